From an optimization exercise on the open Yosys and OpenROAD flow, aimed at small area; shortcuts taken in it are not production practice.
RTL that was checked went through simulation tests only; none was proved equivalent to the original.
The runs stand in the order in which they began. Some may have run side by side, so a run need not build on the results above it, and the first need not be the original design.
The series may have gaps, and a smaller design here may also do less where the tests do not look.
For run 3, only the layout was checked, not whether the RTL still works.
Power is estimated from default activity; no workload was simulated.

`flow/run.sh`:
```
#!/bin/bash
# synth_recipe.tcl (not shown) runs the flow's synth.tcl, then flattens the netlist and writes it again
# the make line also repeats each setting of config.mk as NAME=value (left out here)
make -C /OpenROAD-flow-scripts/flow DESIGN_CONFIG=/design/flow/config.mk WORK_HOME=/design/flow/orfs CLKGATE_MAP_FILE= SYNTH_SCRIPT=/design/flow/synth_recipe.tcl finish
```
`flow/config.mk`:
```
export PLATFORM = sky130hd
export DESIGN_NAME = morseMain
export DESIGN_NICKNAME = morseMain
export VERILOG_FILES = /design/flow/design.v
export SDC_FILE = /design/flow/constraint.sdc
export NUM_CORES = 4
export LEC_CHECK = 0
export CAP_MARGIN = 20
export CORE_MARGIN = 2
export CORE_UTILIZATION = 40
export SLEW_MARGIN = 20
```
`flow/constraint.sdc`:
```
create_clock -name core_clock -period 10.0 [get_ports {clk}]
set_input_delay 2.0000 -clock core_clock [delete_from_list [all_inputs] [get_ports {clk}]]
set_output_delay 2.0000 -clock core_clock [all_outputs]
set_load 0.01 [all_outputs]
```
`flow/design.v`:
```
module morseio(
    input morsein,
    input clk,
    input rst,
    output reg valid,
    output reg [3:0] morse_length,
    output reg [7:0] morse_input
);
reg [31:0] cnt1;
reg [31:0] cnt0;
        reg state;
always @(posedge clk)
begin
    if (rst || valid)
    begin
        cnt1 <= 0;
        cnt0 <= 0;
        morse_length <= 0;
        morse_input <= 0;
        valid <= 0;
                if (rst) state <= 0;
    end
    else
    begin
        if (morsein)
        begin
            cnt1 <= cnt1 + 1;
            cnt0 <= 0;
        end
        else 
        begin 
            cnt0 <= cnt0 + 1;
            if (cnt0 + 1 >= 10  * 20 /2)
            begin
                    if (cnt1 >= 10  * 20 /2)
                        if (cnt1 < 300  * 20 /2)
                        begin
                            morse_input <= {morse_input, 1'b0};
                            morse_length <= morse_length + 1;
                        end
                        else if (cnt1 < 600  * 20 /2)
                        begin
                            morse_input <= {morse_input, 1'b1};
                            morse_length <= morse_length + 1;
                        end 
                        if (state)
                        begin
                            if (cnt1 >= 2000 * 20 /2)
                            begin
                                state <= 0;
                            end 
                            else if (cnt1 + 1 >= 600  * 20 /2)
                            begin
                                valid <= 1;
                            end
                            cnt0 <= 0;
                        end
                        else
                        begin 
                            if (cnt1 >= 600  * 20 /2)
                            begin
                                state <= 1;
                                cnt0 <= 0;
                            end 
                            else if (cnt0 + 1 >= 600  * 20 /2)
                            begin
                                valid <= 1;
                                cnt0 <= 0;
                            end
                        end
                cnt1 <= 0;
            end
        end
    end
end
endmodule
module morseTR(
    input [3:0] morse_length,
    input [7:0] morse_input,
    input clk,
    output reg valid_reg,
    output reg [16:0] sixteen_disp
);
reg [6:0] morse_index;
reg valid;
wire [16:0] sixteen_disp_arr [0:60];
assign sixteen_disp_arr[0] = 'h00000;  
assign sixteen_disp_arr[1] = 'h1000C;  
assign sixteen_disp_arr[6] = 'h09371;  
assign sixteen_disp_arr[7] = 'h00200;  
assign sixteen_disp_arr[8] = 'h01400;  
assign sixteen_disp_arr[9] = 'h04100;  
assign sixteen_disp_arr[11] = 'h0AA00;  
assign sixteen_disp_arr[12] = 'h04000;  
assign sixteen_disp_arr[13] = 'h08800;  
assign sixteen_disp_arr[14] = 'h10000;  
assign sixteen_disp_arr[15] = 'h04400;  
assign sixteen_disp_arr[16] = 'h044FF;  
assign sixteen_disp_arr[17] = 'h0040C;  
assign sixteen_disp_arr[18] = 'h08877;  
assign sixteen_disp_arr[19] = 'h0083F;  
assign sixteen_disp_arr[20] = 'h0888C;  
assign sixteen_disp_arr[21] = 'h090B3;  
assign sixteen_disp_arr[22] = 'h088FB;  
assign sixteen_disp_arr[23] = 'h0000F;  
assign sixteen_disp_arr[24] = 'h088FF;  
assign sixteen_disp_arr[25] = 'h088BF;  
assign sixteen_disp_arr[26] = 'h02200;  
assign sixteen_disp_arr[27] = 'h04200;  
assign sixteen_disp_arr[29] = 'h08830;  
assign sixteen_disp_arr[31] = 'h12807;  
assign sixteen_disp_arr[32] = 'h00AF7;  
assign sixteen_disp_arr[33] = 'h088CF;  
assign sixteen_disp_arr[34] = 'h02A3F;  
assign sixteen_disp_arr[35] = 'h000F3;  
assign sixteen_disp_arr[36] = 'h0223F;  
assign sixteen_disp_arr[37] = 'h080F3;  
assign sixteen_disp_arr[38] = 'h080C3;  
assign sixteen_disp_arr[39] = 'h008FB;  
assign sixteen_disp_arr[40] = 'h088CC;  
assign sixteen_disp_arr[41] = 'h02233;  
assign sixteen_disp_arr[42] = 'h0007C;  
assign sixteen_disp_arr[43] = 'h094C0;  
assign sixteen_disp_arr[44] = 'h000F0;  
assign sixteen_disp_arr[45] = 'h005CC;  
assign sixteen_disp_arr[46] = 'h011CC;  
assign sixteen_disp_arr[47] = 'h000FF;  
assign sixteen_disp_arr[48] = 'h088C7;  
assign sixteen_disp_arr[49] = 'h010FF;  
assign sixteen_disp_arr[50] = 'h098C7;  
assign sixteen_disp_arr[51] = 'h088BB;  
assign sixteen_disp_arr[52] = 'h02203;  
assign sixteen_disp_arr[53] = 'h000FC;  
assign sixteen_disp_arr[54] = 'h044C0;  
assign sixteen_disp_arr[55] = 'h050CC;  
assign sixteen_disp_arr[56] = 'h05500;  
assign sixteen_disp_arr[57] = 'h088BC;  
assign sixteen_disp_arr[58] = 'h04433;  
assign sixteen_disp_arr[59] = 'h00030;  
assign sixteen_disp_arr[2] = 'h00000;
assign sixteen_disp_arr[3] = 'h00000;
assign sixteen_disp_arr[4] = 'h00000;
assign sixteen_disp_arr[5] = 'h00000;
assign sixteen_disp_arr[10] = 'h00000;
assign sixteen_disp_arr[28] = 'h00000;
assign sixteen_disp_arr[30] = 'h00000;
assign sixteen_disp_arr[60] = 'h00000;
always @(*)
begin
    morse_index = 0;
    valid = 1'b0;
    case (morse_length)
        0: begin  
            morse_index = 0;  
            valid = 1'b0;
        end
        1: begin  
            if (morse_input[0] == 1'b0) begin morse_index = 37; valid = 1'b1; end  
            else if (morse_input[0] == 1'b1) begin morse_index = 52; valid = 1'b1; end  
        end
        2: begin  
            if (morse_input[1:0] == 2'b00) begin morse_index = 41; valid = 1'b1; end  
            else if (morse_input[1:0] == 2'b01) begin morse_index = 33; valid = 1'b1; end  
            else if (morse_input[1:0] == 2'b10) begin morse_index = 46; valid = 1'b1; end  
            else if (morse_input[1:0] == 2'b11) begin morse_index = 45; valid = 1'b1; end  
        end
        3: begin  
            if (morse_input[2:0] == 3'b000) begin morse_index = 51; valid = 1'b1; end  
            else if (morse_input[2:0] == 3'b001) begin morse_index = 53; valid = 1'b1; end  
            else if (morse_input[2:0] == 3'b010) begin morse_index = 50; valid = 1'b1; end  
            else if (morse_input[2:0] == 3'b011) begin morse_index = 55; valid = 1'b1; end  
            else if (morse_input[2:0] == 3'b100) begin morse_index = 36; valid = 1'b1; end  
            else if (morse_input[2:0] == 3'b110) begin morse_index = 39; valid = 1'b1; end  
            else if (morse_input[2:0] == 3'b111) begin morse_index = 47; valid = 1'b1; end  
        end
        4: begin  
            if (morse_input[3:0] == 4'b0000) begin morse_index = 40; valid = 1'b1; end  
            else if (morse_input[3:0] == 4'b0001) begin morse_index = 54; valid = 1'b1; end  
            else if (morse_input[3:0] == 4'b0010) begin morse_index = 38; valid = 1'b1; end  
            else if (morse_input[3:0] == 4'b0100) begin morse_index = 44; valid = 1'b1; end  
            else if (morse_input[3:0] == 4'b0110) begin morse_index = 48; valid = 1'b1; end  
            else if (morse_input[3:0] == 4'b0111) begin morse_index = 42; valid = 1'b1; end  
            else if (morse_input[3:0] == 4'b1000) begin morse_index = 34; valid = 1'b1; end  
            else if (morse_input[3:0] == 4'b1001) begin morse_index = 56; valid = 1'b1; end  
            else if (morse_input[3:0] == 4'b1010) begin morse_index = 35; valid = 1'b1; end  
            else if (morse_input[3:0] == 4'b1011) begin morse_index = 57; valid = 1'b1; end  
            else if (morse_input[3:0] == 4'b1100) begin morse_index = 58; valid = 1'b1; end  
            else if (morse_input[3:0] == 4'b1101) begin morse_index = 49; valid = 1'b1; end  
        end
        5: begin  
            if (morse_input[4:0] == 5'b10001) begin morse_index = 29; valid = 1'b1; end  
            else if (morse_input[4:0] == 5'b11111) begin morse_index = 21; valid = 1'b1; end  
            else if (morse_input[4:0] == 5'b00001) begin morse_index = 20; valid = 1'b1; end  
            else if (morse_input[4:0] == 5'b00011) begin morse_index = 19; valid = 1'b1; end  
            else if (morse_input[4:0] == 5'b00111) begin morse_index = 18; valid = 1'b1; end  
            else if (morse_input[4:0] == 5'b01111) begin morse_index = 17; valid = 1'b1; end  
            else if (morse_input[4:0] == 5'b10000) begin morse_index = 22; valid = 1'b1; end  
            else if (morse_input[4:0] == 5'b11000) begin morse_index = 23; valid = 1'b1; end  
            else if (morse_input[4:0] == 5'b11100) begin morse_index = 24; valid = 1'b1; end  
            else if (morse_input[4:0] == 5'b11110) begin morse_index = 25; valid = 1'b1; end  
            else if (morse_input[4:0] == 5'b11111) begin morse_index = 16; valid = 1'b1; end  
            else if (morse_input[4:0] == 5'b10010) begin morse_index = 15; valid = 1'b1; end  
            else if (morse_input[4:0] == 5'b10110) begin morse_index = 8; valid = 1'b1; end  
        end
        6: begin  
            if (morse_input[5:0] == 6'b001100) begin morse_index = 31; valid = 1'b1; end  
            else if (morse_input[5:0] == 6'b101010) begin morse_index = 27; valid = 1'b1; end  
            else if (morse_input[5:0] == 6'b110011) begin morse_index = 12; valid = 1'b1; end  
            else if (morse_input[5:0] == 6'b100001) begin morse_index = 13; valid = 1'b1; end  
            else if (morse_input[5:0] == 6'b101101) begin morse_index = 9; valid = 1'b1; end  
            else if (morse_input[5:0] == 6'b011110) begin morse_index = 7; valid = 1'b1; end  
            else if (morse_input[5:0] == 6'b010101) begin morse_index = 11; valid = 1'b1; end  
            else if (morse_input[5:0] == 6'b111000) begin morse_index = 26; valid = 1'b1; end  
            else if (morse_input[5:0] == 6'b001101) begin morse_index = 59; valid = 1'b1; end  
        end
        7: begin  
            if (morse_input[6:0] == 7'b1011001) begin morse_index = 1; valid = 1'b1; end  
            else if (morse_input[6:0] == 7'b0101110) begin morse_index = 6; valid = 1'b1; end  
            else if (morse_input[6:0] == 7'b0101010) begin morse_index = 14; valid = 1'b1; end  
            else if (morse_input[6:0] == 7'b0110010) begin morse_index = 32; valid = 1'b1; end  
            else if (morse_input == 7'b0000000) morse_index = 0;    valid = 1'b1;  
        end
        default: begin
            morse_index = 0;  
            valid = 1'b0;
        end
    endcase
end
always @(posedge clk)
    begin
        sixteen_disp <= sixteen_disp_arr[morse_index];
        valid_reg <= valid;
    end
endmodule
module morseMain(
    input din,
    input clk,
    input rst,
    output reg [16:0] sixteen_disp
);
wire [16:0] sixteen_disp_buf;
wire [3:0] morse_length;
wire [7:0] morse_input;
wire validio;
wire validtr;
reg isiovalid;
morseio io(
    .morsein(din),
    .clk(clk),
    .rst(rst),
    .valid(validio),
    .morse_length(morse_length),
    .morse_input(morse_input)
);
morseTR tr(
    .morse_length(morse_length),
    .morse_input(morse_input),
    .clk(clk),
    .valid_reg(validtr),
    .sixteen_disp(sixteen_disp_buf)
);
always @(posedge clk)
if (rst)
begin
    isiovalid <= 0;
    sixteen_disp <= 0;
end
else 
begin
    if (validio) isiovalid <= 1;
    if ((isiovalid||validio)&&validtr)
    begin
        sixteen_disp <= sixteen_disp_buf;
        isiovalid <= 0;
    end
end
endmodule
```
==> results of run 1 <==
-- routing by layer --
metal | vias up | wire [µm]
met4 | 0 | 311
met5 | - | 0
met2 | 191 | 9080
met3 | 25 | 958
li1 | 3711 | -
met1 | 3434 | 9000
-- metrics by stage --
step	utilization, %	hold slack (ns)	power (µW)	cell area [µm²]	instances
after floorplan	-	0.409	484	7580	1045
after global placement	41.6	0.421	491	7720	1212
after detailed placement	41.6	0.424	492	7720	1212
after CTS	43.2	0.438	873	8020	1228
after global routing	43.2	0.451	889	8030	1228
final	43.2	0.426	860	8030	1228
-- cell families after synthesis --
family                   after synthesis
multiplexers                          16
other                                  1
flip-flops                           111
AND/OR/NAND/NOR                      457
XOR/XNOR                              25
adder cells (fa/ha/maj)                8
AO/OA/AOI/OAI                        294
buffers and inverters                115
-- final timing paths --
check                                    startpoint          endpoint  slack, ns  cells past startpoint
worst min-delay path            tr.sixteen_disp[15]  sixteen_disp[15]       0.43                      2
worst max-delay path                     io.cnt0[0]       io.cnt1[21]       5.44                     10
worst max register to register           io.cnt0[0]       io.cnt1[21]       5.44                     10
worst min register to register  tr.sixteen_disp[15]  sixteen_disp[15]       0.43                      2
-- layout make-up --
cell class                 count  area, µm²  share of cell area (%)
sequential                   111       2230                    27.8
clock inverter                 4       53.8                   0.670
inverter                      18       67.6                   0.842
timing repair buffer          30        268                    3.34
multi-input combinational    819       4870                    60.6
tap                          234        293                    3.65
clock buffer                  12        246                    3.07
-- worst register-to-register path: stages (launching register included) --
cell	delay (ns)
dfxtp_1	0.41
ha_1	0.50
nand2_1	0.16
nor4_4	0.29
o211ai_1	0.13
nor2b_1	0.14
or4_1	0.52
a211o_1	0.30
nor3_2	0.65
nand2_1	0.84
a311oi_1	0.52
-- cell usage in the layout, fill, tap and decap left out, drive strengths merged, types with 13 or more instances in the layout --
cell type	count
xnor2	14
conb	19
nor4	19
nand3	51
inv	19
clkdlybuf4s50	18
nor2b	13
nand2	141
nor2	90
mux2i	15
a21oi	76
and3	16
a31oi	26
a311oi	20
nor3	37
dfxtp	110
nand4	16
o21ai	55
-- report_power, final --
part / switching (µW) / internal (µW) / total, µW / leakage (µW)
logic: 19.0 / 7.89 / 26.9 / 0.00156
registers: 6.46 / 448 / 454 / 0.000904
clock network: 175 / 203 / 379 / 0.000145
==> flow_summary.json, run 1 <==
{
  "synth_top_area_share_pct": 29.3,
  "synth_cell_types": 87,
  "met3_usage_pct": 3.94,
  "ys_ff_latch": 111,
  "yosysSeqAreaShare_pct": 29.7,
  "drt_iter0_drc": 694,
  "cpMostUsedCell": "nand2_1",
  "routed_wl_mm": 19.4,
  "grt_use_met2_pct": 31.6,
  "yosys_warnings": 3,
  "cts_sinks": 111,
  "critPathSlowestCell": "nand2_1",
  "endpoint_kind": "register",
  "worstMarginPinSlew_ns": 1.07,
  "fillers": 1876,
  "cts_buffers": 9,
  "hpwl_mm": 12.7,
  "yosysMostFrequentCell": "nand2_1",
  "drtPass1Iterations": 5,
  "fin_setup_tns_ns": 0,
  "crit_path_max_incr_delay_ns": 0.84,
  "drc": 0,
  "drive_gt1_share_pct": 5.43,
  "rsz0062_at_grt": "no",
  "reg_top3": "io.cnt0: 32 flops, io.cnt1: 32 flops",
  "grtUsageTotal_pct": 19.2,
  "slew_headroom_pct": 28.3,
  "p_per_area_nw_per_um2": 107,
  "synth_top_family_by_area": "simple AND/OR/NAND/NOR gates",
  "nNetsFinal": 1000,
  "cts_hold_buf": 0,
  "root_buffer": "clkbuf_16",
  "cp-start-kind": "register",
  "path_buf_inv": 0,
  "synthXorXnorAreaFrac_pct": 2.91,
  "initial_core_util_pct": 40.4,
  "area_growth_pct": 6.81,
  "place_ws_ns": 5.07,
  "antenna_found_initial": 0,
  "ant_nets": 0,
  "grt_use_met1_pct": 25.5,
  "finalClockSkew_ns": 0.0116,
  "core_area_um2": 18600,
  "setup_violations": 0,
  "grt_max_degree": 56,
  "die_h_um": 141,
  "setup.worst_path.class": "reg2reg",
  "top_usage_layer": "met2",
  "vias": 7361,
  "ioPinCount": 20,
  "row_count": 50,
  "hold_path.class": "reg2reg",
  "synth_cells": 1027,
  "vias_per_cell": 5.99,
  "clock_latency_ns": 0.37,
  "synth_compound_area_share_pct": 26.2,
  "path_delay_family": "simple AND/OR/NAND/NOR gates",
  "grt_pass1_vias": 6447,
  "synthAdderAreaFrac_pct": 1.33,
  "postCtsResizedCells": 0,
  "slew_violations": 0,
  "cts_tree": "done",
  "max_freq_mhz": 219,
  "clk_path_buf_depth": 2,
  "grt_first_pass_wirelength_mm": 32.0,
  "critPathMaxFanout": 29,
  "synthSimpleGateAreaFrac_pct": 30.9,
  "power.leakage_uw": 0.00261,
  "synth-edff-count": 1,
  "synthArstFlopShare_pct": 0,
  "synth_area_per_cell_um2": 7.32,
  "cap_violations": 0,
  "die_x_um": 141,
  "n_antenna_cell": 0,
  "ys_top_cells_by_area": "dfxtp_1 (29%), nand2_1 (7.0%), a21oi_1 (5.1%), nor2_1 (4.4%), o21ai_0 (3.6%)",
  "fin_ws_ns": 5.44,
  "ys_top_cells_by_count": "nand2_1 (141), dfxtp_1 (110), nor2_1 (89)",
  "crit_chain": "ha_1, nand2_1, nor4_4, o211ai_1, nor2b_1, or4_1, a211o_1, nor3_2, nand2_1, a311oi_1",
  "cp.arrival_ns": 4.82,
  "finalHoldViolations": 0,
  "overflow": 0,
  "synthFlopType": "dfxtp_1",
  "ir_worst_vdd_mv": 0.0865,
  "synthMuxAreaShare_pct": 2.15,
  "cts_setup_buffers": 0,
  "dieArea_um2": 19900,
  "synth_largest_area_cell": "dfxtp_1",
  "wl_per_cell_um": 15.8,
  "fin_crit_sh_pct": 45.6,
  "required_ns": 10.27,
  "finalWeightedCongestion": 0.866,
  "port_buffers": 19,
  "path_clk_slew_ns": 0.08,
  "finalCriticalPeriod_ns": 4.56,
  "synthesis.area_um2": 7510,
  "htreeDepth": 3,
  "status": "complete, no violations"
}
==> inputs of run 2 (changes only) <==
==> flow/design.v (replaced) <==
module morseio(
    input morsein,
    input clk,
    input rst,
    output valid,
    output reg [3:0] len,
    output reg [6:0] bits
);
reg [14:0] cnt;
reg [6:0] ph;
reg state;
wire ev   = (ph == 7'd99);
wire e1   = (ph == 7'd100);
wire gap  = (ph == 7'd101);
wire post = e1 | gap;
wire ge100   = cnt >= 15'd100;
wire ge3000  = cnt >= 15'd3000;
wire ge5999  = cnt >= 15'd5999;
wire ge6000  = cnt >= 15'd6000;
wire ge20000 = cnt >= 15'd20000;
assign valid = (e1 & state & ge5999 & ~ge20000) | (gap & ~state & ge6000);
always @(posedge clk) begin
    if (rst || valid) begin
        cnt <= 0;
        ph <= 0;
        if (rst) state <= 0;
    end else begin
        if (e1) begin
            if (!state && ge6000) state <= 1;
            if (state && ge20000) state <= 0;
        end
        if (morsein) begin
            ph <= 0;
            if (post) cnt <= 1;
            else if (!ge20000) cnt <= cnt + 1'b1;
        end else begin
            if (!gap) ph <= ph + 1'b1;
            if (e1) cnt <= state ? 15'd1 : 15'd101;
            else if (gap) cnt <= cnt + 1'b1;
        end
    end
end
always @(posedge clk) begin
    if (ph == 7'd0 && cnt == 15'd0)
        len <= 0;
    else if (e1 && ge100 && !ge6000) begin
        len <= len + 1'b1;
        bits <= {bits[5:0], ge3000};
    end
end
endmodule
module morseTR(
    input [3:0] morse_length,
    input [7:0] morse_input,
    output reg [5:0] morse_index,
    output reg valid
);
always @(*) begin
    morse_index = 0;
    valid = 1'b0;
    case (morse_length)
        1: begin valid = 1'b1; morse_index = morse_input[0] ? 52 : 37; end
        2: begin valid = 1'b1;
            case (morse_input[1:0])
                2'b00: morse_index = 41; 2'b01: morse_index = 33;
                2'b10: morse_index = 46; 2'b11: morse_index = 45;
            endcase end
        3: case (morse_input[2:0])
                3'b000: begin morse_index = 51; valid = 1'b1; end
                3'b001: begin morse_index = 53; valid = 1'b1; end
                3'b010: begin morse_index = 50; valid = 1'b1; end
                3'b011: begin morse_index = 55; valid = 1'b1; end
                3'b100: begin morse_index = 36; valid = 1'b1; end
                3'b110: begin morse_index = 39; valid = 1'b1; end
                3'b111: begin morse_index = 47; valid = 1'b1; end
                default: ;
            endcase
        4: case (morse_input[3:0])
                4'b0000: begin morse_index = 40; valid = 1'b1; end
                4'b0001: begin morse_index = 54; valid = 1'b1; end
                4'b0010: begin morse_index = 38; valid = 1'b1; end
                4'b0100: begin morse_index = 44; valid = 1'b1; end
                4'b0110: begin morse_index = 48; valid = 1'b1; end
                4'b0111: begin morse_index = 42; valid = 1'b1; end
                4'b1000: begin morse_index = 34; valid = 1'b1; end
                4'b1001: begin morse_index = 56; valid = 1'b1; end
                4'b1010: begin morse_index = 35; valid = 1'b1; end
                4'b1011: begin morse_index = 57; valid = 1'b1; end
                4'b1100: begin morse_index = 58; valid = 1'b1; end
                4'b1101: begin morse_index = 49; valid = 1'b1; end
                default: ;
            endcase
        5: case (morse_input[4:0])
                5'b10001: begin morse_index = 29; valid = 1'b1; end
                5'b11111: begin morse_index = 21; valid = 1'b1; end
                5'b00001: begin morse_index = 20; valid = 1'b1; end
                5'b00011: begin morse_index = 19; valid = 1'b1; end
                5'b00111: begin morse_index = 18; valid = 1'b1; end
                5'b01111: begin morse_index = 17; valid = 1'b1; end
                5'b10000: begin morse_index = 22; valid = 1'b1; end
                5'b11000: begin morse_index = 23; valid = 1'b1; end
                5'b11100: begin morse_index = 24; valid = 1'b1; end
                5'b11110: begin morse_index = 25; valid = 1'b1; end
                5'b10010: begin morse_index = 15; valid = 1'b1; end
                5'b10110: begin morse_index = 8;  valid = 1'b1; end
                default: ;
            endcase
        6: case (morse_input[5:0])
                6'b001100: begin morse_index = 31; valid = 1'b1; end
                6'b101010: begin morse_index = 27; valid = 1'b1; end
                6'b110011: begin morse_index = 12; valid = 1'b1; end
                6'b100001: begin morse_index = 13; valid = 1'b1; end
                6'b101101: begin morse_index = 9;  valid = 1'b1; end
                6'b011110: begin morse_index = 7;  valid = 1'b1; end
                6'b010101: begin morse_index = 11; valid = 1'b1; end
                6'b111000: begin morse_index = 26; valid = 1'b1; end
                6'b001101: begin morse_index = 59; valid = 1'b1; end
                default: ;
            endcase
        7: begin valid = 1'b1;
            case (morse_input[6:0])
                7'b1011001: morse_index = 1;
                7'b0101110: morse_index = 6;
                7'b0101010: morse_index = 14;
                7'b0110010: morse_index = 32;
                default: morse_index = 0;
            endcase end
        default: ;
    endcase
end
endmodule
module morseSeg(
    input [5:0] idx,
    output reg [16:0] seg
);
always @(*) begin
    case (idx)
        1:  seg = 'h1000C;  6: seg = 'h09371;  7: seg = 'h00200;  8: seg = 'h01400;
        9:  seg = 'h04100; 11: seg = 'h0AA00; 12: seg = 'h04000; 13: seg = 'h08800;
        14: seg = 'h10000; 15: seg = 'h04400; 17: seg = 'h0040C;
        18: seg = 'h08877; 19: seg = 'h0083F; 20: seg = 'h0888C; 21: seg = 'h090B3;
        22: seg = 'h088FB; 23: seg = 'h0000F; 24: seg = 'h088FF; 25: seg = 'h088BF;
        26: seg = 'h02200; 27: seg = 'h04200; 29: seg = 'h08830; 31: seg = 'h12807;
        32: seg = 'h00AF7; 33: seg = 'h088CF; 34: seg = 'h02A3F; 35: seg = 'h000F3;
        36: seg = 'h0223F; 37: seg = 'h080F3; 38: seg = 'h080C3; 39: seg = 'h008FB;
        40: seg = 'h088CC; 41: seg = 'h02233; 42: seg = 'h0007C; 44: seg = 'h000F0;
        45: seg = 'h005CC; 46: seg = 'h011CC; 47: seg = 'h000FF; 48: seg = 'h088C7;
        49: seg = 'h010FF; 50: seg = 'h098C7; 51: seg = 'h088BB; 52: seg = 'h02203;
        53: seg = 'h000FC; 54: seg = 'h044C0; 55: seg = 'h050CC; 56: seg = 'h05500;
        57: seg = 'h088BC; 58: seg = 'h04433; 59: seg = 'h00030;
        default: seg = 'h00000;
    endcase
end
endmodule
module morseMain(
    input din,
    input clk,
    input rst,
    output [16:0] sixteen_disp
);
wire [3:0] morse_length;
wire [6:0] morse_input;
wire validio;
wire validtr;
wire [5:0] idx;
reg [5:0] shown;
reg isiovalid;
morseio io(
    .morsein(din),
    .clk(clk),
    .rst(rst),
    .valid(validio),
    .len(morse_length),
    .bits(morse_input)
);
morseTR tr(
    .morse_length(morse_length),
    .morse_input({1'b0, morse_input}),
    .morse_index(idx),
    .valid(validtr)
);
morseSeg seg(
    .idx(shown),
    .seg(sixteen_disp)
);
wire upd = (isiovalid || validio) && validtr;
always @(posedge clk)
if (rst) begin
    isiovalid <= 0;
    shown <= 0;
end else begin
    if (validio) isiovalid <= 1;
    if (upd) begin
        shown <= idx;
        isiovalid <= 0;
    end
end
endmodule
==> run 2 against run 1 <==
Still clean on timing, DRC and antenna; first-iteration DRC count down 50%; final cell count decreased by 38%; worst hold slack better by 0.077 ns; non-clock buffer count is 8 lower; worst setup slack worse by 0.71 ns; die area fell by 34%; clock skew up 0.0038 ns; register-to-register slack got worse by 0.27 ns; fmax fell by 14%; critical endpoint is now sixteen_disp[5].
==> flow_summary.json, run 2 <==
{
  "fin_crit_sh_pct": 52.7,
  "critPathMaxFanout": 12,
  "initial_core_util_pct": 40.8,
  "drive_gt1_share_pct": 5.97,
  "r2r-start": "io.ph[6]",
  "clock_latency_ns": 0.35,
  "ioPinCount": 20,
  "yosysSeqAreaShare_pct": 29.9,
  "mostFrequentLayoutCells": "dfxtp_1 (61), nand2_1 (56), nor2_1 (52)",
  "ys_ff_latch": 69,
  "row_count": 40,
  "rsz0062_at_grt": "no",
  "ys_top_cells_by_area": "dfxtp_1 (25%), ha_1 (5.9%), edfxtp_1 (4.9%), nand2_1 (4.3%), nor2_1 (4.0%)",
  "core_area_um2": 12000,
  "synth-edff-count": 8,
  "r2r_cells": 12,
  "synth_cell_types": 76,
  "clk_path_buf_depth": 2,
  "hpwl_mm": 9.01,
  "hold_ws_ns": 0.503,
  "cp-start-kind": "input pin",
  "whs_path_depth": 2,
  "overflow": 0,
  "cts_setup_buffers": 0,
  "postCtsResizedCells": 0,
  "synthArstFlopShare_pct": 0,
  "setup_violations": 0,
  "setup.worst_path.class": "in2reg",
  "port_buffers": 19,
  "nNetsFinal": 641,
  "hold_path.class": "reg2reg",
  "routed_wl_mm": 13.1,
  "worstHoldStart": "io.ph[1]",
  "htreeDepth": 3,
  "synth_largest_area_cell": "dfxtp_1",
  "fin_setup_tns_ns": 0,
  "vias_per_cell": 6.18,
  "yosysMostFrequentCell": "dfxtp_1",
  "finalHoldViolations": 0,
  "synthesis.area_um2": 4890,
  "path_clk_slew_ns": 0.06,
  "cts_tree": "done",
  "max_freq_mhz": 190,
  "root_buffer": "clkbuf_16",
  "slew_violations": 0,
  "ys_top_cells_by_count": "dfxtp_1 (61), nand2_1 (56), nor2_1 (52)",
  "synth_top_area_share_pct": 25.0,
  "grt_first_pass_wirelength_mm": 21.2,
  "grt_pass1_vias": 4253,
  "cts_buffers": 9,
  "cp.arrival_ns": 5.50,
  "wl_per_cell_um": 17.0,
  "cap_violations": 0,
  "finalWeightedCongestion": 0.944,
  "fillers": 1184,
  "synth_cells": 622,
  "finalCriticalPeriod_ns": 5.27,
  "slew_headroom_pct": 36.9,
  "drtPass1Iterations": 5,
  "synthFlopType": "dfxtp_1",
  "n_antenna_cell": 0,
  "die_h_um": 115,
  "final_common_cell": "dfxtp_1",
  "r2r_slack_ns": 5.17,
  "antenna_found_initial": 0,
  "required_ns": 10.23,
  "worstMarginPinSlew_ns": 0.921,
  "r2r-end": "sixteen_disp[5]",
  "ant_nets": 0,
  "cts_sinks": 69,
  "finalClockSkew_ns": 0.0154,
  "synth_area_per_cell_um2": 7.86,
  "drc": 0,
  "hold_end": "io.ph[1]",
  "endpoint_kind": "register",
  "grt_max_degree": 32,
  "yosys_warnings": 4,
  "status": "complete, no violations",
  "die_x_um": 115,
  "drt_iter0_drc": 345,
  "grtUsageTotal_pct": 20.2,
  "area_growth_pct": 10.4,
  "dieArea_um2": 13100,
  "cts_hold_buf": 0,
  "vias": 4741
}
-- run 2: worst max path at each step --
stage,start,to,slack [ns],depth (start not counted)
after CTS,rst,sixteen_disp[5],4.82,11
after detailed placement,rst,sixteen_disp[5],4.44,11
after global placement,rst,sixteen_disp[5],4.61,11
after floorplan,rst,sixteen_disp[5],5.32,12
after global routing,rst,sixteen_disp[5],4.53,11
final,rst,sixteen_disp[5],4.73,11
-- run 2: through the flow --
step	setup slack [ns]	utilization (%)	cell area, µm²	std cells
2_1_floorplan	5.32	-	4890	622
3_3_place_gp	4.61	42.5	5090	751
3_5_place_dp	4.44	42.5	5090	751
4_1_cts	4.82	45.1	5400	767
5_1_grt	4.53	45.1	5400	767
6_report	4.73	45.1	5400	767
-- run 2: kinds of logic (layout without fill, tap and decap cells) --
family | count (synthesis) | in the layout | share of synthesized area, %
mux | 18 | 18 | 4.02
flops | 69 | 69 | 29.9
compound gates | 174 | 174 | 24.8
simple gates | 246 | 246 | 25.5
xor+xnor | 18 | 18 | 3.23
buf+inv | 74 | 72 | 6.71
fa+ha+maj | 23 | 23 | 5.89
-- run 2: final cells by class --
type                            count  area, µm²  share of cell area [%]
Clock buffer                       15        278                    5.15
Clock inverter                      1       30.0                   0.557
Inverter                           34        133                    2.46
Multi-Input combinational cell    479       3100                    57.4
Sequential cell                    69       1460                    27.1
Tap cell                          147        184                    3.41
Timing Repair Buffer               22        213                    3.94
-- run 2: worst max-delay path, cell delays in order --
cell and delay (ns):
clkdlybuf4s50_1 0.60, inv_1 0.36, nand2_1 0.12, o21a_1 0.32
clkinv_1 0.26, ha_1 0.31, inv_1 0.13, a31oi_1 0.43
a211oi_1 0.13, o31a_1 0.33, or4b_1 0.50
-- run 2: routing by layer --
layer | GRT usage (%) | wire length (µm) | vias to the layer above
met5 | 0 | 0 | -
met4 | 8.86 | 265 | 0
met3 | 3.81 | 847 | 24
met2 | 31.0 | 5920 | 184
met1 | 27.5 | 6020 | 2238
li1 | - | - | 2295
Power of run 2 is not shown: the default activity estimate is doubtful for this run.
==> inputs of run 3 (changes only) <==
==> flow/design.v (replaced) <==
module morseio(
    input morsein,
    input clk,
    input rst,
    output valid,
    output reg [3:0] len,
    output reg [6:0] bits
);
reg [14:0] cnt;
reg [6:0] ph;
reg state;
wire ev   = (ph == 7'd99);
wire e1   = (ph == 7'd100);
wire gap  = (ph == 7'd101);
wire post = e1 | gap;
wire ge100   = cnt >= 15'd100;
wire ge3000  = cnt >= 15'd3000;
wire ge5999  = cnt >= 15'd5999;
wire ge6000  = cnt >= 15'd6000;
wire ge20000 = cnt >= 15'd20000;
assign valid = (e1 & state & ge5999 & ~ge20000) | (gap & ~state & ge6000);
always @(posedge clk) begin
    if (rst || valid) begin
        cnt <= 0;
        ph <= 0;
        if (rst) state <= 0;
    end else begin
        if (e1) begin
            if (!state && ge6000) state <= 1;
            if (state && ge20000) state <= 0;
        end
        if (morsein) begin
            ph <= 0;
            if (post) cnt <= 1;
            else if (!ge20000) cnt <= cnt + 1'b1;
        end else begin
            if (!gap) ph <= ph + 1'b1;
            if (e1) cnt <= state ? 15'd1 : 15'd101;
            else if (gap) cnt <= cnt + 1'b1;
        end
    end
end
always @(posedge clk) begin
    if (ph == 7'd0 && cnt == 15'd0)
        len <= 0;
    else if (e1 && ge100 && !ge6000) begin
        len <= len + 1'b1;
        bits <= {bits[5:0], ge3000};
    end
end
endmodule
module morseTR(
    input [3:0] morse_length,
    input [6:0] morse_input,
    output [5:0] morse_index,
    output valid
);
wire [49:0] m;
assign m[0] = (morse_length == 4'd1 && morse_input[0:0] == 1'b0);
assign m[1] = (morse_length == 4'd1 && morse_input[0:0] == 1'b1);
assign m[2] = (morse_length == 4'd2 && morse_input[1:0] == 2'b00);
assign m[3] = (morse_length == 4'd2 && morse_input[1:0] == 2'b01);
assign m[4] = (morse_length == 4'd2 && morse_input[1:0] == 2'b10);
assign m[5] = (morse_length == 4'd2 && morse_input[1:0] == 2'b11);
assign m[6] = (morse_length == 4'd3 && morse_input[2:0] == 3'b000);
assign m[7] = (morse_length == 4'd3 && morse_input[2:0] == 3'b001);
assign m[8] = (morse_length == 4'd3 && morse_input[2:0] == 3'b010);
assign m[9] = (morse_length == 4'd3 && morse_input[2:0] == 3'b011);
assign m[10] = (morse_length == 4'd3 && morse_input[2:0] == 3'b100);
assign m[11] = (morse_length == 4'd3 && morse_input[2:0] == 3'b110);
assign m[12] = (morse_length == 4'd3 && morse_input[2:0] == 3'b111);
assign m[13] = (morse_length == 4'd4 && morse_input[3:0] == 4'b0000);
assign m[14] = (morse_length == 4'd4 && morse_input[3:0] == 4'b0001);
assign m[15] = (morse_length == 4'd4 && morse_input[3:0] == 4'b0010);
assign m[16] = (morse_length == 4'd4 && morse_input[3:0] == 4'b0100);
assign m[17] = (morse_length == 4'd4 && morse_input[3:0] == 4'b0110);
assign m[18] = (morse_length == 4'd4 && morse_input[3:0] == 4'b0111);
assign m[19] = (morse_length == 4'd4 && morse_input[3:0] == 4'b1000);
assign m[20] = (morse_length == 4'd4 && morse_input[3:0] == 4'b1001);
assign m[21] = (morse_length == 4'd4 && morse_input[3:0] == 4'b1010);
assign m[22] = (morse_length == 4'd4 && morse_input[3:0] == 4'b1011);
assign m[23] = (morse_length == 4'd4 && morse_input[3:0] == 4'b1100);
assign m[24] = (morse_length == 4'd4 && morse_input[3:0] == 4'b1101);
assign m[25] = (morse_length == 4'd5 && morse_input[4:0] == 5'b10001);
assign m[26] = (morse_length == 4'd5 && morse_input[4:0] == 5'b11111);
assign m[27] = (morse_length == 4'd5 && morse_input[4:0] == 5'b00001);
assign m[28] = (morse_length == 4'd5 && morse_input[4:0] == 5'b00011);
assign m[29] = (morse_length == 4'd5 && morse_input[4:0] == 5'b00111);
assign m[30] = (morse_length == 4'd5 && morse_input[4:0] == 5'b01111);
assign m[31] = (morse_length == 4'd5 && morse_input[4:0] == 5'b10000);
assign m[32] = (morse_length == 4'd5 && morse_input[4:0] == 5'b11000);
assign m[33] = (morse_length == 4'd5 && morse_input[4:0] == 5'b11100);
assign m[34] = (morse_length == 4'd5 && morse_input[4:0] == 5'b11110);
assign m[35] = (morse_length == 4'd5 && morse_input[4:0] == 5'b10010);
assign m[36] = (morse_length == 4'd5 && morse_input[4:0] == 5'b10110);
assign m[37] = (morse_length == 4'd6 && morse_input[5:0] == 6'b001100);
assign m[38] = (morse_length == 4'd6 && morse_input[5:0] == 6'b101010);
assign m[39] = (morse_length == 4'd6 && morse_input[5:0] == 6'b110011);
assign m[40] = (morse_length == 4'd6 && morse_input[5:0] == 6'b100001);
assign m[41] = (morse_length == 4'd6 && morse_input[5:0] == 6'b101101);
assign m[42] = (morse_length == 4'd6 && morse_input[5:0] == 6'b011110);
assign m[43] = (morse_length == 4'd6 && morse_input[5:0] == 6'b010101);
assign m[44] = (morse_length == 4'd6 && morse_input[5:0] == 6'b111000);
assign m[45] = (morse_length == 4'd6 && morse_input[5:0] == 6'b001101);
assign m[46] = (morse_length == 4'd7 && morse_input[6:0] == 7'b1011001);
assign m[47] = (morse_length == 4'd7 && morse_input[6:0] == 7'b0101110);
assign m[48] = (morse_length == 4'd7 && morse_input[6:0] == 7'b0101010);
assign m[49] = (morse_length == 4'd7 && morse_input[6:0] == 7'b0110010);
assign valid = (|m) | (morse_length == 4'd7);
assign morse_index = ({6{m[0]}} & 6'd37)
    | ({6{m[1]}} & 6'd52)
    | ({6{m[2]}} & 6'd41)
    | ({6{m[3]}} & 6'd33)
    | ({6{m[4]}} & 6'd46)
    | ({6{m[5]}} & 6'd45)
    | ({6{m[6]}} & 6'd51)
    | ({6{m[7]}} & 6'd53)
    | ({6{m[8]}} & 6'd50)
    | ({6{m[9]}} & 6'd55)
    | ({6{m[10]}} & 6'd36)
    | ({6{m[11]}} & 6'd39)
    | ({6{m[12]}} & 6'd47)
    | ({6{m[13]}} & 6'd40)
    | ({6{m[14]}} & 6'd54)
    | ({6{m[15]}} & 6'd38)
    | ({6{m[16]}} & 6'd44)
    | ({6{m[17]}} & 6'd48)
    | ({6{m[18]}} & 6'd42)
    | ({6{m[19]}} & 6'd34)
    | ({6{m[20]}} & 6'd56)
    | ({6{m[21]}} & 6'd35)
    | ({6{m[22]}} & 6'd57)
    | ({6{m[23]}} & 6'd58)
    | ({6{m[24]}} & 6'd49)
    | ({6{m[25]}} & 6'd29)
    | ({6{m[26]}} & 6'd21)
    | ({6{m[27]}} & 6'd20)
    | ({6{m[28]}} & 6'd19)
    | ({6{m[29]}} & 6'd18)
    | ({6{m[30]}} & 6'd17)
    | ({6{m[31]}} & 6'd22)
    | ({6{m[32]}} & 6'd23)
    | ({6{m[33]}} & 6'd24)
    | ({6{m[34]}} & 6'd25)
    | ({6{m[35]}} & 6'd15)
    | ({6{m[36]}} & 6'd8)
    | ({6{m[37]}} & 6'd31)
    | ({6{m[38]}} & 6'd27)
    | ({6{m[39]}} & 6'd12)
    | ({6{m[40]}} & 6'd13)
    | ({6{m[41]}} & 6'd9)
    | ({6{m[42]}} & 6'd7)
    | ({6{m[43]}} & 6'd11)
    | ({6{m[44]}} & 6'd26)
    | ({6{m[45]}} & 6'd59)
    | ({6{m[46]}} & 6'd1)
    | ({6{m[47]}} & 6'd6)
    | ({6{m[48]}} & 6'd14)
    | ({6{m[49]}} & 6'd32);
endmodule
module morseSeg(
    input [5:0] idx,
    output [16:0] seg
);
assign seg = ({17{idx == 6'd1}} & 17'h1000C)
    | ({17{idx == 6'd6}} & 17'h09371)
    | ({17{idx == 6'd7}} & 17'h00200)
    | ({17{idx == 6'd8}} & 17'h01400)
    | ({17{idx == 6'd9}} & 17'h04100)
    | ({17{idx == 6'd11}} & 17'h0AA00)
    | ({17{idx == 6'd12}} & 17'h04000)
    | ({17{idx == 6'd13}} & 17'h08800)
    | ({17{idx == 6'd14}} & 17'h10000)
    | ({17{idx == 6'd15}} & 17'h04400)
    | ({17{idx == 6'd16}} & 17'h044FF)
    | ({17{idx == 6'd17}} & 17'h0040C)
    | ({17{idx == 6'd18}} & 17'h08877)
    | ({17{idx == 6'd19}} & 17'h0083F)
    | ({17{idx == 6'd20}} & 17'h0888C)
    | ({17{idx == 6'd21}} & 17'h090B3)
    | ({17{idx == 6'd22}} & 17'h088FB)
    | ({17{idx == 6'd23}} & 17'h0000F)
    | ({17{idx == 6'd24}} & 17'h088FF)
    | ({17{idx == 6'd25}} & 17'h088BF)
    | ({17{idx == 6'd26}} & 17'h02200)
    | ({17{idx == 6'd27}} & 17'h04200)
    | ({17{idx == 6'd29}} & 17'h08830)
    | ({17{idx == 6'd31}} & 17'h12807)
    | ({17{idx == 6'd32}} & 17'h00AF7)
    | ({17{idx == 6'd33}} & 17'h088CF)
    | ({17{idx == 6'd34}} & 17'h02A3F)
    | ({17{idx == 6'd35}} & 17'h000F3)
    | ({17{idx == 6'd36}} & 17'h0223F)
    | ({17{idx == 6'd37}} & 17'h080F3)
    | ({17{idx == 6'd38}} & 17'h080C3)
    | ({17{idx == 6'd39}} & 17'h008FB)
    | ({17{idx == 6'd40}} & 17'h088CC)
    | ({17{idx == 6'd41}} & 17'h02233)
    | ({17{idx == 6'd42}} & 17'h0007C)
    | ({17{idx == 6'd43}} & 17'h094C0)
    | ({17{idx == 6'd44}} & 17'h000F0)
    | ({17{idx == 6'd45}} & 17'h005CC)
    | ({17{idx == 6'd46}} & 17'h011CC)
    | ({17{idx == 6'd47}} & 17'h000FF)
    | ({17{idx == 6'd48}} & 17'h088C7)
    | ({17{idx == 6'd49}} & 17'h010FF)
    | ({17{idx == 6'd50}} & 17'h098C7)
    | ({17{idx == 6'd51}} & 17'h088BB)
    | ({17{idx == 6'd52}} & 17'h02203)
    | ({17{idx == 6'd53}} & 17'h000FC)
    | ({17{idx == 6'd54}} & 17'h044C0)
    | ({17{idx == 6'd55}} & 17'h050CC)
    | ({17{idx == 6'd56}} & 17'h05500)
    | ({17{idx == 6'd57}} & 17'h088BC)
    | ({17{idx == 6'd58}} & 17'h04433)
    | ({17{idx == 6'd59}} & 17'h00030);
endmodule
module morseMain(
    input din,
    input clk,
    input rst,
    output [16:0] sixteen_disp
);
wire [3:0] morse_length;
wire [6:0] morse_input;
wire validio;
wire validtr;
wire [5:0] idx;
reg [5:0] shown;
reg isiovalid;
morseio io(
    .morsein(din),
    .clk(clk),
    .rst(rst),
    .valid(validio),
    .len(morse_length),
    .bits(morse_input)
);
morseTR tr(
    .morse_length(morse_length),
    .morse_input(morse_input),
    .morse_index(idx),
    .valid(validtr)
);
morseSeg seg(
    .idx(shown),
    .seg(sixteen_disp)
);
wire upd = (isiovalid || validio) && validtr;
always @(posedge clk)
if (rst) begin
    isiovalid <= 0;
    shown <= 0;
end else begin
    if (validio) isiovalid <= 1;
    if (upd) begin
        shown <= idx;
        isiovalid <= 0;
    end
end
endmodule
==> run 3 against run 2 <==
Flip-flop and latch count is 28 lower; register-to-register slack better by 1.9 ns; count of clock-buffer cells in the layout is 8 lower; synthesized area is 13% lower; routed wire length is 12% lower; still clean; critical path type is now reg2out; non-clock buffer count is 3 higher; first-iteration DRC count is 7.5% higher; largest cell class unchanged; clock skew is 0.0061 ns lower; sequential share of layout area is 7.1 points lower; worst setup slack worse by 0.024 ns; die area is 12% lower.
==> flow_summary.json, run 3 <==
{
  "status": "complete, no violations",
  "utilization_pct": 43.6,
  "hold_path.class": "reg2reg",
  "slew_violations": 0,
  "finalHoldViolations": 0,
  "wl_per_cell_um": 16.1,
  "ys_top_cells_by_count": "nor2_1 (61), nand2_1 (59), a21oi_1 (44)",
  "fin_crit_sh_pct": 52.9,
  "synthesis.area_um2": 4260,
  "die_h_um": 107,
  "synthArstFlopShare_pct": 0,
  "cp-start-kind": "register",
  "largest_reg_flops": 15,
  "p_sw_share_pct": 23.8,
  "synth_top_area_share_pct": 15.5,
  "power_frac_comb_pct": 4.6,
  "yosysMostFrequentCell": "nor2_1",
  "fin_setup_tns_ns": 0,
  "path_clk_slew_ns": 0.08,
  "final_common_cell": "nor2_1",
  "ioPinCount": 20,
  "r2r_cells": 9,
  "fin_cells": 715,
  "drt_iter0_drc": 371,
  "grt_first_pass_wirelength_mm": 19.2,
  "root_buffer": "clkbuf_8",
  "vias_per_cell": 6.29,
  "endpoint_kind": "output pin",
  "cp-startpoint": "shown[5]",
  "drive_gt1_share_pct": 5.53,
  "die_x_um": 107,
  "row_count": 37,
  "finalClockSkew_ns": 0.00932,
  "whs_path_depth": 2,
  "drc": 0,
  "port_buffers": 19,
  "area_growth_pct": 5.61,
  "numPlacedInstances": 707,
  "clk_path_buf_depth": 2,
  "n_antenna_cell": 0,
  "yosysSeqAreaShare_pct": 21.1,
  "overflow": 0,
  "cts_tree": "done",
  "fillers": 1067,
  "hpwl_mm": 7.98,
  "largest_register": "io.cnt",
  "routed_wl_mm": 11.5,
  "core_area_um2": 10300,
  "grt_max_degree": 41,
  "dieArea_um2": 11500,
  "power.leakage_uw": 0.00154,
  "p_int_uw": 231,
  "initial_core_util_pct": 41.3,
  "cp.arrival_ns": 3.29,
  "nNetsFinal": 590,
  "worstHoldStart": "shown[3]",
  "p_switching_uw": 72.1,
  "ant_nets": 0,
  "max_freq_mhz": 189,
  "cts_buffers": 5,
  "synth_largest_area_cell": "dfxtp_1",
  "reg_top3": "io.cnt: 15 flops, io.bits: 7 flops, io.ph: 7 flops",
  "clock_latency_ns": 0.30,
  "p_clk_share_pct": 38.8,
  "ys_ff_latch": 41,
  "worstMarginPinSlew_ns": 1.00,
  "yosys_warnings": 2,
  "drtPass1Iterations": 5,
  "cts_setup_buffers": 0,
  "synth_cell_types": 81,
  "seqPwrFrac_pct": 56.6,
  "r2r-start": "io.ph[1]",
  "htreeDepth": 2,
  "required_ns": 8.00,
  "p_per_area_nw_per_um2": 67.2,
  "grt_pass1_vias": 3980,
  "setup_violations": 0,
  "synthFlopType": "dfxtp_1",
  "finalWeightedCongestion": 0.913,
  "ys_top_cells_by_area": "dfxtp_1 (15%), edfxtp_1 (5.6%), nor2_1 (5.4%), nand2_1 (5.2%), a21oi_1 (5.2%)",
  "setup.worst_path.class": "reg2out",
  "antenna_found_initial": 0,
  "rsz0062_at_grt": "no",
  "cts_sinks": 41,
  "grtUsageTotal_pct": 19.8,
  "synth-edff-count": 8,
  "ir_worst_vdd_mv": 0.0530,
  "synth_area_per_cell_um2": 7.08,
  "finalCriticalPeriod_ns": 5.29,
  "cap_violations": 0,
  "postCtsResizedCells": 0,
  "critPathMaxFanout": 27,
  "cts_hold_buf": 0,
  "slew_headroom_pct": 33.3,
  "synth_cells": 602,
  "mostFrequentLayoutCells": "nor2_1 (61), nand2_1 (59), a21oi_1 (44)",
  "vias": 4496
}
## run 3: cell types whose count changed in the layout (fill, tap and decap cells not counted), moves of 9 or more
cell | before | now
clkbuf_16 | 9 | 0
a22oi_1 | 13 | 4
nand3_1 | 28 | 19
nor2_1 | 52 | 61
ha_1 | 23 | 9
o21ai_0 | 25 | 41
dfxtp_1 | 61 | 33
and3_1 | 14 | 5
inv_1 | 31 | 16
## run 3: worst paths after layout
check | end | slack, ns
max | sixteen_disp[4] | 4.71
min | shown[3] | 0.47
min reg2reg | shown[3] | 0.47
max reg2reg | io.state | 7.11
## run 3: through the flow
step | hold WS [ns] | area [µm²] | setup slack [ns] | total power [µW]
3_3_place_gp | 0.439 | 4410 | 5.22 | 189
4_1_cts | 0.469 | 4500 | 4.77 | 308
5_1_grt | 0.490 | 4500 | 4.43 | 315
3_5_place_dp | 0.457 | 4410 | 5.11 | 189
2_1_floorplan | 0.421 | 4260 | 6.14 | 186
6_report | 0.466 | 4500 | 4.71 | 303
## run 3: cells by family (layout without fill, tap and decap cells)
logic type,Yosys count,in the layout,share of synthesized area [%]
simple gates,264,264,32.6
compound gates,186,186,30.0
buf+inv,74,51,7.66
flops,41,41,21.1
xor+xnor,21,21,4.31
fa+ha+maj,9,9,2.64
mux,7,7,1.67
## run 3: layout make-up
class	instances	area [µm²]	share of cell area, %
multi-input cells	487	3040	67.4
clock buffers	7	86.3	1.92
inverters	18	67.6	1.50
flip-flops and latches	41	901	20.0
well taps	136	170	3.78
clock inverters	1	6.26	0.139
repair buffers	25	235	5.23
## run 3: critical path: stages, from the launching register on
cell	delay [ns]
dfxtp_1	0.92
clkinv_1	0.51
nor2_1	0.40
a2bb2oi_1	0.20
o21ai_0	0.11
a21oi_1	0.15
o211a_1	0.17
clkdlybuf4s50_1	0.54
## run 3: per-layer routing
metal / track usage [%] / routed length (µm) / up-vias
met1: 28.4 / 5410 / 2107
li1: - / - / 2202
met2: 31.1 / 5260 / 167
met3: 2.01 / 643 / 20
met4: 6.40 / 224 / 0
met5: 0 / 0 / -
## run 3: power by group through the flow
stage                     clock network, µW  registers (µW)  logic, µW
after CTS                               122             171       14.2
after floorplan                           0             174       11.3
final                                   117             171       14.1
after global placement                    0             175       13.8
after global routing                    128             172       15.8
after detailed placement                  0             175       14.0
==> inputs of run 4 (changes only) <==
==> flow/design.v (replaced) <==
module morseio(
    input morsein,
    input clk,
    input rst,
    output valid,
    output reg [7:0] s,
    output reg ov
);
reg [14:0] cnt;
reg [6:0] ph;
reg state;
wire e1   = (ph == 7'd100);
wire gap  = (ph == 7'd101);
wire post = e1 | gap;
wire ge100   = cnt >= 15'd100;
wire ge3000  = cnt >= 15'd3000;
wire ge5999  = cnt >= 15'd5999;
wire ge6000  = cnt >= 15'd6000;
wire ge20000 = cnt >= 15'd20000;
assign valid = (e1 & state & ge5999 & ~ge20000) | (gap & ~state & ge6000);
always @(posedge clk) begin
    if (rst || valid) begin
        cnt <= 0;
        ph <= 0;
        if (rst) state <= 0;
    end else begin
        if (e1) begin
            if (!state && ge6000) state <= 1;
            if (state && ge20000) state <= 0;
        end
        if (morsein) begin
            ph <= 0;
            if (post) cnt <= 1;
            else if (!ge20000) cnt <= cnt + 1'b1;
        end else begin
            if (!gap) ph <= ph + 1'b1;
            if (e1) cnt <= state ? 15'd1 : 15'd101;
            else if (gap) cnt <= cnt + 1'b1;
        end
    end
end
always @(posedge clk) begin
    if (ph == 7'd0 && cnt == 15'd0) begin
        s <= 8'd1;
        ov <= 0;
    end else if (e1 && ge100 && !ge6000) begin
        if (ov) begin
            if (s[6]) begin s <= 8'd1; ov <= 0; end
            else s <= {s[6:0], 1'b1};
        end else begin
            if (s[7]) begin s <= 8'd0; ov <= 1; end
            else s <= {s[6:0], ge3000};
        end
    end
end
endmodule
module morseTR(
    input [7:0] s,
    input ov,
    output [16:0] pat,
    output valid
);
wire [49:0] m;
assign m[0] = (s == 8'b00000010);
assign m[1] = (s == 8'b00000011);
assign m[2] = (s == 8'b00000100);
assign m[3] = (s == 8'b00000101);
assign m[4] = (s == 8'b00000110);
assign m[5] = (s == 8'b00000111);
assign m[6] = (s == 8'b00001000);
assign m[7] = (s == 8'b00001001);
assign m[8] = (s == 8'b00001010);
assign m[9] = (s == 8'b00001011);
assign m[10] = (s == 8'b00001100);
assign m[11] = (s == 8'b00001110);
assign m[12] = (s == 8'b00001111);
assign m[13] = (s == 8'b00010000);
assign m[14] = (s == 8'b00010001);
assign m[15] = (s == 8'b00010010);
assign m[16] = (s == 8'b00010100);
assign m[17] = (s == 8'b00010110);
assign m[18] = (s == 8'b00010111);
assign m[19] = (s == 8'b00011000);
assign m[20] = (s == 8'b00011001);
assign m[21] = (s == 8'b00011010);
assign m[22] = (s == 8'b00011011);
assign m[23] = (s == 8'b00011100);
assign m[24] = (s == 8'b00011101);
assign m[25] = (s == 8'b00110001);
assign m[26] = (s == 8'b00111111);
assign m[27] = (s == 8'b00100001);
assign m[28] = (s == 8'b00100011);
assign m[29] = (s == 8'b00100111);
assign m[30] = (s == 8'b00101111);
assign m[31] = (s == 8'b00110000);
assign m[32] = (s == 8'b00111000);
assign m[33] = (s == 8'b00111100);
assign m[34] = (s == 8'b00111110);
assign m[35] = (s == 8'b00110010);
assign m[36] = (s == 8'b00110110);
assign m[37] = (s == 8'b01001100);
assign m[38] = (s == 8'b01101010);
assign m[39] = (s == 8'b01110011);
assign m[40] = (s == 8'b01100001);
assign m[41] = (s == 8'b01101101);
assign m[42] = (s == 8'b01011110);
assign m[43] = (s == 8'b01010101);
assign m[44] = (s == 8'b01111000);
assign m[45] = (s == 8'b01001101);
assign m[46] = (s == 8'b11011001);
assign m[47] = (s == 8'b10101110);
assign m[48] = (s == 8'b10101010);
assign m[49] = (s == 8'b10110010);
assign valid = ~ov & ((|m) | s[7]);
assign pat = ({17{m[0]}} & 17'h080F3)
    | ({17{m[1]}} & 17'h02203)
    | ({17{m[2]}} & 17'h02233)
    | ({17{m[3]}} & 17'h088CF)
    | ({17{m[4]}} & 17'h011CC)
    | ({17{m[5]}} & 17'h005CC)
    | ({17{m[6]}} & 17'h088BB)
    | ({17{m[7]}} & 17'h000FC)
    | ({17{m[8]}} & 17'h098C7)
    | ({17{m[9]}} & 17'h050CC)
    | ({17{m[10]}} & 17'h0223F)
    | ({17{m[11]}} & 17'h008FB)
    | ({17{m[12]}} & 17'h000FF)
    | ({17{m[13]}} & 17'h088CC)
    | ({17{m[14]}} & 17'h044C0)
    | ({17{m[15]}} & 17'h080C3)
    | ({17{m[16]}} & 17'h000F0)
    | ({17{m[17]}} & 17'h088C7)
    | ({17{m[18]}} & 17'h0007C)
    | ({17{m[19]}} & 17'h02A3F)
    | ({17{m[20]}} & 17'h05500)
    | ({17{m[21]}} & 17'h000F3)
    | ({17{m[22]}} & 17'h088BC)
    | ({17{m[23]}} & 17'h04433)
    | ({17{m[24]}} & 17'h010FF)
    | ({17{m[25]}} & 17'h08830)
    | ({17{m[26]}} & 17'h090B3)
    | ({17{m[27]}} & 17'h0888C)
    | ({17{m[28]}} & 17'h0083F)
    | ({17{m[29]}} & 17'h08877)
    | ({17{m[30]}} & 17'h0040C)
    | ({17{m[31]}} & 17'h088FB)
    | ({17{m[32]}} & 17'h0000F)
    | ({17{m[33]}} & 17'h088FF)
    | ({17{m[34]}} & 17'h088BF)
    | ({17{m[35]}} & 17'h04400)
    | ({17{m[36]}} & 17'h01400)
    | ({17{m[37]}} & 17'h12807)
    | ({17{m[38]}} & 17'h04200)
    | ({17{m[39]}} & 17'h04000)
    | ({17{m[40]}} & 17'h08800)
    | ({17{m[41]}} & 17'h04100)
    | ({17{m[42]}} & 17'h00200)
    | ({17{m[43]}} & 17'h0AA00)
    | ({17{m[44]}} & 17'h02200)
    | ({17{m[45]}} & 17'h00030)
    | ({17{m[46]}} & 17'h1000C)
    | ({17{m[47]}} & 17'h09371)
    | ({17{m[48]}} & 17'h10000)
    | ({17{m[49]}} & 17'h00AF7);
endmodule
module morseMain(
    input din,
    input clk,
    input rst,
    output reg [16:0] sixteen_disp
);
wire [7:0] code;
wire code_ov;
wire validio;
wire validtr;
wire [16:0] pat;
reg isiovalid;
morseio io(
    .morsein(din),
    .clk(clk),
    .rst(rst),
    .valid(validio),
    .s(code),
    .ov(code_ov)
);
morseTR tr(
    .s(code),
    .ov(code_ov),
    .pat(pat),
    .valid(validtr)
);
wire upd = (isiovalid || validio) && validtr;
always @(posedge clk)
if (rst) begin
    isiovalid <= 0;
    sixteen_disp <= 0;
end else begin
    if (validio) isiovalid <= 1;
    if (upd) begin
        sixteen_disp <= pat;
        isiovalid <= 0;
    end
end
endmodule
==> run 4 against run 3 <==
Combinational power decreased by 11%; flip-flop and latch count increased by 8; clock power increased by 21%; count of clock-buffer cells in the layout decreased by 1; critical path type is now reg2reg; still clean; worst hold slack improved by 0.030 ns.
==> flow_summary.json, run 4 <==
{
  "yosys_warnings": 2,
  "power_frac_comb_pct": 3.6,
  "overflow": 0,
  "p_int_uw": 268,
  "cts_buffers": 5,
  "r2r-end": "sixteen_disp[14]",
  "numPlacedInstances": 602,
  "synthFlopType": "dfxtp_1",
  "ys_top_cells_by_count": "nor2_1 (51), dfxtp_1 (48), a21oi_1 (45)",
  "clock_latency_ns": 0.31,
  "ir_worst_vdd_mv": 0.0597,
  "htreeDepth": 2,
  "largest_register": "sixteen_disp",
  "finalWeightedCongestion": 0.996,
  "cts_hold_buf": 0,
  "finalClockSkew_ns": 0.00494,
  "required_ns": 10.21,
  "cts_sinks": 49,
  "final_common_cell": "nor2_1",
  "r2r_cells": 8,
  "cts_tree": "done",
  "synth_top_area_share_pct": 25.7,
  "setup.worst_path.class": "reg2reg",
  "ys_ff_latch": 49,
  "hold_path.class": "reg2reg",
  "synthAdderAreaFrac_pct": 1.67,
  "slew_violations": 0,
  "synth_largest_area_cell": "dfxtp_1",
  "die_x_um": 101,
  "die_h_um": 101,
  "reg_top3": "sixteen_disp: 16 flops, io.cnt: 15 flops, io.s: 8 flops",
  "port_buffers": 19,
  "p_per_area_nw_per_um2": 87.4,
  "fillers": 934,
  "cts_setup_buffers": 0,
  "root_buffer": "clkbuf_8",
  "finalHoldViolations": 0,
  "n_antenna_cell": 0,
  "cp-start-kind": "register",
  "r2r-start": "io.s[4]",
  "vias": 3895,
  "status": "complete, no violations",
  "endpoint_kind": "register",
  "grt_first_pass_wirelength_mm": 17.9,
  "clk_path_buf_depth": 2,
  "seqCellArea_um2": 991,
  "multiInputGateArea_um2": 2490,
  "vias_per_cell": 6.39,
  "crit_chain": "nor4_2, buf_4, a32oi_1, nor2b_1, nor4b_1, nand4_1, and2_1, a311oi_1",
  "antenna_found_initial": 0,
  "seqPwrFrac_pct": 56.2,
  "synth_cell_types": 69,
  "max_freq_mhz": 252,
  "dieArea_um2": 10100,
  "p_clk_share_pct": 40.2,
  "synth_compound_area_share_pct": 25.9,
  "synthMuxAreaShare_pct": 0.267,
  "critPathMaxFanout": 32,
  "drt_iter0_drc": 413,
  "routed_wl_mm": 11.0,
  "synthArstFlopShare_pct": 0,
  "postCtsResizedCells": 0,
  "ys_top_cells_by_area": "dfxtp_1 (26%), a21oi_1 (6.0%), nor2_1 (5.1%), a211oi_1 (3.8%), nand2_1 (3.5%)",
  "fin_crit_sh_pct": 39.8,
  "drtPass1Iterations": 5,
  "p_switching_uw": 85.4,
  "ioPinCount": 20,
  "row_count": 35,
  "largest_reg_flops": 16,
  "synth_top_family_by_area": "simple AND/OR/NAND/NOR gates",
  "p_sw_share_pct": 24.2,
  "synth_cells": 507,
  "path_delay_family": "simple AND/OR/NAND/NOR gates",
  "synth-edff-count": 1,
  "core_area_um2": 9150,
  "drc": 0,
  "critPathSlowestCell": "dfxtp_1",
  "cp.arrival_ns": 4.18,
  "synth_area_per_cell_um2": 7.38,
  "area_growth_pct": 8.06,
  "whs_path_depth": 2,
  "drive_gt1_share_pct": 5.41,
  "cap_violations": 0,
  "setup_violations": 0,
  "synthXorXnorAreaFrac_pct": 3.98,
  "synthesis.area_um2": 3740,
  "synthSimpleGateAreaFrac_pct": 34.8,
  "nNetsFinal": 506,
  "crit_path_max_incr_delay_ns": 1.00,
  "mostFrequentLayoutCells": "nor2_1 (51), dfxtp_1 (48), a21oi_1 (45)",
  "power.leakage_uw": 0.00133,
  "ant_nets": 0,
  "fin_setup_tns_ns": 0,
  "r2r_slack_ns": 6.02,
  "path_clk_slew_ns": 0.10,
  "grt_max_degree": 48,
  "fin_cells": 610,
  "grt_pass1_vias": 3568,
  "path_buf_inv": 1,
  "rsz0062_at_grt": "no",
  "finalCriticalPeriod_ns": 3.98,
  "initial_core_util_pct": 40.9,
  "worstMarginPinSlew_ns": 1.01,
  "hpwl_mm": 7.67,
  "slew_headroom_pct": 32.4,
  "yosysMostFrequentCell": "nor2_1",
  "grtUsageTotal_pct": 21.9,
  "wl_per_cell_um": 18.0,
  "yosysSeqAreaShare_pct": 26.5,
  "worstHoldStart": "io.ph[1]",
  "hold_end": "io.ph[1]"
}
## run 4: cell types whose count changed in the layout (fill, tap and decap cells not counted), sizes merged, moves of 10 or more
cell | previous run | this run
nand2 | 59 | 35
o21ai | 41 | 20
dfxtp | 33 | 48
a211oi | 8 | 19
o22ai | 14 | 4
## run 4: kinds of logic after synthesis
kind of cell,Yosys count
flops,49
xor+xnor,17
simple gates,233
compound gates,146
buf+inv,56
fa+ha+maj,5
mux,1
## run 4: cell type report
cell class / instances / share of cell area (%)
Clock inverter: 2 / 0.495
Inverter: 11 / 1.02
Timing Repair Buffer: 29 / 6.56
Multi-Input combinational cell: 402 / 61.7
Sequential cell: 49 / 24.5
Tap cell: 111 / 3.43
Clock buffer: 6 / 2.32
## run 4: worst register-to-register path, cell delays in order, from the launching register on
cell      delay [ns]
dfxtp_1         1.00
nor4_2          0.14
buf_4           0.23
a32oi_1         0.21
nor2b_1         0.24
nor4b_1         0.41
nand4_1         0.73
and2_1          0.56
a311oi_1        0.35
## run 4: power by group through the flow
stage	registers (µW)	clock network [µW]	logic (µW)
2_1_floorplan	203	0	9.02
3_3_place_gp	203	0	12.3
3_5_place_dp	203	0	12.7
4_1_cts	199	147	12.7
5_1_grt	199	153	14.5
6_report	199	142	12.6
## run 4: metal layers
layer	vias to the layer above	global-route usage (%)	wire, µm
met5	-	0	0
met4	0	10.2	473
met3	34	3.68	852
met2	195	35.3	5040
met1	1789	28.5	4640
li1	1877	-	-
## run 4: worst max-delay path by stage
stage / startpoint / end / cells after the start
2_1_floorplan: din / io.cnt[14] / 6
3_3_place_gp: rst / io.cnt[11] / 4
3_5_place_dp: rst / io.ph[4] / 4
4_1_cts: io.s[4] / sixteen_disp[14] / 8
5_1_grt: io.s[0] / sixteen_disp[14] / 8
6_report: io.s[4] / sixteen_disp[14] / 8
## run 4: stage by stage
step,util [%],hold slack (ns),area [µm²],total power (µW),setup WS [ns]
2_1_floorplan,-,0.457,3740,212,6.93
3_3_place_gp,42.9,0.476,3930,215,6.20
3_5_place_dp,42.9,0.486,3930,216,6.14
4_1_cts,44.2,0.501,4040,359,6.20
5_1_grt,44.2,0.514,4040,367,5.64
6_report,44.2,0.496,4040,353,6.02
==> inputs of run 5 (changes only) <==
--- a/flow/design.v
+++ b/flow/design.v
@@ -6,21 +6,25 @@
     output reg [7:0] s,
     output reg ov
 );
-reg [14:0] cnt;
+reg [6:0] lo;
+reg [7:0] hi;
 reg [6:0] ph;
 reg state;
-wire e1   = (ph == 7'd100);
-wire gap  = (ph == 7'd101);
-wire post = e1 | gap;
-wire ge100   = cnt >= 15'd100;
-wire ge3000  = cnt >= 15'd3000;
-wire ge5999  = cnt >= 15'd5999;
-wire ge6000  = cnt >= 15'd6000;
-wire ge20000 = cnt >= 15'd20000;
+wire e1   = ph[6] & ph[5] & ph[2] & ~ph[0];    
+wire gap  = ph[6] & ph[5] & ph[2] &  ph[0];    
+wire post = ph[6] & ph[5] & ph[2];
+wire lo99 = lo[6] & lo[5] & lo[1] & lo[0];     
+wire ge100   = |hi;
+wire ge3000  = hi[7] | hi[6] | hi[5] | (hi[4] & hi[3] & hi[2] & hi[1]);
+wire ge6000  = hi[7] | hi[6] | (hi[5] & hi[4] & hi[3] & hi[2]);
+wire ge5999  = ge6000 | (hi == 8'd59 && lo99);
+wire ge20000 = hi[7] & hi[6] & hi[3];
 assign valid = (e1 & state & ge5999 & ~ge20000) | (gap & ~state & ge6000);
+wire inc = ~ge20000 & (morsein ? ~post : gap);
 always @(posedge clk) begin
     if (rst || valid) begin
-        cnt <= 0;
+        lo <= 0;
+        hi <= 0;
         ph <= 0;
         if (rst) state <= 0;
     end else begin
@@ -28,19 +32,19 @@
             if (!state && ge6000) state <= 1;
             if (state && ge20000) state <= 0;
         end
-        if (morsein) begin
-            ph <= 0;
-            if (post) cnt <= 1;
-            else if (!ge20000) cnt <= cnt + 1'b1;
-        end else begin
-            if (!gap) ph <= ph + 1'b1;
-            if (e1) cnt <= state ? 15'd1 : 15'd101;
-            else if (gap) cnt <= cnt + 1'b1;
+        if (morsein) ph <= 0;
+        else if (!gap) ph <= ph + 1'b1;
+        if (post && (morsein || e1)) begin
+            lo <= 7'd1;
+            hi <= (morsein || state) ? 8'd0 : 8'd1;
+        end else if (inc) begin
+            lo <= lo99 ? 7'd0 : lo + 1'b1;
+            if (lo99) hi <= hi + 1'b1;
         end
     end
 end
 always @(posedge clk) begin
-    if (ph == 7'd0 && cnt == 15'd0) begin
+    if (ph == 7'd0 && lo == 7'd0 && hi == 8'd0) begin
         s <= 8'd1;
         ov <= 0;
     end else if (e1 && ge100 && !ge6000) begin
@@ -57,7 +61,6 @@
 module morseTR(
     input [7:0] s,
     input ov,
-    output [16:0] pat,
     output valid
 );
 wire [49:0] m;
@@ -112,6 +115,62 @@
 assign m[48] = (s == 8'b10101010);
 assign m[49] = (s == 8'b10110010);
 assign valid = ~ov & ((|m) | s[7]);
+endmodule
+module morseSeg(
+    input [7:0] s,
+    output [16:0] pat
+);
+wire [49:0] m;
+assign m[0] = (s == 8'b00000010);
+assign m[1] = (s == 8'b00000011);
+assign m[2] = (s == 8'b00000100);
+assign m[3] = (s == 8'b00000101);
+assign m[4] = (s == 8'b00000110);
+assign m[5] = (s == 8'b00000111);
+assign m[6] = (s == 8'b00001000);
+assign m[7] = (s == 8'b00001001);
+assign m[8] = (s == 8'b00001010);
+assign m[9] = (s == 8'b00001011);
+assign m[10] = (s == 8'b00001100);
+assign m[11] = (s == 8'b00001110);
+assign m[12] = (s == 8'b00001111);
+assign m[13] = (s == 8'b00010000);
+assign m[14] = (s == 8'b00010001);
+assign m[15] = (s == 8'b00010010);
+assign m[16] = (s == 8'b00010100);
+assign m[17] = (s == 8'b00010110);
+assign m[18] = (s == 8'b00010111);
+assign m[19] = (s == 8'b00011000);
+assign m[20] = (s == 8'b00011001);
+assign m[21] = (s == 8'b00011010);
+assign m[22] = (s == 8'b00011011);
+assign m[23] = (s == 8'b00011100);
+assign m[24] = (s == 8'b00011101);
+assign m[25] = (s == 8'b00110001);
+assign m[26] = (s == 8'b00111111);
+assign m[27] = (s == 8'b00100001);
+assign m[28] = (s == 8'b00100011);
+assign m[29] = (s == 8'b00100111);
+assign m[30] = (s == 8'b00101111);
+assign m[31] = (s == 8'b00110000);
+assign m[32] = (s == 8'b00111000);
+assign m[33] = (s == 8'b00111100);
+assign m[34] = (s == 8'b00111110);
+assign m[35] = (s == 8'b00110010);
+assign m[36] = (s == 8'b00110110);
+assign m[37] = (s == 8'b01001100);
+assign m[38] = (s == 8'b01101010);
+assign m[39] = (s == 8'b01110011);
+assign m[40] = (s == 8'b01100001);
+assign m[41] = (s == 8'b01101101);
+assign m[42] = (s == 8'b01011110);
+assign m[43] = (s == 8'b01010101);
+assign m[44] = (s == 8'b01111000);
+assign m[45] = (s == 8'b01001101);
+assign m[46] = (s == 8'b11011001);
+assign m[47] = (s == 8'b10101110);
+assign m[48] = (s == 8'b10101010);
+assign m[49] = (s == 8'b10110010);
 assign pat = ({17{m[0]}} & 17'h080F3)
     | ({17{m[1]}} & 17'h02203)
     | ({17{m[2]}} & 17'h02233)
@@ -167,13 +226,13 @@
     input din,
     input clk,
     input rst,
-    output reg [16:0] sixteen_disp
+    output [16:0] sixteen_disp
 );
 wire [7:0] code;
 wire code_ov;
 wire validio;
 wire validtr;
-wire [16:0] pat;
+reg [7:0] shown;    
 reg isiovalid;
 morseio io(
     .morsein(din),
@@ -186,18 +245,21 @@
 morseTR tr(
     .s(code),
     .ov(code_ov),
-    .pat(pat),
     .valid(validtr)
+);
+morseSeg seg(
+    .s(shown),
+    .pat(sixteen_disp)
 );
 wire upd = (isiovalid || validio) && validtr;
 always @(posedge clk)
 if (rst) begin
     isiovalid <= 0;
-    sixteen_disp <= 0;
+    shown <= 0;
 end else begin
     if (validio) isiovalid <= 1;
     if (upd) begin
-        sixteen_disp <= pat;
+        shown <= code;
         isiovalid <= 0;
     end
 end
==> run 5 against run 4 <==
Final area decreased by 2.5%; clock skew increased by 0.0052 ns; combinational power increased by 7%; critical path depth decreased by 1; global-route usage decreased by 1.5 points; fmax decreased by 28%; still clean; flip-flop and latch count decreased by 8; critical endpoint is now sixteen_disp[4]; worst hold slack got worse by 0.023 ns; via count decreased by 5.0%; largest power group unchanged; worst setup slack got worse by 1.6 ns.
==> flow_summary.json, run 5 <==
{
  "status": "complete, no violations",
  "required_ns": 8.00,
  "synth_compound_area_share_pct": 23.1,
  "dieArea_um2": 9990,
  "yosys_warnings": 2,
  "ys_top_cells_by_count": "nor2_1 (52), nand2_1 (45), dfxtp_1 (40)",
  "grt_use_met2_pct": 33.3,
  "antenna_found_initial": 0,
  "finalHoldViolations": 0,
  "synth_largest_area_cell": "dfxtp_1",
  "n_antenna_cell": 0,
  "synth_cells": 511,
  "routed_wl_mm": 10.0,
  "setup.worst_path.class": "reg2out",
  "hold_path.class": "reg2reg",
  "setup_violations": 0,
  "drc": 0,
  "ioPinCount": 20,
  "drtPass1Iterations": 5,
  "nNetsFinal": 502,
  "postCtsResizedCells": 0,
  "yosysSeqAreaShare_pct": 22.6,
  "ys_ff_latch": 41,
  "cp-start-kind": "register",
  "path_clk_slew_ns": 0.07,
  "cpMostUsedCell": "nor2_1",
  "slew_headroom_pct": 33.2,
  "synthesis.area_um2": 3680,
  "cts_sinks": 41,
  "synth_area_per_cell_um2": 7.20,
  "row_count": 35,
  "core_area_um2": 9060,
  "ir_worst_vdd_mv": 0.0684,
  "cts_setup_buffers": 0,
  "cts_hold_buf": 0,
  "place_ws_ns": 4.77,
  "met3_usage_pct": 2.37,
  "grt_pass1_vias": 3368,
  "hpwl_mm": 7.01,
  "p_total_uw": 322,
  "synth-edff-count": 1,
  "reg_top3": "io.hi: 8 flops, io.s: 8 flops, shown: 8 flops",
  "grt_max_degree": 43,
  "drt_iter0_drc": 230,
  "critPathSlowestCell": "dfxtp_1",
  "cap_violations": 0,
  "mostFrequentLayoutCells": "nor2_1 (52), nand2_1 (45), dfxtp_1 (40)",
  "critPathMaxFanout": 30,
  "overflow": 0,
  "synthFlopType": "dfxtp_1",
  "synthArstFlopShare_pct": 0,
  "finalClockSkew_ns": 0.0101,
  "synthAdderAreaFrac_pct": 2.04,
  "finalCriticalPeriod_ns": 5.53,
  "worstMarginPinSlew_ns": 0.994,
  "area_growth_pct": 7.07,
  "wl_per_cell_um": 16.6,
  "fin_cells": 605,
  "rsz0062_at_grt": "no",
  "final_common_cell": "nor2_1",
  "p_per_area_nw_per_um2": 81.7,
  "synthSimpleGateAreaFrac_pct": 37.8,
  "die_h_um": 99.9,
  "max_freq_mhz": 181,
  "grtUsageTotal_pct": 20.4,
  "synthMuxAreaShare_pct": 3.54,
  "htreeDepth": 2,
  "cts_buffers": 5,
  "root_buffer": "clkbuf_8",
  "port_buffers": 19,
  "hold_ws_ns": 0.473,
  "fin_crit_sh_pct": 55.3,
  "clk_path_buf_depth": 2,
  "numPlacedInstances": 597,
  "synth_top_family_by_area": "simple AND/OR/NAND/NOR gates",
  "synth_cell_types": 72,
  "top_usage_layer": "met2",
  "initial_core_util_pct": 40.6,
  "clock_latency_ns": 0.30,
  "synthXorXnorAreaFrac_pct": 3.81,
  "grt_first_pass_wirelength_mm": 16.9,
  "ant_nets": 0,
  "fin_ws_ns": 4.47,
  "yosysMostFrequentCell": "nor2_1",
  "grt_use_met1_pct": 27.7,
  "ys_top_cells_by_area": "dfxtp_1 (22%), nor2_1 (5.3%), nand2_1 (4.6%), nand2b_1 (4.6%), a21oi_1 (4.5%)",
  "die_x_um": 99.9,
  "synth_top_area_share_pct": 21.8,
  "cts_tree": "done",
  "endpoint_kind": "output pin",
  "power.leakage_uw": 0.00134,
  "slew_violations": 0,
  "drive_gt1_share_pct": 5.67,
  "finalWeightedCongestion": 0.944,
  "vias": 3700,
  "vias_per_cell": 6.12,
  "crit_path_max_incr_delay_ns": 0.96,
  "crit_chain": "nor4b_1, nor2_1, o32a_1, o21ai_0, nor2_1, o2111ai_1, clkdlybuf4s50_1",
  "fin_setup_tns_ns": 0,
  "cp.arrival_ns": 3.53
}
-- run 5: power breakdown --
group	internal [µW]	total, µW	leakage [µW]	switching, µW
clock network	81.2	141	0.0000574	59.8
logic	5.17	13.5	0.000946	8.30
registers	165	168	0.000333	2.42
total	251	322	0.00134	70.5
-- run 5: worst paths after layout --
kind / from / endpoint / slack [ns] / cells past startpoint
worst min register to register: shown[4] / shown[4] / 0.47 / 2
worst max register to register: io.hi[1] / shown[0] / 7.71 / 7
worst max-delay path: shown[5] / sixteen_disp[4] / 4.47 / 7
worst min-delay path: shown[4] / shown[4] / 0.47 / 2
-- run 5: routing by layer --
metal	wire (µm)	up-vias	share of wire, %
li1	-	1826	-
met1	4570	1719	46
met2	4600	126	46
met3	514	29	5.1
met4	350	0	3.5
met5	0	-	0
-- run 5: cells by family (layout without fill, tap and decap cells) --
family,count (synthesis),in the layout
AOI/OAI and AO/OA,123,123
xor gates and xnor gates,16,16
adders and majority gates,6,6
buffers and inverters,60,43
DFF,41,41
muxes,13,13
and+or+nand+nor,252,252
-- run 5: through the flow --
step / util (%) / instance area (µm²)
6_report: 43.5 / 3940
5_1_grt: 43.5 / 3940
3_5_place_dp: 42.2 / 3820
3_3_place_gp: 42.2 / 3820
4_1_cts: 43.5 / 3940
2_1_floorplan: - / 3680
-- run 5: final cells by class --
| class | instances | area (µm²) |
|---|---|---|
| fillers | 953 | 5120 |
| repair buffers | 23 | 220 |
| flip-flops and latches | 41 | 831 |
| inverters | 12 | 45.0 |
| multi-input cells | 410 | 2590 |
| clock buffers | 6 | 82.6 |
| well taps | 111 | 139 |
| clock inverters | 2 | 37.5 |
-- run 5: worst max-delay path, delay by kind of cell, from the launching register on --
| kind | cells | cell delay [ns] |
|---|---|---|
| buffers and inverters | 1 | 0.58 |
| and+or+nand+nor | 3 | 1.05 |
| DFF | 1 | 0.96 |
| AOI/OAI and AO/OA | 3 | 0.64 |

[what the ideal ports hide]
Ports are ideal in the flow. The routed layouts listed here were re-timed in OpenROAD. Step 1: set_driving_cell puts a clkbuf_16 on clk and a buf_2 on each other input, an assumption about the parent block. Step 2 times the ports against the registers' clock, not the clock port: input delays grow and output delays shrink by t, the midpoint of the rising clock arrivals with the driver on. Slacks: ideal ports / drivers / drivers and shift; pairs: ideal ports / drivers.
run | shift t [ns] | setup slack, ns | clock arrival spread, ns | slew at the worst register clock pin (ns)
run 1 | 0.405 | 5.441 / 5.441 / 5.048 | 0.011 / 0.012 | 0.08 / 0.08
run 2 | 0.385 | 4.729 / 4.738 / 4.353 | 0.015 / 0.015 | 0.06 / 0.06
run 3 | 0.320 | 4.705 / 4.676 / 4.996 | 0.009 / 0.009 | 0.09 / 0.09
run 4 | 0.338 | 6.024 / 6.024 / 6.024 | 0.005 / 0.005 | 0.10 / 0.10
run 5 | 0.320 | 4.470 / 4.440 / 4.760 | 0.010 / 0.010 | 0.08 / 0.08
After both steps setup and hold are still met in every run listed. The setup slack of run 1, which loses most, moves by 0.000 ns with the drivers and by -0.393 ns with both steps.
